What follows belongs to an exercise in optimizing a design on an open flow for small area, a short achievable clock period and few clock cycles; a production flow would make more cautious choices. In this exercise RTL edits were held to simulation tests only and were not proved equivalent to the original. Runs are listed by start time; runs that overlapped did not see each other's results, and the first one shown may already differ from the original design. The series may have gaps, and a smaller design here may also do less where the tests do not look. Power and IR drop assume default switching activity.

==> flow/design.v <==
`timescale 1ns / 1ps
module dff #(parameter WIDTH = 32) (  
    input clk,
	 input en,
	 input rst,
    input [WIDTH-1:0] datain,
    output reg [WIDTH-1:0] dataout
    );
	always@(posedge clk)
	begin
		if(rst)
			dataout <= 0;
		else if(en)
			dataout <= datain;
	end
endmodule
`timescale 1ns / 1ps
module mux #(parameter WIDTH = 32)(
    input sel,
    input [WIDTH-1:0] d0,
    input [WIDTH-1:0] d1,
    output [WIDTH-1:0] out
    );
	assign out = (sel == 1'b1 ? d1 : d0);
endmodule
`timescale 1ns / 1ps
module mux4 #(parameter WIDTH = 32)(
    input [1:0] sel,
    input [WIDTH-1:0] d0,
    input [WIDTH-1:0] d1,
	 input [WIDTH-1:0] d2,
	 input [WIDTH-1:0] d3,
    output reg [WIDTH-1:0] out
    );
	always@(*)
		case(sel)
			2'b00: out=d0;
			2'b01: out=d1;
			2'b10: out=d2;
			2'b11: out=d3;
			default:;
		endcase
endmodule
`timescale 1ns / 1ps
module alu(
    input [31:0] alu_a,
    input [31:0] alu_b,
    input [4:0] alu_op,
    output reg [31:0] alu_out
    );
	always@(*)
		case (alu_op)
			5'd00: alu_out = 0;
			5'd01: alu_out = alu_a + alu_b;
			5'd02: alu_out = alu_a - alu_b;
			5'd03: alu_out = alu_a & alu_b;
			5'd04 : alu_out = alu_a | alu_b;
			5'd05: alu_out = alu_a ^ alu_b;
			5'd06: alu_out = ~(alu_a | alu_b);
			5'd07: alu_out = alu_a + alu_b;
			5'd08: alu_out = alu_a - alu_b;
			5'd09:  
				begin
					if(alu_a[31] == alu_b[31]) alu_out = (alu_a < alu_b) ? 32'b1 : 32'b0;
					else alu_out = (alu_a[31] < alu_b[31]) ? 32'b0 : 32'b1;
				end
			5'd10: alu_out = (alu_a < alu_b) ? 32'b1 : 32'b0;
			5'd11: alu_out = alu_b << alu_a[4:0];
			5'd12: alu_out = alu_b >> alu_a[4:0];
			5'd13: alu_out = $signed(alu_b) >>> alu_a[4:0];
			5'd14: alu_out = alu_b; 
			5'd15: alu_out = alu_b << 16;
			default: alu_out = 0;
		endcase
endmodule
`timescale 1ns / 1ps
module compare(
	 input signed [31:0] a,
	 input signed [31:0] b,
	 output reg [1:0] res
    );
	 always @(*)
		if(a == b) res = 2'b01;
		else if(a < b) res = 2'b00;
		else res = 2'b10;
endmodule
`timescale 1ns / 1ps
module control(
	input clk,rst,
	input [5:0] Op,  
	input [4:0] Rt,  
	input [5:0] Funct, 
	input [1:0] RsCMPRt,
	input [1:0] RsCMPZero,
	output reg [1:0] PCSrc,  
	output reg RegDst, 
	output reg ALUSrcASel, 
	output reg [1:0] ALUSrcBSel,  
	output reg [4:0] ALUControl,
	output reg DMemRead, 
	output reg DMemWrite, 
	output reg DMemtoReg, 
	output reg RegWrite 
    );
	reg [1:0] tmpsrc;
	always @(*)
	begin
	tmpsrc = 2'b00;
	{{PCSrc},{RegDst},{ALUSrcASel},{ALUSrcBSel},{ALUControl},{DMemRead},{DMemWrite},{DMemtoReg},{RegWrite}}={{6'b00_0_0_00},{5'd00},{4'b0000}};
	if(rst) 
		begin
			{{PCSrc},{RegDst},{ALUSrcASel},{ALUSrcBSel},{ALUControl},{DMemRead},{DMemWrite},{DMemtoReg},{RegWrite}}={{6'b00_0_0_00},{5'd00},{4'b0001}};
		end
	else
				case(Op)
					6'b000000:  
						case(Funct)
							6'b000000:  
								{{PCSrc},{RegDst},{ALUSrcASel},{ALUSrcBSel},{ALUControl},{DMemRead},{DMemWrite},{DMemtoReg},{RegWrite}}={{6'b00_1_1_00},{5'd11},{4'b0001}};
							6'b000010:  
								{{PCSrc},{RegDst},{ALUSrcASel},{ALUSrcBSel},{ALUControl},{DMemRead},{DMemWrite},{DMemtoReg},{RegWrite}}={{6'b00_1_1_00},{5'd12},{4'b0001}};
							6'b000011:  
								{{PCSrc},{RegDst},{ALUSrcASel},{ALUSrcBSel},{ALUControl},{DMemRead},{DMemWrite},{DMemtoReg},{RegWrite}}={{6'b00_1_1_00},{5'd13},{4'b0001}};
							6'b000100:  
								{{PCSrc},{RegDst},{ALUSrcASel},{ALUSrcBSel},{ALUControl},{DMemRead},{DMemWrite},{DMemtoReg},{RegWrite}}={{6'b00_1_0_00},{5'd11},{4'b0001}};
							6'b000110:  
								{{PCSrc},{RegDst},{ALUSrcASel},{ALUSrcBSel},{ALUControl},{DMemRead},{DMemWrite},{DMemtoReg},{RegWrite}}={{6'b00_1_0_00},{5'd12},{4'b0001}};
							6'b000111:  
								{{PCSrc},{RegDst},{ALUSrcASel},{ALUSrcBSel},{ALUControl},{DMemRead},{DMemWrite},{DMemtoReg},{RegWrite}}={{6'b00_1_0_00},{5'd13},{4'b0001}};
							6'b001000:  
								{{PCSrc},{RegDst},{ALUSrcASel},{ALUSrcBSel},{ALUControl},{DMemRead},{DMemWrite},{DMemtoReg},{RegWrite}}={{6'b11_0_0_00},{5'd00},{4'b0000}};
							6'b001010:  
								{{PCSrc},{RegDst},{ALUSrcASel},{ALUSrcBSel},{ALUControl},{DMemRead},{DMemWrite},{DMemtoReg},{RegWrite}}={{6'b00_1_0_00},{5'd14},{3'b000},{RsCMPZero[0]}};
							6'b001011:  
								{{PCSrc},{RegDst},{ALUSrcASel},{ALUSrcBSel},{ALUControl},{DMemRead},{DMemWrite},{DMemtoReg},{RegWrite}}={{6'b00_1_0_00},{5'd14},{3'b000},{~RsCMPZero[0]}};
							6'b100000:  
								{{PCSrc},{RegDst},{ALUSrcASel},{ALUSrcBSel},{ALUControl},{DMemRead},{DMemWrite},{DMemtoReg},{RegWrite}}={{6'b00_1_0_00},{5'd01},{4'b0001}};
							6'b100001:  
								{{PCSrc},{RegDst},{ALUSrcASel},{ALUSrcBSel},{ALUControl},{DMemRead},{DMemWrite},{DMemtoReg},{RegWrite}}={{6'b00_1_0_00},{5'd07},{4'b0001}};
							6'b100010:  
								{{PCSrc},{RegDst},{ALUSrcASel},{ALUSrcBSel},{ALUControl},{DMemRead},{DMemWrite},{DMemtoReg},{RegWrite}}={{6'b00_1_0_00},{5'd02},{4'b0001}};
							6'b100011:  
								{{PCSrc},{RegDst},{ALUSrcASel},{ALUSrcBSel},{ALUControl},{DMemRead},{DMemWrite},{DMemtoReg},{RegWrite}}={{6'b00_1_0_00},{5'd02},{4'b0001}};
							6'b100100:  
								{{PCSrc},{RegDst},{ALUSrcASel},{ALUSrcBSel},{ALUControl},{DMemRead},{DMemWrite},{DMemtoReg},{RegWrite}}={{6'b00_1_0_00},{5'd03},{4'b0001}};
							6'b100101:  
								{{PCSrc},{RegDst},{ALUSrcASel},{ALUSrcBSel},{ALUControl},{DMemRead},{DMemWrite},{DMemtoReg},{RegWrite}}={{6'b00_1_0_00},{5'd04},{4'b0001}};
							6'b100110:  
								{{PCSrc},{RegDst},{ALUSrcASel},{ALUSrcBSel},{ALUControl},{DMemRead},{DMemWrite},{DMemtoReg},{RegWrite}}={{6'b00_1_0_00},{5'd05},{4'b0001}};
							6'b100111:  
								{{PCSrc},{RegDst},{ALUSrcASel},{ALUSrcBSel},{ALUControl},{DMemRead},{DMemWrite},{DMemtoReg},{RegWrite}}={{6'b00_1_0_00},{5'd06},{4'b0001}};
							6'b101010:  
								{{PCSrc},{RegDst},{ALUSrcASel},{ALUSrcBSel},{ALUControl},{DMemRead},{DMemWrite},{DMemtoReg},{RegWrite}}={{6'b00_1_0_00},{5'd09},{4'b0001}};
							6'b101011:  
								{{PCSrc},{RegDst},{ALUSrcASel},{ALUSrcBSel},{ALUControl},{DMemRead},{DMemWrite},{DMemtoReg},{RegWrite}}={{6'b00_1_0_00},{5'd10},{4'b0001}};
						endcase
					6'b000001: 
						case(Rt)
							6'b00000:  
							begin
								if(RsCMPZero == 2'b00) tmpsrc = 2'b01; else tmpsrc = 2'b00;
								{{PCSrc},{RegDst},{ALUSrcASel},{ALUSrcBSel},{ALUControl},{DMemRead},{DMemWrite},{DMemtoReg},{RegWrite}}={{tmpsrc},{4'b0_0_00},{5'd00},{4'b0000}};
							end
							6'b00001:  
							begin
								if(RsCMPZero == 2'b10 || RsCMPZero == 2'b01) tmpsrc = 2'b01; else tmpsrc = 2'b00;
								{{PCSrc},{RegDst},{ALUSrcASel},{ALUSrcBSel},{ALUControl},{DMemRead},{DMemWrite},{DMemtoReg},{RegWrite}}={{tmpsrc},{4'b0_0_00},{5'd00},{4'b0000}};
							end
						endcase
					6'b000010:  
						{{PCSrc},{RegDst},{ALUSrcASel},{ALUSrcBSel},{ALUControl},{DMemRead},{DMemWrite},{DMemtoReg},{RegWrite}}={{6'b10_0_0_00},{5'd00},{4'b0000}};
					6'b000100:  
						{{PCSrc},{RegDst},{ALUSrcASel},{ALUSrcBSel},{ALUControl},{DMemRead},{DMemWrite},{DMemtoReg},{RegWrite}}={{{1'b0},{RsCMPRt[0]}},{4'b0_0_00},{5'd00},{4'b0000}};
					6'b000101:  
						{{PCSrc},{RegDst},{ALUSrcASel},{ALUSrcBSel},{ALUControl},{DMemRead},{DMemWrite},{DMemtoReg},{RegWrite}}={{{1'b0},{~RsCMPRt[0]}},{4'b0_0_00},{5'd00},{4'b0000}};
					6'b000110:  
						begin
						if(RsCMPZero == 2'b00 || RsCMPZero == 2'b01) tmpsrc = 2'b01; else tmpsrc = 2'b00;
						{{PCSrc},{RegDst},{ALUSrcASel},{ALUSrcBSel},{ALUControl},{DMemRead},{DMemWrite},{DMemtoReg},{RegWrite}}={{tmpsrc},{4'b0_0_00},{5'd00},{4'b0000}};
						end
					6'b000111:  
						begin
						if(RsCMPZero == 2'b10) tmpsrc = 2'b01; else tmpsrc = 2'b00;
						{{PCSrc},{RegDst},{ALUSrcASel},{ALUSrcBSel},{ALUControl},{DMemRead},{DMemWrite},{DMemtoReg},{RegWrite}}={{tmpsrc},{4'b0_0_00},{5'd00},{4'b0000}};
						end
					6'b001000:  
						{{PCSrc},{RegDst},{ALUSrcASel},{ALUSrcBSel},{ALUControl},{DMemRead},{DMemWrite},{DMemtoReg},{RegWrite}}={{6'b00_0_0_01},{5'd01},{4'b0001}};
					6'b001001:  
						{{PCSrc},{RegDst},{ALUSrcASel},{ALUSrcBSel},{ALUControl},{DMemRead},{DMemWrite},{DMemtoReg},{RegWrite}}={{6'b00_0_0_01},{5'd07},{4'b0001}};
					6'b001010:  
						{{PCSrc},{RegDst},{ALUSrcASel},{ALUSrcBSel},{ALUControl},{DMemRead},{DMemWrite},{DMemtoReg},{RegWrite}}={{6'b00_0_0_01},{5'd09},{4'b0001}};
					6'b001011:  
						{{PCSrc},{RegDst},{ALUSrcASel},{ALUSrcBSel},{ALUControl},{DMemRead},{DMemWrite},{DMemtoReg},{RegWrite}}={{6'b00_0_0_01},{5'd10},{4'b0001}};
					6'b001100:  
						{{PCSrc},{RegDst},{ALUSrcASel},{ALUSrcBSel},{ALUControl},{DMemRead},{DMemWrite},{DMemtoReg},{RegWrite}}={{6'b00_0_0_10},{5'd03},{4'b0001}};
					6'b001101:  
						{{PCSrc},{RegDst},{ALUSrcASel},{ALUSrcBSel},{ALUControl},{DMemRead},{DMemWrite},{DMemtoReg},{RegWrite}}={{6'b00_0_0_10},{5'd04},{4'b0001}};
					6'b001110:  
						{{PCSrc},{RegDst},{ALUSrcASel},{ALUSrcBSel},{ALUControl},{DMemRead},{DMemWrite},{DMemtoReg},{RegWrite}}={{6'b00_0_0_10},{5'd05},{4'b0001}};
					6'b001111:  
						{{PCSrc},{RegDst},{ALUSrcASel},{ALUSrcBSel},{ALUControl},{DMemRead},{DMemWrite},{DMemtoReg},{RegWrite}}={{6'b00_0_0_10},{5'd15},{4'b0001}};
					6'b100011:  
						{{PCSrc},{RegDst},{ALUSrcASel},{ALUSrcBSel},{ALUControl},{DMemRead},{DMemWrite},{DMemtoReg},{RegWrite}}={{6'b00_0_0_01},{5'd01},{4'b1011}};
					6'b101011:  
						{{PCSrc},{RegDst},{ALUSrcASel},{ALUSrcBSel},{ALUControl},{DMemRead},{DMemWrite},{DMemtoReg},{RegWrite}}={{6'b00_0_0_01},{5'd01},{4'b0100}};
					default: ;
				endcase		
	end
endmodule
`timescale 1ns / 1ps
module forward(
	 input [4:0] Rs_EX,
	 input [4:0] Rt_EX,
    input RegWrite_MEM,
	 input RegWrite_WB,
    input [4:0] RegWtaddr_MEM,
	 input [4:0] RegWtaddr_WB,
	 output reg [1:0] RegRdout1Sel_Forward_EX,
	 output reg [1:0] RegRdout2Sel_Forward_EX
    );
	always @(*) begin
		RegRdout1Sel_Forward_EX[0] = RegWrite_WB && (RegWtaddr_WB != 0) && !(RegWrite_MEM && (RegWtaddr_MEM != 0) && (RegWtaddr_MEM == Rs_EX)) && (RegWtaddr_WB == Rs_EX);
		RegRdout1Sel_Forward_EX[1] = RegWrite_MEM && (RegWtaddr_MEM != 0) && (RegWtaddr_MEM == Rs_EX);
		RegRdout2Sel_Forward_EX[0] = RegWrite_WB && (RegWtaddr_WB != 0) && !(RegWrite_MEM && (RegWtaddr_MEM != 0) && (RegWtaddr_MEM == Rt_EX)) && (RegWtaddr_WB == Rt_EX);
		RegRdout2Sel_Forward_EX[1] = RegWrite_MEM && (RegWtaddr_MEM != 0) && (RegWtaddr_MEM == Rt_EX);	
	end
endmodule
`timescale 1ns / 1ps
module hazard( 
	 input [4:0] Rs_ID,
	 input [4:0] Rt_ID, 
	 input [5:0] Op_ID,
	 input [5:0] Funct_ID,
	 input [4:0] RegWtaddr_EX,
	 input DMemRead_EX,
	 input RegWrite_EX,
	 input [4:0] RegWtaddr_MEM,
	 input RegWrite_MEM,
	 output PCEn,
	 output IF_ID_En,
	 output ID_EX_Flush
    );
	wire LoadUse = ((RegWtaddr_EX == Rs_ID) || (RegWtaddr_EX == Rt_ID)) && DMemRead_EX;
	wire RsUsedID = (Op_ID == 6'b000000 && (Funct_ID == 6'b001000 || Funct_ID == 6'b001010 || Funct_ID == 6'b001011))  
	             || (Op_ID == 6'b000001) || (Op_ID[5:2] == 4'b0001);  
	wire RtUsedID = (Op_ID == 6'b000100) || (Op_ID == 6'b000101);  
	wire BusyEX_Rs = RegWrite_EX && (RegWtaddr_EX != 0) && (RegWtaddr_EX == Rs_ID);
	wire BusyEX_Rt = RegWrite_EX && (RegWtaddr_EX != 0) && (RegWtaddr_EX == Rt_ID);
	wire BusyMEM_Rs = RegWrite_MEM && (RegWtaddr_MEM != 0) && (RegWtaddr_MEM == Rs_ID);
	wire BusyMEM_Rt = RegWrite_MEM && (RegWtaddr_MEM != 0) && (RegWtaddr_MEM == Rt_ID);
	wire IDUse = (RsUsedID && (BusyEX_Rs || BusyMEM_Rs)) || (RtUsedID && (BusyEX_Rt || BusyMEM_Rt));
	assign ID_EX_Flush = LoadUse || IDUse;
	assign IF_ID_En = ~ID_EX_Flush;
	assign PCEn = ~ID_EX_Flush;
endmodule
`timescale 1ns / 1ps
module regfile(
	input	clk,
	input rst,
	input [4:0] rAddr1,
	output [31:0] rDout1,
	input [4:0] rAddr2,
	output [31:0] rDout2,
	input [4:0] wAddr,
	input [31:0] wDin,
	input wEna
);
	reg [31:0] data [1:31];
	integer i;
	wire wHit1 = wEna && (wAddr != 0) && (wAddr == rAddr1);
	wire wHit2 = wEna && (wAddr != 0) && (wAddr == rAddr2);
	assign rDout1 = (rAddr1 == 0) ? 32'b0 : wHit1 ? wDin : data[rAddr1];
	assign rDout2 = (rAddr2 == 0) ? 32'b0 : wHit2 ? wDin : data[rAddr2];
	always@(posedge clk)
		if(rst)
		begin
			for(i=1; i<32; i=i+1) data[i]<=0;
		end
		else
		begin
			if(wEna && (wAddr != 0))
				data[wAddr]<=wDin;
		end
endmodule
`timescale 1ns / 1ps
module IFID(
    input clk,
	 input en,
	 input flush,
    input [31:0] PCPlus_in,
	 input [31:0] IMemout_in,
    output [31:0] PCPlus_out,
	 output [31:0] IMemout_out
    );
	 dff dff1(clk,en,flush,PCPlus_in,PCPlus_out);
	 dff dff2(clk,en,flush,IMemout_in,IMemout_out);
endmodule
`timescale 1ns / 1ps
module IDEX(
    input clk,
	 input en,
	 input flush, 
	 input [31:0] PCPlus_in,
    input [31:0] RegRdout1_in,
	 input [31:0] RegRdout2_in,
	 input [31:0] IMMSignExtended_in,
	 input [31:0] IMMZeroExtended_in,
	 input [31:0] ShamtZeroExtended_in,
	 input [4:0] Rs_in,
	 input [4:0] Rt_in,
	 input [4:0] RegWtaddr_in,
	 output [31:0] PCPlus_out,
    output [31:0] RegRdout1_out,
	 output [31:0] RegRdout2_out,
	 output [31:0] IMMSignExtended_out,
	 output [31:0] IMMZeroExtended_out,
	 output [31:0] ShamtZeroExtended_out,
	 output [4:0] Rs_out,
	 output [4:0] Rt_out,
	 output [4:0] RegWtaddr_out,
	 input RegDst_in,
	 input ALUSrcASel_in,
	 input [1:0] ALUSrcBSel_in, 
	 input [4:0] ALUControl_in,
	 input DMemRead_in,
	 input DMemWrite_in,
	 input DMemtoReg_in,
	 input RegWrite_in,
	 output RegDst_out,
	 output ALUSrcASel_out,
	 output [1:0] ALUSrcBSel_out, 
	 output [4:0] ALUControl_out,
	 output DMemRead_out,
	 output DMemWrite_out,
	 output DMemtoReg_out,
	 output RegWrite_out
    );
	 dff dff1(clk,en,flush,PCPlus_in,PCPlus_out);
	 dff dff2(clk,en,flush,RegRdout1_in,RegRdout1_out);
	 dff dff3(clk,en,flush,RegRdout2_in,RegRdout2_out);
	 dff dff4(clk,en,flush,IMMSignExtended_in,IMMSignExtended_out);
	 dff dff5(clk,en,flush,IMMZeroExtended_in,IMMZeroExtended_out);
	 dff dff6(clk,en,flush,ShamtZeroExtended_in,ShamtZeroExtended_out);
	 dff #(5) dff7(clk,en,flush,Rs_in,Rs_out);
	 dff #(5) dff8(clk,en,flush,Rt_in,Rt_out);
	 dff #(5) dff9(clk,en,flush,RegWtaddr_in,RegWtaddr_out);
	 dff #(1) dff10(clk,en,flush,RegDst_in,RegDst_out);
	 dff #(1) dff11(clk,en,flush,ALUSrcASel_in,ALUSrcASel_out);
	 dff #(2) dff12(clk,en,flush,ALUSrcBSel_in,ALUSrcBSel_out);	 
	 dff #(5) dff13(clk,en,flush,ALUControl_in,ALUControl_out);	 
	 dff #(1) dff14(clk,en,flush,DMemRead_in,DMemRead_out);
	 dff #(1) dff15(clk,en,flush,DMemWrite_in,DMemWrite_out);
	 dff #(1) dff16(clk,en,flush,DMemtoReg_in,DMemtoReg_out);
	 dff #(1) dff17(clk,en,flush,RegWrite_in,RegWrite_out);	 
endmodule
`timescale 1ns / 1ps
module EXMEM(
    input clk,
	 input en,
	 input flush,
	 input [31:0] ALUResult_in,
	 input [31:0] DMemin_in,
	 input [4:0] RegWtaddr_in,
	 output [31:0] ALUResult_out,
	 output [31:0] DMemin_out,
	 output [4:0] RegWtaddr_out,
	 input DMemRead_in,
	 input DMemWrite_in,
	 input DMemtoReg_in,
	 input RegWrite_in,
	 output DMemRead_out,
	 output DMemWrite_out,
	 output DMemtoReg_out,
	 output RegWrite_out
    );
	 dff dff1(clk,en,flush,ALUResult_in,ALUResult_out);
	 dff dff2(clk,en,flush,DMemin_in,DMemin_out);
	 dff #(5) dff3(clk,en,flush,RegWtaddr_in,RegWtaddr_out);
	 dff #(1) dff14(clk,en,flush,DMemRead_in,DMemRead_out);
	 dff #(1) dff15(clk,en,flush,DMemWrite_in,DMemWrite_out);
	 dff #(1) dff16(clk,en,flush,DMemtoReg_in,DMemtoReg_out);
	 dff #(1) dff17(clk,en,flush,RegWrite_in,RegWrite_out);
endmodule
`timescale 1ns / 1ps
module MEMWB(
    input clk,
	 input en,
	 input flush,
	 input [31:0] ALUResult_in,
	 input [31:0] DMemout_in,
	 input [4:0] RegWtaddr_in,
	 output [31:0] ALUResult_out,
	 output [31:0] DMemout_out,
	 output [4:0] RegWtaddr_out,
	 input DMemtoReg_in,
	 input RegWrite_in,
	 output DMemtoReg_out,
	 output RegWrite_out
    );
	 dff dff1(clk,en,flush,ALUResult_in,ALUResult_out);
	 dff dff2(clk,en,flush,DMemout_in,DMemout_out);
	 dff #(5) dff3(clk,en,flush,RegWtaddr_in,RegWtaddr_out);
	 dff #(1) dff16(clk,en,flush,DMemtoReg_in,DMemtoReg_out);
	 dff #(1) dff17(clk,en,flush,RegWrite_in,RegWrite_out);
endmodule
`timescale 1ns / 1ps
module mips_core(
	input clk,
	input rst,
	output [31:0] imem_addr,
	input [31:0] imem_rdata,
	output [31:0] dmem_addr,
	output [31:0] dmem_wdata,
	output dmem_we,
	input [31:0] dmem_rdata
	);
	wire ALUSrcASel_ID;
	wire ALUSrcASel_EX;
	wire [1:0] ALUSrcBSel_ID;
	wire [1:0] ALUSrcBSel_EX;
	wire [31:0] ALUSrcA_EX;
	wire [31:0] ALUSrcB_EX;
	wire [4:0] ALUControl_ID;
	wire [4:0] ALUControl_EX;
	wire [31:0] ALUResult_EX;
	wire [31:0] ALUResult_MEM;
	wire [31:0] ALUResult_WB;
	wire [1:0] RsCMPZero;
	wire [1:0] RsCMPRt;
	wire [31:0] IMMSignExtended_ID;
	wire [31:0] IMMSignExtended_EX;
	wire [31:0] IMMZeroExtended_ID;
	wire [31:0] IMMZeroExtended_EX;
	wire [31:0] ShamtZeroExtended_ID;
	wire [31:0] ShamtZeroExtended_EX;
	wire [1:0] RegRdout1Sel_Forward_EX;
	wire [1:0] RegRdout2Sel_Forward_EX;
	wire [31:0] RegRdout1_Forward_EX;
	wire [31:0] RegRdout2_Forward_EX;
	wire [4:0] RegRdaddr1_ID;
	wire [31:0] RegRdout1_ID;
	wire [31:0] RegRdout1_EX;
	wire [4:0] RegRdaddr2_ID;
	wire [31:0] RegRdout2_ID;
	wire [31:0] RegRdout2_EX;
	wire [4:0] RegWtaddr_ID;
	wire [4:0] RegWtaddr_EX;
	wire [4:0] RegWtaddr_MEM;
	wire [4:0] RegWtaddr_WB;
	wire [31:0] RegWtin_WB;
	wire RegWrite_ID;
	wire RegWrite_EX;
	wire RegWrite_MEM;
	wire RegWrite_WB;
	wire RegDst_ID;
	wire RegDst_EX;
	wire [31:0] IMemout;
	wire [31:0] DMemaddr_MEM;
	wire [31:0] DMemin_MEM;
	wire DMemRead_ID;
	wire DMemRead_EX;
	wire DMemRead_MEM;
	wire [31:0] DMemout_MEM;
	wire [31:0] DMemout_WB;
	wire DMemWrite_ID;
	wire DMemWrite_EX;
	wire DMemWrite_MEM;
	wire DMemtoReg_ID;
	wire DMemtoReg_EX;
	wire DMemtoReg_MEM;
	wire DMemtoReg_WB;
	wire [31:0] PC;
	wire [31:0] PCPlus_IF;
	wire [31:0] PCPlus_ID;
	wire [31:0] PCPlus_EX;
	wire [31:0] nextPC;
	wire PCEn;
	wire [1:0] PCSrc_ID; 
	wire IF_ID_En;
	wire IF_ID_Flush;
	wire ID_EX_Flush;
	wire [31:0] PCJump_ID;
	wire [31:0] PCJR_ID;
	wire [31:0] PCBranch_ID;
	wire [31:0] Instr;
	wire [5:0] Funct;
	wire [4:0] Shamt;
	wire [15:0] IMM16;
	wire [4:0] Rd;
	wire [4:0] Rt;
	wire [4:0] Rs;
	wire [5:0] Op;
	wire [4:0] Rt_EX;
	wire [4:0] Rs_EX;
	wire [25:0] JumpIMM;
	wire [31:0] IMMSignExtendedShiftLeft2;
	mux4 MUXPC(
		.sel(PCSrc_ID),
		.d0(PCPlus_IF),
		.d1(PCBranch_ID),
		.d2(PCJump_ID),
		.d3(PCJR_ID),
		.out(nextPC)
	);
	dff DFFPC(
		.clk(clk),
		.en(PCEn),
		.rst(rst),
		.datain(nextPC),
		.dataout(PC)
	);
	alu ALUPCPlus(PC,32'd4,5'd01,PCPlus_IF);
	assign imem_addr = PC;
	assign IMemout = imem_rdata;
	IFID IFID(
		.clk(clk),
		.en(IF_ID_En),
		.flush(IF_ID_Flush || rst),
		.PCPlus_in(PCPlus_IF),
		.IMemout_in(IMemout),
		.PCPlus_out(PCPlus_ID),
		.IMemout_out(Instr)
	);
	assign JumpIMM = Instr[25:0];
	assign Funct = Instr[5:0];
	assign Shamt = Instr[10:6];
	assign IMM16 = Instr[15:0];
	assign Rd = Instr[15:11];
	assign Rt = Instr[20:16];
	assign Rs = Instr[25:21];
	assign Op = Instr[31:26];
	control control(
		.clk(clk),
		.rst(rst),
		.Op(Op),
		.Rt(Rt),
		.Funct(Funct),
		.RsCMPRt(RsCMPRt),
		.RsCMPZero(RsCMPZero),
		.PCSrc(PCSrc_ID),
		.RegDst(RegDst_ID),
		.ALUSrcASel(ALUSrcASel_ID),
		.ALUSrcBSel(ALUSrcBSel_ID),
		.ALUControl(ALUControl_ID),
		.DMemRead(DMemRead_ID),
		.DMemWrite(DMemWrite_ID),
		.DMemtoReg(DMemtoReg_ID),
		.RegWrite(RegWrite_ID)
	);
	assign RegRdaddr1_ID = Rs;
	assign RegRdaddr2_ID = Rt;
	mux #(5) MUXRegWtaddr(RegDst_ID,Rt,Rd,RegWtaddr_ID);
	assign ShamtZeroExtended_ID = {{27{1'b0}},Shamt};
	assign IMMSignExtended_ID = {{16{IMM16[15]}},IMM16};
	assign IMMZeroExtended_ID = {{16{1'b0}},IMM16};
	assign IMMSignExtendedShiftLeft2 = IMMSignExtended_ID << 2;
	alu BranchALU(PCPlus_ID,IMMSignExtendedShiftLeft2,5'd01,PCBranch_ID);
	assign PCJump_ID = {{PCPlus_ID[31:28]},{{2'b00,JumpIMM}<<2}};
	assign PCJR_ID = RegRdout1_ID;
	assign IF_ID_Flush = (PCSrc_ID != 2'b00) && !ID_EX_Flush;
	regfile regfile(clk,rst,RegRdaddr1_ID,RegRdout1_ID,RegRdaddr2_ID,RegRdout2_ID,RegWtaddr_WB,RegWtin_WB,RegWrite_WB);
	compare compare1(RegRdout1_ID,RegRdout2_ID,RsCMPRt); 
	compare compare2(RegRdout1_ID,32'd0,RsCMPZero); 
	hazard hazard(Rs,Rt,Op,Funct,RegWtaddr_EX,DMemRead_EX,RegWrite_EX,RegWtaddr_MEM,RegWrite_MEM,PCEn,IF_ID_En,ID_EX_Flush);
	IDEX IDEX(
		.clk(clk),
		.en(1'b1),
		.flush(ID_EX_Flush || rst),
		.PCPlus_in(PCPlus_ID),
		.RegRdout1_in(RegRdout1_ID),
		.RegRdout2_in(RegRdout2_ID),
		.IMMSignExtended_in(IMMSignExtended_ID),
		.IMMZeroExtended_in(IMMZeroExtended_ID),
		.ShamtZeroExtended_in(ShamtZeroExtended_ID),
		.Rs_in(Rs),
		.Rt_in(Rt),
		.RegWtaddr_in(RegWtaddr_ID),
		.PCPlus_out(PCPlus_EX),
		.RegRdout1_out(RegRdout1_EX),
		.RegRdout2_out(RegRdout2_EX),
		.IMMSignExtended_out(IMMSignExtended_EX),
		.IMMZeroExtended_out(IMMZeroExtended_EX),
		.ShamtZeroExtended_out(ShamtZeroExtended_EX),
		.Rs_out(Rs_EX),
		.Rt_out(Rt_EX),
		.RegWtaddr_out(RegWtaddr_EX),
		.RegDst_in(RegDst_ID),
		.ALUSrcASel_in(ALUSrcASel_ID),
		.ALUSrcBSel_in(ALUSrcBSel_ID),
		.ALUControl_in(ALUControl_ID),
		.DMemRead_in(DMemRead_ID),
		.DMemWrite_in(DMemWrite_ID),
		.DMemtoReg_in(DMemtoReg_ID),
		.RegWrite_in(RegWrite_ID),
		.RegDst_out(RegDst_EX),
		.ALUSrcASel_out(ALUSrcASel_EX),
		.ALUSrcBSel_out(ALUSrcBSel_EX),
		.ALUControl_out(ALUControl_EX),
		.DMemRead_out(DMemRead_EX),
		.DMemWrite_out(DMemWrite_EX),
		.DMemtoReg_out(DMemtoReg_EX),
		.RegWrite_out(RegWrite_EX)
	);
	forward forward(Rs_EX,Rt_EX,RegWrite_MEM,RegWrite_WB,RegWtaddr_MEM,RegWtaddr_WB,RegRdout1Sel_Forward_EX,RegRdout2Sel_Forward_EX);
	mux4 MUXRegRdout1FW(RegRdout1Sel_Forward_EX,RegRdout1_EX,RegWtin_WB,ALUResult_MEM,32'd0,RegRdout1_Forward_EX); 
	mux4 MUXRegRdout2FW(RegRdout2Sel_Forward_EX,RegRdout2_EX,RegWtin_WB,ALUResult_MEM,32'd0,RegRdout2_Forward_EX); 
	mux MUXALUSrcA(ALUSrcASel_EX,RegRdout1_Forward_EX,ShamtZeroExtended_EX,ALUSrcA_EX);
	mux4 MUXALUSrcB(ALUSrcBSel_EX,RegRdout2_Forward_EX,IMMSignExtended_EX,IMMZeroExtended_EX,32'd0,ALUSrcB_EX);
	alu alu(ALUSrcA_EX,ALUSrcB_EX,ALUControl_EX,ALUResult_EX);
	EXMEM EXMEM(
		.clk(clk),
		.en(1'b1),
		.flush(rst),
		.ALUResult_in(ALUResult_EX),
		.DMemin_in(RegRdout2_Forward_EX),
		.RegWtaddr_in(RegWtaddr_EX),
		.ALUResult_out(ALUResult_MEM),
		.DMemin_out(DMemin_MEM),
		.RegWtaddr_out(RegWtaddr_MEM),
		.DMemRead_in(DMemRead_EX),
		.DMemWrite_in(DMemWrite_EX),
		.DMemtoReg_in(DMemtoReg_EX),
		.RegWrite_in(RegWrite_EX),
		.DMemRead_out(DMemRead_MEM),
		.DMemWrite_out(DMemWrite_MEM),
		.DMemtoReg_out(DMemtoReg_MEM),
		.RegWrite_out(RegWrite_MEM)
	);
	assign DMemaddr_MEM = ALUResult_MEM;
	assign dmem_addr = DMemaddr_MEM;
	assign dmem_wdata = DMemin_MEM;
	assign dmem_we = DMemWrite_MEM;
	assign DMemout_MEM = dmem_rdata;
	MEMWB MEMWB(
		.clk(clk),
		.en(1'b1),
		.flush(rst),
		.ALUResult_in(ALUResult_MEM),
		.DMemout_in(DMemout_MEM),
		.RegWtaddr_in(RegWtaddr_MEM),
		.ALUResult_out(ALUResult_WB),
		.DMemout_out(DMemout_WB),
		.RegWtaddr_out(RegWtaddr_WB),
		.DMemtoReg_in(DMemtoReg_MEM),
		.RegWrite_in(RegWrite_MEM),
		.DMemtoReg_out(DMemtoReg_WB),
		.RegWrite_out(RegWrite_WB)
	);
	mux MUXDMemtoReg(DMemtoReg_WB,ALUResult_WB,DMemout_WB,RegWtin_WB);
endmodule
==> flow/run.sh <==
#!/bin/bash
# synth_recipe.tcl (not shown) runs the flow's synth.tcl, then flattens the netlist and writes it again
# the make line also repeats each setting of config.mk as NAME=value (left out here)
make -C /OpenROAD-flow-scripts/flow DESIGN_CONFIG=/design/flow/config.mk WORK_HOME=/design/flow/orfs CLKGATE_MAP_FILE= SYNTH_SCRIPT=/design/flow/synth_recipe.tcl finish
==> flow/config.mk <==
export PLATFORM = sky130hd
export DESIGN_NAME = mips_core
export DESIGN_NICKNAME = mips_core
export VERILOG_FILES = /design/flow/design.v
export SDC_FILE = /design/flow/constraint.sdc
export NUM_CORES = 4
export LEC_CHECK = 0
export CAP_MARGIN = 20
export CORE_MARGIN = 2
export CORE_UTILIZATION = 45
export PLACE_DENSITY = 0.6
export SLEW_MARGIN = 20
==> flow/constraint.sdc <==
create_clock -name core_clock -period 8.0 [get_ports {clk}]
set_input_delay 1.6000 -clock core_clock [delete_from_list [all_inputs] [get_ports {clk}]]
set_output_delay 1.6000 -clock core_clock [all_outputs]
set_load 0.01 [all_outputs]
==> results of run 1 <==
layout make-up:
type | count | area (um^2)
flip-flops and latches | 1378 | 37900
fillers | 15300 | 85200
well taps | 2325 | 2910
multi-input cells | 4936 | 38100
inverters | 168 | 632
diodes | 6 | 15.0
clock inverters | 86 | 931
clock buffers | 195 | 4260
repair buffers | 466 | 4110
power by group:
part           leakage, nW  internal (mW)  switching [mW]
Combinational         15.0           1.20            2.23
Sequential            13.5           7.92           0.255
Clock                 2.54           4.20            3.22
Total                 31.0           13.3            5.70
cell families (layout without fill, tap and decap cells):
group | count (synthesis) | in the layout | synth area share
AO/OA/AOI/OAI | 1362 | 1362 | 0.118
XOR/XNOR | 118 | 118 | 0.0131
adder cells (fa/ha/maj) | 137 | 137 | 0.0220
buffers and inverters | 829 | 915 | 0.0477
flip-flops | 1378 | 1378 | 0.480
multiplexers | 768 | 768 | 0.180
other | 1 | 38 | 0.0000476
AND/OR/NAND/NOR | 2519 | 2519 | 0.139
path summary, 6_finish.rpt:
kind	depth (start not counted)	to	start	slack, ns
worst max register to register	21	EXMEM.dff1.dataout[31]$_SDFF_PP0_	MEMWB.dff3.dataout[2]$_SDFF_PP0_	0.81
worst min-delay path	1	MEMWB.dff16.dataout$_SDFF_PP0_	EXMEM.dff16.dataout$_SDFF_PP0_	0.48
worst min register to register	1	MEMWB.dff16.dataout$_SDFF_PP0_	EXMEM.dff16.dataout$_SDFF_PP0_	0.48
worst max-delay path	21	EXMEM.dff1.dataout[31]$_SDFF_PP0_	MEMWB.dff3.dataout[2]$_SDFF_PP0_	0.81
worst max-delay path, cell delays in order (launching register included):
cell and delay (ns):
dfxtp_1 0.63, or3_1 0.32, o21a_1 0.36, a31oi_1 0.13, o31ai_1 0.43, mux2i_1 0.15
o21ai_1 0.89, ha_1 0.33, o21ba_2 0.16, o21ai_0 0.13, a21oi_1 0.26, o21bai_1 0.12
a311oi_1 0.48, o31ai_1 0.27, a211o_1 0.39, a221oi_1 0.47, a221oi_1 0.24, a221oi_1 0.38
buf_4 0.19, nor3_1 0.05, o41ai_1 0.47, o211ai_1 0.15
state kept, by name, summed over array words and instances, names as in the netlist, 5 cells and up, named ones only:
name,count
IDEX.dff2.dataout,32
MEMWB.dff2.dataout,32
EXMEM.dff3.dataout,5
IDEX.dff9.dataout,5
MEMWB.dff1.dataout,32
MEMWB.dff3.dataout,5
IDEX.dff5.dataout,12
IFID.dff1.dataout,32
regfile.data,1024
IDEX.dff3.dataout,32
IDEX.dff7.dataout,5
EXMEM.dff2.dataout,32
EXMEM.dff1.dataout,32
IDEX.dff8.dataout,5
IFID.dff2.dataout,32
DFFPC.dataout,32
metal layers:
metal,track usage,up-vias
met1,0.473,32500
met2,0.576,5034
met3,0.105,1108
met5,0,-
met4,0.231,10
li1,-,26600
layout by cell type, fill, tap and decap left out, types with 27 or more instances in the layout:
master           synthesis  layout
a211oi_1                66      63
a211oi_2                24      27
a21o_1                  34      33
a21oi_1                255     255
a221oi_1                64      63
a22oi_1                131     131
a31oi_1                 78      78
and2_1                  42      41
and3_1                  94      92
buf_4                   39     288
clkbuf_16                0     159
clkdlybuf4s50_1          0     161
clkinv_1                 7      30
conb_1                   1      32
dfxtp_1                354     346
edfxtp_1              1024    1024
ha_1                   133     133
inv_1                  158     158
mux2i_1                235     199
mux2i_4                  0      36
mux4_2                 484     484
nand2_1                481     423
nand2_2                  0      56
nand2b_1                41      41
nand3_1                 80      80
nand4_1                 51      51
nor2_1                1387    1381
nor2b_1                107     104
nor3_1                  86      82
nor4_1                  47      47
o211ai_1                35      35
o21ai_0                279     273
o221ai_1                28      28
o22ai_1                 76      76
o31ai_1                 29      29
or3_1                   35      34
xnor2_1                 85      85
xor2_1                  33      33
per-stage QoR:
stage / power, mW / cells
2_1_floorplan: 10.3 / 7143
3_3_place_gp: 11.6 / 9271
3_5_place_dp: 11.6 / 9273
4_1_cts: 18.9 / 9554
5_1_grt: 19.4 / 9554
6_report: 19.0 / 9560
==> summary.txt, run 1 <==
outcome: timing/DRC/antenna clean
startpoint types: flop
chip width: 422 um
GRT Overall Usage: 0.376
Worst-Skew Late Latency: 0.85 ns
post-layout min period: 7.19 ns
CTS Buf Count: 155
Final setup viols: 0
Worst EP arrival: 7.89 ns
top sig layer: met5
WL met3: 43,000 um
worst setup margin: 0.805 ns
Worst EP required: 8.70 ns
PD cells: 214 mW/mm^2
cell leakage power: 31.0 nW
post-CTS setup buffer count: 0
Synth area leader: edfxtp_1
Final Cycle Share: 0.899
DP Area: 0.0836 mm^2
Achievable Freq: 139 MHz
sequential share of the synthesized area: 0.480
Nets: 7,307
CTS tree: built
final hold vios: 0
Setup crit end kind: flop
hpwl dp: 232,000 um
worst relative slew slack: 0.103
CTS Sinks: 1,378
top cells by count, synth: nor2_1 (1,387), edfxtp_1 (1,024), mux4_2 (484)
Root Driver: clkbuf_16
Slew Limit Fails: 0
post-route setup TNS: 0 ns
Design Area, Final: 0.0888 mm^2
pin count of the biggest net entering global routing: 76
CTS Hold Buffers Added: 0
Antenna Nets Post-Route: 0
CTS HTree Levels: 4
die extent in y: 422 um
GR Overflow Total: 0
number of global-route vias before repair: 62,400
die area: 0.179 mm^2
Placement Rows: 153
RSZ-0062 raised after global routing: no
Synth Warn #: 10
Yosys reg bits: 1,378
worst hold slack: 0.480 ns
Peak VDD IR: 216 uV
Total Wirelength: 343,000 um
Post-synth EDFFs: 1,024
vias: 65,300
DR pass1 iterations: 7
I/O pins: 163
share of the synthesized area in the top cell type: 0.390
CTS max path bufs: 3
WL met1: 121,000 um
global-route wire length before repair: 478,000 um
initial antenna violation count: 17
Hold Crit Class: reg2reg
clk slew on worst S/H paths: 0.06 ns
Synth Cell Area: 0.0788 mm^2
DRC viols: 0
CORE AREA: 0.174 mm^2
syn_area_per_cell: 11.1 um^2
Via-to-Cell Ratio: 6.83
post-CTS resize count: 0
met2 WL: 154,000 um
max_cap viols: 0
worst-margin pin slew: 1.33 ns
Layout area overhead: 12.7%
CP Class: reg2reg
Main synth FF type: edfxtp_1
main area contributors after synthesis: edfxtp_1 (39%), mux4_2 (14%), dfxtp_1 (9.0%)
Initial Util: 0.453
Distinct cells, synth: 110
Synth async-reset ratio: 0
dpl ws: 1.10 ns
layout cells sized above 1: 0.175
GP Congestion: 1.02
Post-Route Utilization: 0.510
number of DRC markers in iteration 0: 10,700
Worst Path Max Fanout: 13
wire per inst: 35.9 um
PortBufs: 162
synthesized instance count: 7,112
top-count cell post-synth: nor2_1
Clock Skews: 0.0402 ns
Testbench counts, summed over its fixed seeds: cycles 60,506.
==> inputs of run 2 (changes only) <==
==> flow/design.v (replaced) <==
`timescale 1ns / 1ps
module regfile(
	input clk,
	input rst,
	input [4:0] ra1,
	output [31:0] rd1,
	input [4:0] ra2,
	output [31:0] rd2,
	input we,
	input [4:0] wa,
	input [31:0] wd
);
	reg [31:0] r [1:31];
	wire [31:0] wdat = wd & {32{~rst}};
	genvar g;
	generate
		for (g = 1; g < 32; g = g + 1) begin : regs
			always @(posedge clk)
				if (rst || (we && wa == g))
					r[g] <= wdat;
		end
	endgenerate
	reg [31:0] o1, o2;
	integer i;
	always @(*) begin
		o1 = 32'b0;
		o2 = 32'b0;
		for (i = 1; i < 32; i = i + 1) begin
			o1 = o1 | ({32{ra1 == i}} & r[i]);
			o2 = o2 | ({32{ra2 == i}} & r[i]);
		end
	end
	assign rd1 = o1;
	assign rd2 = o2;
endmodule
`timescale 1ns / 1ps
module mips_core(
	input clk,
	input rst,
	output [31:0] imem_addr,
	input [31:0] imem_rdata,
	output [31:0] dmem_addr,
	output [31:0] dmem_wdata,
	output dmem_we,
	input [31:0] dmem_rdata
	);
	reg [9:0] pc;
	reg        e_we, e_ld, e_st, e_br;
	reg [4:0]  e_rd;
	reg [31:0] e_a, e_b, e_sd;
	reg        e_sadd, e_sslt, e_slog, e_ssh, e_sb;
	reg        e_sub, e_uns, e_shr, e_sha;
	reg [1:0]  e_lop;
	reg        e_mov, e_movn;
	reg [1:0]  e_bt;      
	reg        e_binv, e_pred;
	reg [9:0]  e_alt;
	reg        m_we, m_ld, m_st;
	reg [4:0]  m_rd;
	reg [31:0] m_res, m_sd;
	wire [31:0] ins = imem_rdata;
	wire [5:0] op = ins[31:26];
	wire [5:0] fn = ins[5:0];
	wire [4:0] rs = ins[25:21];
	wire [4:0] rt = ins[20:16];
	wire [4:0] rd = ins[15:11];
	wire [4:0] sh = ins[10:6];
	wire [15:0] imm = ins[15:0];
	wire d_r      = (op == 6'h00);
	wire d_jr     = d_r && (fn == 6'h08);
	wire d_mov    = d_r && (fn[5:1] == 5'b00101);
	wire d_shimm  = d_r && (fn[5:2] == 4'b0000);
	wire d_shift  = d_r && (fn[5:3] == 3'b000);
	wire d_addsub = d_r && (fn[5:2] == 4'b1000);
	wire d_logic  = d_r && (fn[5:2] == 4'b1001);
	wire d_slt    = d_r && (fn[5:1] == 5'b10101);
	wire d_regimm = (op == 6'h01);
	wire d_j      = (op == 6'h02);
	wire d_bcmp   = (op[5:1] == 5'b00010);
	wire d_bz     = (op[5:1] == 5'b00011);
	wire d_br     = d_regimm | d_bcmp | d_bz;
	wire d_immop  = (op[5:3] == 3'b001);
	wire d_addi   = (op[5:1] == 5'b00100);
	wire d_slti   = (op[5:1] == 5'b00101);
	wire d_logi   = (op[5:2] == 4'b0011) && (op[1:0] != 2'b11);
	wire d_lui    = (op == 6'h0F);
	wire d_lw     = (op == 6'h23);
	wire d_sw     = (op == 6'h2B);
	wire [4:0] d_rd = d_r ? rd : rt;
	wire d_we = ((d_r && !d_jr) || d_immop || d_lw) && (d_rd != 5'd0);
	wire d_use_rs = !(d_j || d_shimm || d_lui);
	wire d_use_rt = d_r || d_bcmp || d_sw;
	wire [31:0] rf1, rf2;
	wire [31:0] m_val = m_ld ? dmem_rdata : m_res;
	wire [31:0] alu;
	wire e_wr;
	regfile regfile(
		.clk(clk), .rst(rst),
		.ra1(rs), .rd1(rf1),
		.ra2(rt), .rd2(rf2),
		.we(m_we), .wa(m_rd), .wd(m_val)
	);
	wire e_hit1 = e_wr && (e_rd == rs);
	wire e_hit2 = e_wr && (e_rd == rt);
	wire m_hit1 = m_we && (m_rd == rs);
	wire m_hit2 = m_we && (m_rd == rt);
	wire [31:0] rs_m = m_hit1 ? m_val : rf1;
	wire [31:0] rt_m = m_hit2 ? m_val : rf2;
	wire [31:0] rs_val = e_hit1 ? alu : rs_m;
	wire [31:0] rt_val = e_hit2 ? alu : rt_m;
	wire stall = e_we && (
		(e_ld && ((d_use_rs && e_rd == rs) || (d_use_rt && e_rd == rt))) ||
		(d_jr && e_rd == rs));
	wire [31:0] immext = d_lui ? {imm, 16'b0} :
	                     d_logi ? {16'b0, imm} : {{16{imm[15]}}, imm};
	wire d_useimm = d_immop || d_lw || d_sw;
	wire [31:0] d_a = d_shimm ? {27'b0, sh} : rs_val;
	wire [31:0] d_b = d_useimm ? immext : rt_val;
	wire [9:0] pc_inc = pc + 10'd1;
	wire [9:0] target = pc_inc + imm[9:0];
	wire d_pred = (imm[15] && !(op == 6'h05 && rs == rt)) || (op == 6'h04 && rs == rt);
	wire mispredict;
	reg [9:0] pc_next;
	always @(*) begin
		if (mispredict) pc_next = e_alt;
		else if (stall) pc_next = pc;
		else if (d_j) pc_next = ins[9:0];
		else if (d_jr) pc_next = rs_m[11:2];
		else if (d_br && d_pred) pc_next = target;
		else pc_next = pc_inc;
	end
	always @(posedge clk) begin
		if (rst) pc <= 10'd0;
		else pc <= pc_next;
	end
	wire kill = rst || mispredict || stall;
	always @(posedge clk) begin
		if (kill) begin
			e_we <= 1'b0;
			e_ld <= 1'b0;
			e_st <= 1'b0;
			e_br <= 1'b0;
		end else begin
			e_we <= d_we;
			e_ld <= d_lw;
			e_st <= d_sw;
			e_br <= d_br;
		end
		e_rd   <= d_rd;
		e_a    <= d_a;
		e_b    <= d_b;
		e_sd   <= rt_val;
		e_sadd <= d_addsub || d_addi || d_lw || d_sw;
		e_sslt <= d_slt || d_slti;
		e_slog <= d_logic || d_logi;
		e_ssh  <= d_shift;
		e_sb   <= d_mov || d_lui;
		e_sub  <= d_r ? fn[1] : (d_immop && op[1]);
		e_uns  <= d_r ? fn[0] : op[0];
		e_lop  <= d_r ? fn[1:0] : op[1:0];
		e_shr  <= fn[1];
		e_sha  <= fn[0];
		e_mov  <= d_mov;
		e_movn <= fn[0];
		e_bt   <= d_bcmp ? 2'd0 : d_bz ? 2'd1 : 2'd2;
		e_binv <= d_regimm ? rt[0] : op[0];
		e_pred <= d_pred;
		e_alt  <= d_pred ? pc_inc : target;
	end
	wire [31:0] bx = e_sub ? ~e_b : e_b;
	wire [32:0] sum = {1'b0, e_a} + {1'b0, bx} + {32'b0, e_sub};
	wire lt = e_uns ? ~sum[32] : ((e_a[31] ^ e_b[31]) ? e_a[31] : sum[31]);
	reg [31:0] lg;
	always @(*)
		case (e_lop)
			2'b00: lg = e_a & e_b;
			2'b01: lg = e_a | e_b;
			2'b10: lg = e_a ^ e_b;
			default: lg = ~(e_a | e_b);
		endcase
	wire [31:0] shl = e_b << e_a[4:0];
	wire [63:0] shx = {{32{e_sha & e_b[31]}}, e_b} >> e_a[4:0];
	wire [31:0] shv = e_shr ? shx[31:0] : shl;
	assign alu = ({32{e_sadd}} & sum[31:0]) |
	             ({32{e_sslt}} & {31'b0, lt}) |
	             ({32{e_slog}} & lg) |
	             ({32{e_ssh}}  & shv) |
	             ({32{e_sb}}   & e_b);
	wire a_zero = (e_a == 32'b0);
	wire a_neg = e_a[31];
	wire eq = (e_a == e_b);
	wire cond = (e_bt == 2'd0) ? eq : (e_bt == 2'd1) ? (a_neg | a_zero) : a_neg;
	wire taken = cond ^ e_binv;
	assign mispredict = e_br && (taken != e_pred);
	assign e_wr = e_we && (!e_mov || (a_zero ^ e_movn));
	always @(posedge clk) begin
		if (rst) begin
			m_we <= 1'b0;
			m_ld <= 1'b0;
			m_st <= 1'b0;
		end else begin
			m_we <= e_wr;
			m_ld <= e_ld;
			m_st <= e_st;
		end
		m_rd  <= e_rd;
		m_res <= alu;
		m_sd  <= e_sd;
	end
	assign imem_addr = {20'b0, pc, 2'b00};
	assign dmem_addr = m_res;
	assign dmem_wdata = m_sd;
	assign dmem_we = m_st;
endmodule
==> summary.txt, run 2 <==
outcome: timing/DRC/antenna clean
xor/xnor share of the synthesized area: 0.0132
I/O pins: 163
Worst Path Max Fanout: 22
max_cap viols: 0
Yosys reg bits: 1,204
top cells by count, synth: edfxtp_1 (992), a22oi_1 (715), nand2_1 (449)
wire per inst: 44.8 um
Initial Util: 0.455
dpl ws: 1.85 ns
Design Area, Final: 0.0686 mm^2
PortBufs: 140
Largest register FFs: 992
initial antenna violation count: 10
hold path cells: 0
Sw Pwr: 5.27 mW
largest register by flop count: regfile.r
Worst-Skew Late Latency: 0.80 ns
number of global-route vias before repair: 50,900
CP Class: in2reg
Placement Rows: 133
Synth Cell Area: 0.0599 mm^2
top-count cell post-synth: edfxtp_1
Antenna Nets Post-Route: 0
share of the synthesized area in the top cell type: 0.497
most common cell after layout, fill and taps aside: edfxtp_1
Hold Crit Class: reg2reg
Synth async-reset ratio: 0
Via-to-Cell Ratio: 7.69
post-synthesis mux area share: 0.0420
reg2reg start: e_a[0]$_DFF_P_
Placed Cells: 6,883
busiest grt layer: met2
CTS HTree Levels: 4
Clock Skews: 0.0537 ns
pin count of the biggest net entering global routing: 58
layout cells sized above 1: 0.126
CORE AREA: 0.132 mm^2
GRT Overall Usage: 0.458
CTS Sinks: 1,204
CTS tree: built
worst-path cell chain: clkdlybuf4s50_1 > nor3b_2 > and2_2 > buf_4 > a22oi_1 > nand4_1 > nor4_1 > a32oi_1 > nor2_1 > a221oi_1
GR Overflow Total: 0
die extent in y: 369 um
global-route wire length before repair: 427,000 um
CTS Buf Count: 130
sequential power share: 0.456
Synth Warn #: 3
power share of the clock group: 0.365
Worst EP required: 8.71 ns
startpoint types: primary input
number of DRC markers in iteration 0: 12,400
routing usage on met2: 0.660
main area contributors after synthesis: edfxtp_1 (50%), a22oi_1 (9.0%), dfxtp_1 (7.1%)
hold endpoint: m_sd[4]$_DFF_P_
Achievable Freq: 171 MHz
Synth Area in Compound Gates: 0.191
Synth area leader: edfxtp_1
post-route setup TNS: 0 ns
Crit path largest cell delay: 1.09 ns
Post-synth EDFFs: 992
Final Cycle Share: 0.729
Post-Route Utilization: 0.521
vias: 54,900
RSZ-0062 raised after global routing: no
worst-margin pin slew: 1.33 ns
most frequent cells in the layout: edfxtp_1 (992), a22oi_1 (715), nand2_1 (448)
reg2reg setup slack: 3.04 ns
Buf+Inv Stages, Crit Path: 2
Gate power share: 0.179
switching share of power: 0.309
post-CTS resize count: 0
Nets: 5,440
die area: 0.136 mm^2
Hold Crit Start: e_sd[4]$_DFF_P_
Setup crit end kind: flop
met1 global-route usage: 0.539
Worst EP arrival: 6.54 ns
GP Congestion: 1.03
sequential share of the synthesized area: 0.568
post-layout power: 17.1 mW
syn_area_per_cell: 11.6 um^2
CTS max path bufs: 3
chip width: 369 um
r2r endpoint: e_sd[20]$_DFF_P_
largest family of logic cells by synthesized area: compound AO/OA/AOI/OAI gates
post-layout min period: 5.83 ns
worst relative slew slack: 0.109
M3 GR Usage: 0.196
Slew Limit Fails: 0
Final setup viols: 0
Root Driver: clkbuf_16
Main synth FF type: edfxtp_1
Layout area overhead: 14.5%
worst setup margin: 2.17 ns
simple-gate share of the synthesized area: 0.124
final hold vios: 0
worst hold slack: 0.325 ns
DR pass1 iterations: 13
Int Pwr: 11.8 mW
cell leakage power: 25.9 nW
Peak VDD IR: 220 uV
r2r worst-path depth: 7
CTS Hold Buffers Added: 0
final std cells w/o fill: 7,138
DRC viols: 0
adder-cell share of the synthesized area: 0.0228
Total Wirelength: 320,000 um
slowest CP cell: and2_2
PD cells: 249 mW/mm^2
clk slew on worst S/H paths: 0.06 ns
Distinct cells, synth: 100
post-CTS setup buffer count: 0
DP Area: 0.0641 mm^2
synthesized instance count: 5,177
CP delay by family, top: simple AND/OR/NAND/NOR gates
hpwl dp: 203,000 um
[run 2: changes by cell type after synthesis, sizes merged, moves of 59 or more]
cell,delta
o21ai,-153
nor2,-1088
a22oi,+584
and3,+74
mux2i,-153
dfxtp,-142
xnor2,-59
clkbuf,-249
nand3,+93
mux4,-449
a21oi,-105
nor2b,-82
a211oi,-60
[run 2: layout make-up]
cell class | instances | area (um^2)
Antenna cell | 14 | 35.0
Clock buffer | 166 | 3540
Clock inverter | 69 | 796
Fill cell | 11500 | 63200
Inverter | 119 | 447
Multi-Input combinational cell | 3442 | 24400
Sequential cell | 1204 | 34000
Tap cell | 1755 | 2200
Timing Repair Buffer | 369 | 3220
[run 2: worst max-delay path by stage]
| stage | startpoint | endpoint | depth (start not counted) |
|---|---|---|---|
| floorplan | imem_rdata[4] | pc[9]$_SDFFE_PP0P_ | 9 |
| global route | imem_rdata[19] | e_b[28]$_DFF_P_ | 10 |
| detailed placement | imem_rdata[19] | e_b[19]$_DFF_P_ | 10 |
| global placement | imem_rdata[19] | e_b[28]$_DFF_P_ | 10 |
| finish | imem_rdata[19] | e_b[28]$_DFF_P_ | 10 |
| CTS | imem_rdata[19] | e_b[19]$_DFF_P_ | 10 |
[run 2: per-layer routing]
layer  vias to the layer above  part of all wire
li1                      20600                 -
met3                      1795              0.16
met4                         4              0.10
met5                         -          0.000066
met2                      5995              0.41
met1                     26500              0.33
[run 2: cell families (layout without fill, tap and decap cells)]
kind of cell	after synthesis	after routing
AO/OA/AOI/OAI	1544	1544
XOR/XNOR	90	90
adder cells (fa/ha/maj)	108	108
buffers and inverters	552	723
flip-flops	1204	1204
multiplexers	173	173
other	1	36
AND/OR/NAND/NOR	1505	1505
[run 2: power groups by stage]
stage / Clock (mW) / Sequential [mW] / Combinational, mW
floorplan: 0 / 7.60 / 1.71
global placement: 0 / 7.88 / 2.88
detailed placement: 0 / 7.87 / 2.89
CTS: 6.21 / 7.74 / 2.90
global route: 6.45 / 7.79 / 3.14
finish: 6.23 / 7.79 / 3.05
Testbench counts for the RTL of run 2, summed over its fixed seeds: cycles 45,553.
==> inputs of run 3 (changes only) <==
--- a/flow/design.v
+++ b/flow/design.v
@@ -46,5 +46,5 @@
 	);
 	reg [9:0] pc;
-	reg        e_we, e_ld, e_st, e_br;
+	reg        e_we, e_ld, e_st;
 	reg [4:0]  e_rd;
 	reg [31:0] e_a, e_b, e_sd;
@@ -53,7 +53,7 @@
 	reg [1:0]  e_lop;
 	reg        e_mov, e_movn;
-	reg [1:0]  e_bt;      
-	reg        e_binv, e_pred;
-	reg [9:0]  e_alt;
+	reg        e_jr, e_j;
+	reg        e_bcmp, e_bz, e_bs, e_bne, e_bgtz, e_bgez;
+	reg [9:0]  e_tgt;     
 	reg        m_we, m_ld, m_st;
 	reg [4:0]  m_rd;
@@ -79,5 +79,4 @@
 	wire d_bcmp   = (op[5:1] == 5'b00010);
 	wire d_bz     = (op[5:1] == 5'b00011);
-	wire d_br     = d_regimm | d_bcmp | d_bz;
 	wire d_immop  = (op[5:3] == 3'b001);
 	wire d_addi   = (op[5:1] == 5'b00100);
@@ -109,30 +108,17 @@
 	wire [31:0] rs_val = e_hit1 ? alu : rs_m;
 	wire [31:0] rt_val = e_hit2 ? alu : rt_m;
-	wire stall = e_we && (
-		(e_ld && ((d_use_rs && e_rd == rs) || (d_use_rt && e_rd == rt))) ||
-		(d_jr && e_rd == rs));
+	wire stall = e_we && e_ld &&
+		((d_use_rs && e_rd == rs) || (d_use_rt && e_rd == rt));
 	wire [31:0] immext = d_lui ? {imm, 16'b0} :
 	                     d_logi ? {16'b0, imm} : {{16{imm[15]}}, imm};
 	wire d_useimm = d_immop || d_lw || d_sw;
-	wire [31:0] d_a = d_shimm ? {27'b0, sh} : rs_val;
+	wire [31:0] d_a = d_shimm ? {27'b0, sh} : d_bcmp ? (rs_val ^ rt_val) : rs_val;
 	wire [31:0] d_b = d_useimm ? immext : rt_val;
-	wire [9:0] pc_inc = pc + 10'd1;
-	wire [9:0] target = pc_inc + imm[9:0];
-	wire d_pred = (imm[15] && !(op == 6'h05 && rs == rt)) || (op == 6'h04 && rs == rt);
-	wire mispredict;
-	reg [9:0] pc_next;
-	always @(*) begin
-		if (mispredict) pc_next = e_alt;
-		else if (stall) pc_next = pc;
-		else if (d_j) pc_next = ins[9:0];
-		else if (d_jr) pc_next = rs_m[11:2];
-		else if (d_br && d_pred) pc_next = target;
-		else pc_next = pc_inc;
-	end
+	wire [9:0] fpc, fpc_inc;
 	always @(posedge clk) begin
 		if (rst) pc <= 10'd0;
-		else pc <= pc_next;
-	end
-	wire kill = rst || mispredict || stall;
+		else pc <= stall ? fpc : fpc_inc;
+	end
+	wire kill = rst || stall;
 	always @(posedge clk) begin
 		if (kill) begin
@@ -140,11 +126,20 @@
 			e_ld <= 1'b0;
 			e_st <= 1'b0;
-			e_br <= 1'b0;
+			e_j  <= 1'b0;
+			e_jr <= 1'b0;
+			{e_bcmp, e_bz, e_bs} <= 3'b0;
 		end else begin
 			e_we <= d_we;
 			e_ld <= d_lw;
 			e_st <= d_sw;
-			e_br <= d_br;
-		end
+			e_j  <= d_j;
+			e_jr <= d_jr;
+			e_bcmp <= d_bcmp;
+			e_bz   <= d_bz;
+			e_bs   <= d_regimm;
+		end
+		e_bne  <= op[0];
+		e_bgtz <= op[0];
+		e_bgez <= rt[0];
 		e_rd   <= d_rd;
 		e_a    <= d_a;
@@ -163,8 +158,5 @@
 		e_mov  <= d_mov;
 		e_movn <= fn[0];
-		e_bt   <= d_bcmp ? 2'd0 : d_bz ? 2'd1 : 2'd2;
-		e_binv <= d_regimm ? rt[0] : op[0];
-		e_pred <= d_pred;
-		e_alt  <= d_pred ? pc_inc : target;
+		e_tgt  <= d_j ? ins[9:0] : fpc + (imm[9:0] + 10'd1);
 	end
 	wire [31:0] bx = e_sub ? ~e_b : e_b;
@@ -189,8 +181,18 @@
 	wire a_zero = (e_a == 32'b0);
 	wire a_neg = e_a[31];
-	wire eq = (e_a == e_b);
-	wire cond = (e_bt == 2'd0) ? eq : (e_bt == 2'd1) ? (a_neg | a_zero) : a_neg;
-	wire taken = cond ^ e_binv;
-	assign mispredict = e_br && (taken != e_pred);
+	wire a_lez = a_neg | a_zero;
+	function [9:0] pick;
+		input [9:0] p, t, r;
+		begin
+			if (e_bcmp)    pick = (a_zero ^ e_bne) ? t : p;
+			else if (e_bz) pick = (a_lez ^ e_bgtz) ? t : p;
+			else if (e_bs) pick = (a_neg ^ e_bgez) ? t : p;
+			else if (e_jr) pick = r;
+			else if (e_j)  pick = t;
+			else           pick = p;
+		end
+	endfunction
+	assign fpc = pick(pc, e_tgt, e_a[11:2]);
+	assign fpc_inc = pick(pc + 10'd1, e_tgt + 10'd1, e_a[11:2] + 10'd1);
 	assign e_wr = e_we && (!e_mov || (a_zero ^ e_movn));
 	always @(posedge clk) begin
@@ -208,5 +210,5 @@
 		m_sd  <= e_sd;
 	end
-	assign imem_addr = {20'b0, pc, 2'b00};
+	assign imem_addr = {20'b0, fpc, 2'b00};
 	assign dmem_addr = m_res;
 	assign dmem_wdata = m_sd;
==> flow/flow/run.sh (new file) <==
#!/bin/bash
# The standard layout, except that the port buffers are plain buf_4 cells
# instead of the delay buffers the resizer picks by default.
set -euo pipefail
export BUFFER_PORTS_ARGS="-buffer_cell sky130_fd_sc_hd__buf_4"
bash standard.sh > standard.log 2>&1
==> flow/standard.sh (new file) <==
#!/bin/bash
# synth_recipe.tcl (not shown) runs the flow's synth.tcl, then flattens the netlist and writes it again
# the make line also repeats each setting of config.mk as NAME=value (left out here)
make -C /OpenROAD-flow-scripts/flow DESIGN_CONFIG=/design/flow/config.mk WORK_HOME=/design/flow/orfs CLKGATE_MAP_FILE= SYNTH_SCRIPT=/design/flow/synth_recipe.tcl "${@:-finish}"
--- a/flow/config.mk
+++ b/flow/config.mk
@@ -6,7 +6,9 @@
 export NUM_CORES = 4
 export LEC_CHECK = 0
+export ABC_CLOCK_PERIOD_IN_PS = 3500
 export CAP_MARGIN = 20
 export CORE_MARGIN = 2
-export CORE_UTILIZATION = 45
-export PLACE_DENSITY = 0.6
+export CORE_UTILIZATION = 60
+export PLACE_DENSITY = 0.7
+export SETUP_SLACK_MARGIN = 3.8
 export SLEW_MARGIN = 20
removed: flow/run.sh
==> summary.txt, run 3 <==
Antenna Nets Post-Route: 0
CTS Buf Count: 118
I/O pins: 163
Synth async-reset ratio: 0
cell leakage power: 26.9 nW
GR Overflow Total: 0
Peak VDD IR: 212 uV
RSZ-0062 raised after global routing: yes
Worst-Skew Late Latency: 0.77 ns
vias: 57,300
Crit path largest cell delay: 0.34 ns
CTS Hold Buffers Added: 0
Design Area, Final: 0.0705 mm^2
Slew Limit Fails: 0
Setup crit end kind: output port
Achievable Freq: 197 MHz
chip width: 323 um
Via-to-Cell Ratio: 8.17
Worst Path Max Fanout: 5
synthesized instance count: 5,376
global-route wire length before repair: 403,000 um
top-count cell post-synth: edfxtp_1
Worst EP arrival: 3.47 ns
Gate power share: 0.194
CTS tree: built
Final Cycle Share: 0.634
wire per inst: 42.7 um
Nets: 5,698
Synth Warn #: 3
Placed Cells: 6,656
DR pass1 iterations: 22
CTS max path bufs: 3
hpwl dp: 180,000 um
PortBufs: 140
reg2reg start: e_a[3]$_DFF_P_
CORE AREA: 0.101 mm^2
initial antenna violation count: 21
Buf+Inv Stages, Crit Path: 7
final hold vios: 0
Root Driver: clkbuf_16
clk slew on worst S/H paths: 0.07 ns
Initial Util: 0.603
startpoint types: flop
Yosys reg bits: 1,206
worst-margin pin slew: 1.28 ns
Fill cells: 7,337
syn_area_per_cell: 11.4 um^2
GRT Overall Usage: 0.561
GP Congestion: 1.05
Layout area overhead: 15.1%
Largest register FFs: 992
final std cells w/o fill: 7,012
sequential share of the synthesized area: 0.557
Distinct cells, synth: 100
number of DRC markers in iteration 0: 14,700
slowest CP cell: dfxtp_2
Worst EP required: 6.40 ns
Placement Rows: 117
Post-synth EDFFs: 992
Final setup viols: 0
Synth area leader: edfxtp_1
share of the synthesized area in the top cell type: 0.487
Hold Crit Class: reg2reg
Hold Crit Start: e_sd[1]$_DFF_P_
CTS HTree Levels: 3
main area contributors after synthesis: edfxtp_1 (49%), a22oi_1 (10%), dfxtp_1 (7.0%)
Clock Skews: 0.0407 ns
most frequent cells in the layout: edfxtp_1 (992), a22oi_1 (839), nand2_1 (470)
post-route setup TNS: 0 ns
most common cell after layout, fill and taps aside: edfxtp_1
pin count of the biggest net entering global routing: 49
CP delay by family, top: buffers and inverters
die area: 0.105 mm^2
DP Area: 0.0643 mm^2
sequential power share: 0.461
CTS Sinks: 1,206
max_cap viols: 0
DRC viols: 0
top cells by count, synth: edfxtp_1 (992), a22oi_1 (839), nand2_1 (479)
Sw Pwr: 5.19 mW
CP Class: reg2out
layout cells sized above 1: 0.177
worst-path cell chain: buf_12 > clkinv_8 > buf_12 > ha_4 > nor4b_4 > nand4_1 > buf_6 > o21ai_4 > xor2_4 > buf_6 > buf_16 > mux2_4 > a211oi_4 > a21oi_2 > buf_4
Total Wirelength: 299,000 um
worst relative slew slack: 0.122
largest register by flop count: regfile.r
switching share of power: 0.306
power share of the clock group: 0.346
PD cells: 241 mW/mm^2
outcome: timing/DRC/antenna clean
Main synth FF type: edfxtp_1
number of global-route vias before repair: 52,200
Int Pwr: 11.8 mW
critical path launch point: e_a[3]$_DFF_P_
Synth Cell Area: 0.0612 mm^2
post-layout min period: 5.07 ns
die extent in y: 323 um
-- run 3: changes by cell type in the layout (fill, tap and decap cells not counted), moves of 67 or more --
cell / before / now
nor2_1: 244 / 329
and3_1: 170 / 87
a22oi_1: 715 / 839
mux2i_1: 81 / 148
buf_4: 223 / 409
clkdlybuf4s50_1: 139 / 0
-- run 3: what timing repair did --
item                                   4_1_cts  5_1_grt
resized for setup                          119       94
pin swaps                                   39       34
gates cloned                                 6        0
setup buffers                               69       38
endpoints found under the hold margin        0        0
setup endpoints to repair                  121       82
-- run 3: power by group through the flow --
| stage | logic [mW] | clock network [mW] | registers [mW] |
|---|---|---|---|
| floorplan | 1.92 | 0 | 7.62 |
| global placement | 2.81 | 0 | 7.91 |
| detailed placement | 2.84 | 0 | 7.91 |
| CTS | 3.04 | 5.80 | 7.78 |
| global route | 3.40 | 6.04 | 7.83 |
| finish | 3.29 | 5.87 | 7.82 |
-- run 3: layout make-up --
| class | instances | area, um^2 | area share |
|---|---|---|---|
| Timing Repair Buffer | 460 | 3930 | 0.0558 |
| Antenna cell | 27 | 67.6 | 0.000959 |
| Multi-Input combinational cell | 3603 | 26100 | 0.371 |
| Clock buffer | 149 | 3210 | 0.0456 |
| Inverter | 132 | 514 | 0.00730 |
| Sequential cell | 1206 | 34100 | 0.484 |
| Tap cell | 1368 | 1710 | 0.0243 |
| Clock inverter | 67 | 783 | 0.0111 |
-- run 3: per-stage QoR --
stage / hold WS [ns] / setup WS [ns] / power [mW] / utilization
6_report: 0.326 / 2.93 / 17.0 / 0.694
4_1_cts: 0.326 / 3.06 / 16.6 / 0.686
5_1_grt: 0.331 / 2.87 / 17.3 / 0.694
3_3_place_gp: 0.311 / 2.10 / 10.7 / 0.634
3_5_place_dp: 0.312 / 2.20 / 10.7 / 0.634
2_1_floorplan: 0.310 / 3.68 / 9.54 / -
-- run 3: cells by family (layout without fill, tap and decap cells) --
family,after synthesis,after routing,share of synthesized area
XOR/XNOR,114,114,0.0164
multiplexers,247,247,0.0544
AND/OR/NAND/NOR,1440,1441,0.109
AO/OA/AOI/OAI,1668,1668,0.200
adder cells (fa/ha/maj),111,111,0.0229
other,1,49,0.0000613
buffers and inverters,589,808,0.0402
flip-flops,1206,1206,0.557
-- run 3: worst paths after layout --
path,to,slack [ns],cells past startpoint
min,m_sd[1]$_DFF_P_,0.33,0
max,imem_addr[9],2.93,15
max reg2reg,e_tgt[9]$_DFF_P_,3.43,27
min reg2reg,m_sd[1]$_DFF_P_,0.33,0
-- run 3: metal layers --
layer  share of wire  global-route usage  up-vias
met1            0.30               0.640    26600
met5          0.0012              0.0343        -
met3            0.19               0.291     2439
met4            0.12               0.485       19
li1                -                   -    21400
met2            0.39               0.766     6809
Testbench counts for the RTL of run 3, summed over its fixed seeds: cycles 41,921.
==> inputs of run 4 (changes only) <==
--- a/flow/design.v
+++ b/flow/design.v
@@ -45,5 +45,4 @@
 	input [31:0] dmem_rdata
 	);
-	reg [9:0] pc;
 	reg        e_we, e_ld, e_st;
 	reg [4:0]  e_rd;
@@ -53,7 +52,8 @@
 	reg [1:0]  e_lop;
 	reg        e_mov, e_movn;
-	reg        e_jr, e_j;
-	reg        e_bcmp, e_bz, e_bs, e_bne, e_bgtz, e_bgez;
-	reg [9:0]  e_tgt;     
+	reg [9:0]  e_t0, e_t1;
+	reg        e_cz, e_cn;    
+	reg [7:0]  e_cg;          
+	reg        e_cs;          
 	reg        m_we, m_ld, m_st;
 	reg [4:0]  m_rd;
@@ -113,10 +113,41 @@
 	                     d_logi ? {16'b0, imm} : {{16{imm[15]}}, imm};
 	wire d_useimm = d_immop || d_lw || d_sw;
-	wire [31:0] d_a = d_shimm ? {27'b0, sh} : d_bcmp ? (rs_val ^ rt_val) : rs_val;
-	wire [31:0] d_b = d_useimm ? immext : rt_val;
-	wire [9:0] fpc, fpc_inc;
-	always @(posedge clk) begin
-		if (rst) pc <= 10'd0;
-		else pc <= stall ? fpc : fpc_inc;
+	wire [31:0] d_a = d_shimm ? {27'b0, sh} : rs_val;
+	wire [31:0] d_c = d_bcmp ? (rs_val ^ rt_val) : rs_val;
+	wire [7:0] d_cg;
+	genvar gi;
+	generate
+		for (gi = 0; gi < 8; gi = gi + 1) begin : cgroup
+			assign d_cg[gi] = ~|d_c[4*gi+3:4*gi];
+		end
+	endgenerate
+	wire d_sub = (d_addsub && fn[1]) || d_slt || d_slti;
+	wire [31:0] d_b = (d_useimm ? immext : rt_val) ^ {32{d_sub}};
+	wire [9:0] fpc;
+	wire cond;
+	wire [9:0] d_off = imm[9:0] + 10'd1;
+	wire [9:0] fnext = cond ? e_t1 + 10'd1 : e_t0 + 10'd1;
+	wire [9:0] ftgt = cond ? e_t1 + d_off : e_t0 + d_off;
+	wire d_inv = d_regimm ? rt[0] : op[0];
+	reg [9:0] d_t0, d_t1;
+	always @(*) begin
+		d_t0 = fnext;
+		d_t1 = fnext;
+		if (rst) begin
+			d_t0 = 10'd0;
+			d_t1 = 10'd0;
+		end else if (stall) begin
+			d_t0 = fpc;
+			d_t1 = fpc;
+		end else if (d_j) begin
+			d_t0 = ins[9:0];
+			d_t1 = ins[9:0];
+		end else if (d_jr) begin
+			d_t0 = rs_val[11:2];
+			d_t1 = rs_val[11:2];
+		end else if (d_bcmp || d_bz || d_regimm) begin
+			if (d_inv) d_t0 = ftgt;
+			else d_t1 = ftgt;
+		end
 	end
 	wire kill = rst || stall;
@@ -126,20 +157,17 @@
 			e_ld <= 1'b0;
 			e_st <= 1'b0;
-			e_j  <= 1'b0;
-			e_jr <= 1'b0;
-			{e_bcmp, e_bz, e_bs} <= 3'b0;
+			e_cz <= 1'b0;
+			e_cn <= 1'b0;
 		end else begin
 			e_we <= d_we;
 			e_ld <= d_lw;
 			e_st <= d_sw;
-			e_j  <= d_j;
-			e_jr <= d_jr;
-			e_bcmp <= d_bcmp;
-			e_bz   <= d_bz;
-			e_bs   <= d_regimm;
-		end
-		e_bne  <= op[0];
-		e_bgtz <= op[0];
-		e_bgez <= rt[0];
+			e_cz <= d_bcmp || d_bz;
+			e_cn <= d_bz || d_regimm;
+		end
+		e_t0   <= d_t0;
+		e_t1   <= d_t1;
+		e_cg   <= d_cg;
+		e_cs   <= d_c[31];
 		e_rd   <= d_rd;
 		e_a    <= d_a;
@@ -151,5 +179,5 @@
 		e_ssh  <= d_shift;
 		e_sb   <= d_mov || d_lui;
-		e_sub  <= d_r ? fn[1] : (d_immop && op[1]);
+		e_sub  <= d_sub;
 		e_uns  <= d_r ? fn[0] : op[0];
 		e_lop  <= d_r ? fn[1:0] : op[1:0];
@@ -158,9 +186,7 @@
 		e_mov  <= d_mov;
 		e_movn <= fn[0];
-		e_tgt  <= d_j ? ins[9:0] : fpc + (imm[9:0] + 10'd1);
-	end
-	wire [31:0] bx = e_sub ? ~e_b : e_b;
-	wire [32:0] sum = {1'b0, e_a} + {1'b0, bx} + {32'b0, e_sub};
-	wire lt = e_uns ? ~sum[32] : ((e_a[31] ^ e_b[31]) ? e_a[31] : sum[31]);
+	end
+	wire [32:0] sum = {1'b0, e_a} + {1'b0, e_b} + {32'b0, e_sub};
+	wire lt = e_uns ? ~sum[32] : ((e_a[31] == e_b[31]) ? e_a[31] : sum[31]);
 	reg [31:0] lg;
 	always @(*)
@@ -171,7 +197,12 @@
 			default: lg = ~(e_a | e_b);
 		endcase
-	wire [31:0] shl = e_b << e_a[4:0];
-	wire [63:0] shx = {{32{e_sha & e_b[31]}}, e_b} >> e_a[4:0];
-	wire [31:0] shv = e_shr ? shx[31:0] : shl;
+	function [31:0] rev;
+		input [31:0] x;
+		integer k;
+		for (k = 0; k < 32; k = k + 1) rev[k] = x[31 - k];
+	endfunction
+	wire [31:0] shin = e_shr ? e_b : rev(e_b);
+	wire [31:0] shout = $signed({e_shr & e_sha & e_b[31], shin}) >>> e_a[4:0];
+	wire [31:0] shv = e_shr ? shout : rev(shout);
 	assign alu = ({32{e_sadd}} & sum[31:0]) |
 	             ({32{e_sslt}} & {31'b0, lt}) |
@@ -179,20 +210,7 @@
 	             ({32{e_ssh}}  & shv) |
 	             ({32{e_sb}}   & e_b);
-	wire a_zero = (e_a == 32'b0);
-	wire a_neg = e_a[31];
-	wire a_lez = a_neg | a_zero;
-	function [9:0] pick;
-		input [9:0] p, t, r;
-		begin
-			if (e_bcmp)    pick = (a_zero ^ e_bne) ? t : p;
-			else if (e_bz) pick = (a_lez ^ e_bgtz) ? t : p;
-			else if (e_bs) pick = (a_neg ^ e_bgez) ? t : p;
-			else if (e_jr) pick = r;
-			else if (e_j)  pick = t;
-			else           pick = p;
-		end
-	endfunction
-	assign fpc = pick(pc, e_tgt, e_a[11:2]);
-	assign fpc_inc = pick(pc + 10'd1, e_tgt + 10'd1, e_a[11:2] + 10'd1);
+	wire a_zero = (e_a == 32'b0);      
+	assign cond = (e_cz && (&e_cg)) || (e_cn && e_cs);
+	assign fpc = cond ? e_t1 : e_t0;
 	assign e_wr = e_we && (!e_mov || (a_zero ^ e_movn));
 	always @(posedge clk) begin
==> flow/config.mk (replaced) <==
export PLATFORM = sky130hd
export DESIGN_NAME = mips_core
export DESIGN_NICKNAME = mips_core
export VERILOG_FILES = /design/flow/design.v
export SDC_FILE = /design/flow/constraint.sdc
export NUM_CORES = 4
export LEC_CHECK = 0
export CAP_MARGIN = 20
export CORE_MARGIN = 2
export CORE_UTILIZATION = 50
export PLACE_DENSITY = 0.6
export SETUP_SLACK_MARGIN = 4.3
export SLEW_MARGIN = 20
==> summary.txt, run 4 <==
outcome: failed layout checks
Fail Reasons: max-capacitance violations, max-slew violations
vias: 60,400
PortBufs: 140
CTS HTree Levels: 4
GR Overflow Total: 0
slowest CP cell: o211ai_1
I/O pins: 163
sequential share of the synthesized area: 0.569
Placement Rows: 127
CORE AREA: 0.119 mm^2
share of the synthesized area in the top cell type: 0.496
synthesized instance count: 5,202
CP Class: reg2reg
initial antenna violation count: 25
GRT Overall Usage: 0.558
Fill cells: 9,108
layout cells sized above 1: 0.305
CTS max path bufs: 3
CP delay by family, top: compound AO/OA/AOI/OAI gates
reg2reg setup slack: 3.93 ns
CTS Sinks: 1,210
Hold Crit Class: reg2reg
pin count of the biggest net entering global routing: 70
Via-to-Cell Ratio: 7.99
Worst EP required: 8.71 ns
global-route wire length before repair: 462,000 um
startpoint types: flop
Worst Path Max Fanout: 13
die extent in y: 350 um
dpl ws: 1.53 ns
Clock Skews: 0.0328 ns
Total Wirelength: 353,000 um
Synth Warn #: 3
worst-margin pin slew: 1.52 ns
CTS Hold Buffers Added: 0
max_cap viols: 1
largest register by flop count: regfile.r
Post-synth EDFFs: 992
main area contributors after synthesis: edfxtp_1 (50%), a22oi_1 (9.4%), dfxtp_1 (7.3%)
hpwl dp: 201,000 um
CTS Buf Count: 131
Buf+Inv Stages, Crit Path: 3
Peak VDD IR: 239 uV
Worst EP arrival: 4.77 ns
Crit path largest cell delay: 0.92 ns
worst relative slew slack: -0.0410
Synth Cell Area: 0.0600 mm^2
most common cell after layout, fill and taps aside: edfxtp_1
most frequent cells in the layout: edfxtp_1 (992), a22oi_1 (717), buf_4 (640)
Slew Limit Fails: 4
Final Cycle Share: 0.508
Root Driver: clkbuf_16
cell leakage power: 29.9 nW
Distinct cells, synth: 102
Worst-Skew Late Latency: 0.81 ns
GP Congestion: 1.11
die area: 0.123 mm^2
CTS tree: built
final hold vios: 0
worst-path cell chain: buf_4 > bufbuf_16 > nand3_2 > o32a_1 > and2_2 > o211ai_1 > a31oi_4 > mux2i_4 > buf_4 > nand4_1 > o31ai_2 > a22oi_1 > a21oi_1
Largest register FFs: 992
top cells by count, synth: edfxtp_1 (992), a22oi_1 (755), nand2_1 (444)
cell repeated most along the worst path: buf_4
top-count cell post-synth: edfxtp_1
RSZ-0062 raised after global routing: yes
Final setup viols: 0
chip width: 350 um
post-route setup TNS: 0 ns
DRC viols: 0
wire per inst: 46.7 um
Setup crit end kind: flop
Yosys reg bits: 1,210
Antenna Nets Post-Route: 0
Layout area overhead: 29.0%
Synth async-reset ratio: 0
syn_area_per_cell: 11.5 um^2
post-layout power: 18.0 mW
Synth area leader: edfxtp_1
worst setup margin: 3.93 ns
post-layout min period: 4.07 ns
number of DRC markers in iteration 0: 14,700
Achievable Freq: 246 MHz
PD cells: 232 mW/mm^2
Initial Util: 0.502
clk slew on worst S/H paths: 0.06 ns
Main synth FF type: edfxtp_1
Nets: 5,966
DP Area: 0.0642 mm^2
worst hold slack: 0.324 ns
DR pass1 iterations: 17
number of global-route vias before repair: 54,700
Design Area, Final: 0.0774 mm^2
run 4: worst register-to-register path: stages (launching register included):
cell and delay (ns):
dfxtp_4 0.43, buf_4 0.15, bufbuf_16 0.27, nand3_2 0.27, o32a_1 0.28, and2_2 0.27
o211ai_1 0.92, a31oi_4 0.30, mux2i_4 0.37, buf_4 0.18, nand4_1 0.13, o31ai_2 0.10
a22oi_1 0.10, a21oi_1 0.19
run 4: stage by stage:
step / std cells / util
finish: 7561 / 0.648
global route: 7540 / 0.647
CTS: 7405 / 0.622
detailed placement: 6786 / 0.537
global placement: 6786 / 0.537
floorplan: 5223 / -
run 4: cell type report:
type	count	area, um^2	area share
antenna	23	57.6	0.000744
clock inverter	67	672	0.00868
timing repair buffer	873	8580	0.111
inverter	134	526	0.00679
sequential	1210	34300	0.443
tap	1612	2020	0.0261
multi-input combinational	3471	27700	0.358
clock buffer	171	3580	0.0463
run 4: cell families after synthesis:
group | count (synthesis) | share of synthesized area
AND/OR/NAND/NOR | 1496 | 0.123
adder cells (fa/ha/maj) | 79 | 0.0168
multiplexers | 213 | 0.0495
buffers and inverters | 561 | 0.0384
XOR/XNOR | 109 | 0.0160
AO/OA/AOI/OAI | 1533 | 0.187
flip-flops | 1210 | 0.569
other | 1 | 0.0000625
run 4: timing repair:
action                                  4_1_cts  5_1_grt
pin swaps                                   109      183
endpoints found under the setup margin      166      254
gates cloned                                 27        6
buffers inserted                            354      126
resized for setup                           560      365
run 4: final timing paths:
check / start / end / cells past startpoint
max: e_shr$_DFF_P_ / e_cg[1]$_DFF_P_ / 13
min: e_sd[28]$_DFF_P_ / m_sd[28]$_DFF_P_ / 0
max reg2reg: e_shr$_DFF_P_ / e_cg[1]$_DFF_P_ / 13
min reg2reg: e_sd[28]$_DFF_P_ / m_sd[28]$_DFF_P_ / 0
run 4: routing by layer:
layer | share of wire | track usage | up-vias
met3 | 0.18 | 0.322 | 2718
met4 | 0.13 | 0.529 | 32
met2 | 0.39 | 0.762 | 7259
li1 | - | - | 21800
met5 | 0.0029 | 0.0412 | -
met1 | 0.30 | 0.594 | 28600
run 4: power breakdown:
part / internal [mW] / leakage [nW] / switching, mW
clock network: 3.50 / 2.05 / 2.71
registers: 7.34 / 12.1 / 0.502
logic: 1.42 / 15.7 / 2.49
total: 12.3 / 29.9 / 5.70
Testbench counts for the RTL of run 4, summed over its fixed seeds: cycles 41,921.
==> inputs of run 5 (changes only) <==
==> flow/flow/run.sh (replaced) <==
#!/bin/bash
# The standard layout with two changes:
#  - the port buffers are plain buf_4 cells instead of the delay buffers the
#    resizer picks by default;
#  - clock tree synthesis clusters up to 24 flip-flops per leaf buffer and
#    inserts no dummy loads (the tree stays balanced; fewer, equal buffers).
set -euo pipefail
export BUFFER_PORTS_ARGS="-buffer_cell sky130_fd_sc_hd__buf_4"
export CTS_ARGS="-sink_clustering_enable -repair_clock_nets -dont_use_dummy_load -sink_clustering_size 24 -sink_clustering_max_diameter 80 -buf_list sky130_fd_sc_hd__clkbuf_16"
bash standard.sh > standard.log 2>&1
--- a/flow/config.mk
+++ b/flow/config.mk
@@ -8,6 +8,6 @@
 export CAP_MARGIN = 20
 export CORE_MARGIN = 2
-export CORE_UTILIZATION = 50
-export PLACE_DENSITY = 0.6
+export CORE_UTILIZATION = 45
+export PLACE_DENSITY = 0.55
 export SETUP_SLACK_MARGIN = 4.3
 export SLEW_MARGIN = 20
==> summary.txt, run 5 <==
outcome: timing/DRC/antenna clean
Layout area overhead: 26.9%
final hold vios: 0
CP Class: in2reg
wire per inst: 47.5 um
pin count of the biggest net entering global routing: 55
Final setup viols: 0
max_cap viols: 0
sequential share of the synthesized area: 0.569
Placed Cells: 6,905
PortBufs: 140
worst setup margin: 3.92 ns
synthesized instance count: 5,202
cell leakage power: 29.1 nW
post-layout min period: 4.08 ns
CTS Buf Count: 73
main area contributors after synthesis: edfxtp_1 (50%), a22oi_1 (9.4%), dfxtp_1 (7.3%)
CTS max path bufs: 3
most frequent cells in the layout: edfxtp_1 (992), a22oi_1 (706), buf_4 (624)
Setup crit end kind: flop
number of DRC markers in iteration 0: 13,700
PD cells: 201 mW/mm^2
Synth async-reset ratio: 0
CTS Sinks: 1,210
CORE AREA: 0.132 mm^2
I/O pins: 163
Buf+Inv Stages, Crit Path: 2
Design Area, Final: 0.0761 mm^2
Peak VDD IR: 150 uV
clk slew on worst S/H paths: 0.09 ns
top-count cell post-synth: edfxtp_1
Worst-Skew Late Latency: 0.78 ns
Post-synth EDFFs: 992
startpoint types: primary input
Clock Skews: 0.114 ns
Synth Warn #: 3
Via-to-Cell Ratio: 7.89
hpwl dp: 208,000 um
Hold Crit Class: reg2reg
Distinct cells, synth: 102
Final Cycle Share: 0.510
slowest CP cell: and2_4
Yosys reg bits: 1,210
number of global-route vias before repair: 54,100
GR Overflow Total: 0
global-route wire length before repair: 471,000 um
Root Driver: clkbuf_16
WP depth: 13
RSZ-0062 raised after global routing: yes
GRT Overall Usage: 0.510
DRC viols: 0
Worst EP arrival: 4.76 ns
DR pass1 iterations: 14
Synth Cell Area: 0.0600 mm^2
Initial Util: 0.455
worst-margin pin slew: 1.35 ns
Largest register FFs: 992
CTS HTree Levels: 3
Antenna Nets Post-Route: 0
Main synth FF type: edfxtp_1
share of the synthesized area in the top cell type: 0.496
Synth area leader: edfxtp_1
GP Congestion: 1.06
Slew Limit Fails: 0
die area: 0.136 mm^2
top cells by count, synth: edfxtp_1 (992), a22oi_1 (755), nand2_1 (444)
r2r worst-path depth: 13
final std cells w/o fill: 7,579
Achievable Freq: 245 MHz
layout cells sized above 1: 0.302
vias: 59,800
post-route setup TNS: 0 ns
syn_area_per_cell: 11.5 um^2
chip width: 369 um
largest register by flop count: regfile.r
Nets: 5,937
DP Area: 0.0643 mm^2
Worst Path Max Fanout: 14
Placement Rows: 133
initial antenna violation count: 33
CP delay by family, top: simple AND/OR/NAND/NOR gates
Total Wirelength: 360,000 um
most common cell after layout, fill and taps aside: edfxtp_1
Crit path largest cell delay: 0.42 ns
worst relative slew slack: 0.0756
post-layout power: 15.3 mW
die extent in y: 369 um
worst-path cell chain: buf_12 > nor2b_4 > and2_4 > buf_6 > a22o_1 > a221oi_1 > nand3_1 > nor4_2 > a32oi_2 > mux2i_4 > or3_1 > a211oi_1 > o32a_1
Worst EP required: 8.68 ns
CTS tree: built
hold path cells: 0
dpl ws: 2.12 ns
[run 5: worst paths after layout]
path | slack (ns) | from | endpoint
min reg2reg | 0.32 | e_sd[19]$_DFF_P_ | m_sd[19]$_DFF_P_
min | 0.32 | e_sd[19]$_DFF_P_ | m_sd[19]$_DFF_P_
max | 3.92 | imem_rdata[17] | e_cg[3]$_DFF_P_
max reg2reg | 4.03 | e_a[1]$_DFF_P_ | e_cg[2]$_DFF_P_
[run 5: power breakdown]
group | internal (mW) | leakage (nW) | total, mW | switching, mW
combinational | 1.36 | 16.2 | 3.69 | 2.33
sequential | 7.33 | 12.1 | 7.83 | 0.506
clock | 1.62 | 0.900 | 3.77 | 2.15
total | 10.3 | 29.1 | 15.3 | 4.99
[run 5: layout make-up]
class                           instances  area, um^2
Multi-Input combinational cell       3471       27900
Timing Repair inverter                  1        5.00
Sequential cell                      1210       34200
Timing Repair Buffer                  901        9360
Antenna cell                           34        85.1
Inverter                              134         520
Clock buffer                           73        1830
Fill cell                           10800       55800
Tap cell                             1755        2200
[run 5: through the flow]
step | utilization | hold WS, ns
finish | 0.577 | 0.320
global route | 0.576 | 0.314
CTS | 0.557 | 0.317
detailed placement | 0.487 | 0.313
global placement | 0.487 | 0.313
floorplan | - | 0.310
[run 5: kinds of logic after synthesis]
| family | count (synthesis) | share of synthesized area |
|---|---|---|
| compound gates | 1533 | 0.187 |
| xor+xnor | 109 | 0.0160 |
| fa+ha+maj | 79 | 0.0168 |
| buf+inv | 561 | 0.0384 |
| flops | 1210 | 0.569 |
| mux | 213 | 0.0495 |
| other cells | 1 | 0.0000625 |
| simple gates | 1496 | 0.123 |
[run 5: routing by layer]
layer / track usage / routed length [um] / vias up / part of all wire
met5: 0.0791 / 1500 / - / 0.0042
met4: 0.456 / 44500 / 36 / 0.12
met3: 0.265 / 60500 / 2457 / 0.17
met2: 0.693 / 141000 / 6988 / 0.39
met1: 0.571 / 113000 / 28600 / 0.31
li1: - / - / 21600 / -
[run 5: repair_timing]
item,in CTS,in global routing
pin swaps,205,168
buffers inserted,409,115
setup endpoints to repair,293,123
gates cloned,31,9
hold buffers,0,0
gates resized for setup,711,280
hold endpoints to repair,0,0
==> inputs of run 6 (changes only) <==
--- a/flow/config.mk
+++ b/flow/config.mk
@@ -6,8 +6,9 @@
 export NUM_CORES = 4
 export LEC_CHECK = 0
-export CAP_MARGIN = 20
+export ABC_AREA = 1
+export CAP_MARGIN = 40
 export CORE_MARGIN = 2
 export CORE_UTILIZATION = 45
 export PLACE_DENSITY = 0.55
 export SETUP_SLACK_MARGIN = 4.3
-export SLEW_MARGIN = 20
+export SLEW_MARGIN = 40
==> summary.txt, run 6 <==
outcome: timing/DRC/antenna clean
RSZ-0062 raised after global routing: yes
post-layout min period: 4.21 ns
Synth Cell Area: 0.0621 mm^2
chip width: 375 um
hpwl dp: 239,000 um
Fill cells: 12,700
most common cell after layout, fill and taps aside: nand2_1
Hold Crit Class: reg2reg
Slew Limit Fails: 0
top-count cell post-synth: nand2_1
DR pass1 iterations: 14
clk slew on worst S/H paths: 0.10 ns
pin count of the biggest net entering global routing: 65
Antenna Nets Post-Route: 0
worst relative slew slack: 0.364
Via-to-Cell Ratio: 7.02
synthesized instance count: 6,968
Design Area, Final: 0.0725 mm^2
Post-synth EDFFs: 992
Synth Warn #: 3
post-route setup TNS: 0 ns
top cells by count, synth: nand2_1 (1,745), edfxtp_1 (992), inv_1 (937)
Worst EP arrival: 2.61 ns
Initial Util: 0.452
Worst-Skew Late Latency: 0.76 ns
final hold vios: 0
syn_area_per_cell: 8.91 um^2
Setup crit end kind: output port
CTS Buf Count: 75
GRT Overall Usage: 0.517
startpoint types: flop
global-route wire length before repair: 491,000 um
DRC viols: 0
sequential share of the synthesized area: 0.550
Final Cycle Share: 0.526
initial antenna violation count: 55
Clock Skews: 0.107 ns
CTS HTree Levels: 3
GP Congestion: 1.04
number of DRC markers in iteration 0: 14,500
I/O pins: 163
Yosys reg bits: 1,210
Main synth FF type: edfxtp_1
Distinct cells, synth: 63
CTS Hold Buffers Added: 0
CTS Sinks: 1,210
number of global-route vias before repair: 55,900
Layout area overhead: 16.9%
GR Overflow Total: 0
Synth area leader: edfxtp_1
most frequent cells in the layout: nand2_1 (1,689), edfxtp_1 (992), inv_1 (903)
die extent in y: 375 um
Final setup viols: 0
PD cells: 202 mW/mm^2
CP Class: reg2out
Synth async-reset ratio: 0
share of the synthesized area in the top cell type: 0.480
main area contributors after synthesis: edfxtp_1 (48%), nand2_1 (11%), dfxtp_1 (7.0%)
die area: 0.141 mm^2
Largest register FFs: 992
Worst EP required: 6.40 ns
layout cells sized above 1: 0.150
post-layout power: 14.7 mW
DP Area: 0.0661 mm^2
worst hold slack: 0.331 ns
largest register by flop count: regfile.r
CTS tree: built
Achievable Freq: 237 MHz
Peak VDD IR: 202 uV
max_cap viols: 0
worst-margin pin slew: 0.927 ns
Worst Path Max Fanout: 5
vias: 64,000
CORE AREA: 0.137 mm^2
Total Wirelength: 379,000 um
cell leakage power: 29.3 nW
CTS max path bufs: 3
Placement Rows: 136
Root Driver: clkbuf_16
wire per inst: 41.6 um
Nets: 7,419
PortBufs: 140
## run 6: cell types whose count changed in the layout (fill, tap and decap cells not counted), moves of 222 or more
cell,change
a22oi_1,-656
buf_4,-285
nand3_1,+222
o22ai_1,+404
inv_1,+788
nor2_1,+248
nand2_1,+1266
## run 6: final cells by class
type	count	area, um^2	share of cell area
Clock buffer	75	1880	0.0259
Sequential cell	1210	34200	0.471
Inverter	998	4020	0.0554
Multi-Input combinational cell	4458	24500	0.338
Timing Repair Buffer	531	5580	0.0770
Antenna cell	51	128	0.00176
Tap cell	1794	2240	0.0309
## run 6: worst paths after layout
path                                       from                  to  slack, ns  cells past startpoint
worst max-delay path            e_cg[3]$_DFF_P_       imem_addr[11]       3.79                      8
worst min-delay path            e_sd[3]$_DFF_P_     m_sd[3]$_DFF_P_       0.33                      0
worst max register to register  e_cg[3]$_DFF_P_  e_t0[8]$_SDFF_PP0_       4.03                     26
worst min register to register  e_sd[3]$_DFF_P_     m_sd[3]$_DFF_P_       0.33                      0
## run 6: worst max-delay path: stages (launching register included)
cell	delay (ns)
dfxtp_2	0.37
nand4_1	0.46
o31ai_4	0.36
buf_6	0.20
buf_12	0.15
nand2_4	0.05
o21ai_4	0.06
inv_2	0.08
buf_6	0.12
## run 6: what timing repair did
| item | CTS | global route |
|---|---|---|
| buffers inserted | 48 | 126 |
| setup endpoints to repair | 138 | 87 |
| resized for setup | 337 | 371 |
| gates cloned | 3 | 7 |
| pin swaps | 17 | 65 |
## run 6: kinds of logic after synthesis
group | count (synthesis) | synth area share
DFF | 1210 | 0.550
muxes | 32 | 0.00516
buffers and inverters | 1322 | 0.0889
AOI/OAI and AO/OA | 1180 | 0.120
adders and majority gates | 79 | 0.0163
other | 1 | 0.0000604
xor gates and xnor gates | 64 | 0.00903
and+or+nand+nor | 3080 | 0.210
## run 6: power by group
group / leakage [nW] / switching (mW) / total (mW) / internal (mW)
clock network: 0.925 / 2.21 / 3.88 / 1.67
logic: 16.3 / 2.34 / 3.17 / 0.833
registers: 12.1 / 0.352 / 7.64 / 7.29
total: 29.3 / 4.90 / 14.7 / 9.79
## run 6: metrics by stage
step           cells  utilization  worst slack (ns)
6_report        9117        0.529              3.79
5_1_grt         9070        0.528              3.84
4_1_cts         8933        0.508              3.94
3_5_place_dp    8807        0.482              2.73
3_3_place_gp    8805        0.479              2.72
2_1_floorplan   6989            -              4.31
## run 6: metal layers
layer / wire length (um) / part of all wire / track usage / up-vias
li1: - / - / - / 24500
met1: 132000 / 0.35 / 0.659 / 30400
met2: 143000 / 0.38 / 0.682 / 7045
met3: 68800 / 0.18 / 0.251 / 2017
met4: 34700 / 0.091 / 0.352 / 46
met5: 758 / 0.0020 / 0.0137 / -

-- what the ideal ports hide --
No port has a modelled driver above. Below, the same layouts with a new extraction and two added sets of constraints.
Step 1: set_driving_cell puts a clkbuf_16 on clk and a buf_2 on each other input, an assumption about the parent block.
Step 2 also shifts input and output timing later by t, the mid clock arrival at the registers, as if the neighbouring blocks saw the same clock.
Slacks: ideal ports / drivers / drivers and shift; pairs: ideal ports / drivers.
run	t, ns	setup slack, ns	worst setup path after step 2
run 1	0.924	0.805 / 0.805 / 0.805	register to register
run 2	0.867	2.166 / 2.225 / 1.358	input to register
run 3	0.827	2.930 / 2.854 / 2.760	input to register
run 4	0.875	3.934 / 3.895 / 3.081	input to register
run 5	0.818	3.919 / 3.930 / 3.112	input to register
run 6	0.784	3.789 / 3.708 / 3.396	input to register
For run 4, which loses most, drivers alone change the setup slack by -0.039 ns; drivers and shift together by -0.853 ns.
